From an optimization exercise on the open Yosys and OpenROAD flow, aimed at small area; shortcuts taken in it are not production practice.
RTL that was checked went through simulation tests only; none was proved equivalent to the original.
Order is by start time. A run may have started before the one above it ended, and the first run may already hold edits.
The series may have gaps, and a smaller design here may also do less where the tests do not look.
Only the layout flow was run in runs 7 and 13; the RTL was not checked for function there.
The clock port is modelled as an ideal driver; clocking choices that lean on that would not hold on a real chip.
No activity file was given, so power comes from the tool's default toggle rates.

File: design/flow/run.sh
#!/bin/bash
# synth_recipe.tcl (not shown) runs the flow's synth.tcl, then flattens the netlist and writes it again
# the make line also repeats each setting of config.mk as NAME=value (left out here)
make -C /OpenROAD-flow-scripts/flow DESIGN_CONFIG=/design/flow/config.mk WORK_HOME=/design/flow/orfs CLKGATE_MAP_FILE= SYNTH_SCRIPT=/design/flow/synth_recipe.tcl finish
File: design/flow/config.mk
export PLATFORM = sky130hd
export DESIGN_NAME = uart_ctrl
export DESIGN_NICKNAME = uart_ctrl
export VERILOG_FILES = /design/flow/design.v
export SDC_FILE = /design/flow/constraint.sdc
export NUM_CORES = 4
export LEC_CHECK = 0
export CAP_MARGIN = 20
export CORE_MARGIN = 2
export CORE_UTILIZATION = 40
export SLEW_MARGIN = 20
File: design/flow/constraint.sdc
create_clock -name core_clock -period 10.0 [get_ports {CLK}]
set_input_delay 2.0000 -clock core_clock [delete_from_list [all_inputs] [get_ports {CLK}]]
set_output_delay 2.0000 -clock core_clock [all_outputs]
set_load 0.01 [all_outputs]
File: design/flow/design.v
`timescale 1ns / 1ps
module clk_div(
    input CLKIN,
    input RST,
    input [3:0] BAUD,
    output CLKOUT
    );
    parameter B300    = 19'b1010001011000010100;
    parameter B600    = 19'b0101000101100001010;
    parameter B1200   = 19'b0010100010110000100;
    parameter B2400   = 19'b0001010001011000010;
    parameter B4800   = 19'b0000101000101100000;
    parameter B9600   = 19'b0000010100010110000;
    parameter B19200  = 19'b0000001010001010111;
    parameter B38400  = 19'b0000000101000101011;
    parameter B57600  = 19'b0000000011011000111;
    parameter B115200 = 19'b0000000001101100011; 
    reg [19:0] clk_cntr;
    reg [19:0] baud_rate;
    always @ (*) begin
      if(RST == 1'b1) begin
        baud_rate = B9600;
      end
      else begin
        case(BAUD)
          4'h0    : baud_rate = B300;
          4'h1    : baud_rate = B600;
          4'h2    : baud_rate = B1200;
          4'h3    : baud_rate = B2400;
          4'h4    : baud_rate = B4800;
          4'h5    : baud_rate = B9600;
          4'h6    : baud_rate = B19200;
          4'h7    : baud_rate = B38400;
          4'h8    : baud_rate = B57600;
          4'h9    : baud_rate = B115200;
          default : baud_rate = B9600;
        endcase   
      end
    end
    always @ (posedge CLKIN) begin
      if(RST == 1'b1) begin
        clk_cntr <= 0;
      end
      else if(clk_cntr == baud_rate) begin
        clk_cntr <= 0;
      end
      else begin
        clk_cntr <= clk_cntr + 1'b1;
      end
    end
   assign CLKOUT = (RST == 1'b0) && (clk_cntr == baud_rate);
endmodule
`timescale 1ns / 1ps
module memory (
  input                       CLK,
  input                       WREN,
  input   [ADDRWIDTH - 1 : 0] WRADDR,
  input   [DATAWIDTH - 1 : 0] WRDATA,
  input   [ADDRWIDTH - 1 : 0] RDADDR,
  output  [DATAWIDTH - 1 : 0] RDDATA                
);
  parameter DATAWIDTH = 8;
  parameter ADDRWIDTH = 3;
  parameter MEMSIZE   = 8;
  reg [DATAWIDTH - 1 : 0] mem [MEMSIZE - 1 : 0];
  always @ (posedge CLK) begin
    if(WREN == 1'b1) begin
      mem[WRADDR] <= WRDATA;
    end
  end
  assign RDDATA = mem[RDADDR];
endmodule
`timescale 1ns / 1ps
module circular_buff(
  input                       CLK,
  input                       RST,
  input                       WRITE,
  input   [DATAWIDTH - 1 : 0] WRDATA,
  input                       READ,
  output  [DATAWIDTH - 1 : 0] RDDATA,
  output                      ISFULL,
  output                      ISEMPTY
);
  parameter DATAWIDTH = 8;
  parameter BUFFSIZE  = 8;
  parameter PTRSIZE   = 3;
  reg [PTRSIZE : 0] buff_count;
  reg [PTRSIZE - 1 : 0] wrptr;
  reg [PTRSIZE - 1 : 0] rdptr;
  wire wren;
  memory mem(
              .CLK(CLK),
              .WREN(wren),
              .WRADDR(wrptr),
              .WRDATA(WRDATA),
              .RDADDR(rdptr),
              .RDDATA(RDDATA)
            );
  assign wren = (RST == 1'b0) && (WRITE == 1'b1) &&
                ((buff_count < BUFFSIZE) || (READ == 1'b1));
  always @ (posedge CLK) begin
    if(RST == 1'b1) begin
      wrptr <= 0;
      rdptr <= 0;
      buff_count <= 0;
    end
    else begin
      case({READ, WRITE})
        'b01: begin
          if(buff_count < BUFFSIZE) begin
            wrptr <= wrptr + 1'b1;
            buff_count <= buff_count + 1'b1;
          end
        end
        'b10: begin
          if(buff_count > 0) begin
            rdptr <= rdptr + 1'b1;
            buff_count <= buff_count - 1'b1;
          end
        end
        'b11: begin
          if(buff_count == 0) begin
            wrptr <= wrptr + 1'b1;
            buff_count <= buff_count + 1'b1;
          end
          else begin
            wrptr <= wrptr + 1'b1;
            rdptr <= rdptr + 1'b1;
          end
        end
        default: begin
        end
      endcase
    end
  end
  assign ISEMPTY = (buff_count == 'b0) ? 1'b1 : 1'b0;
  assign ISFULL = (buff_count == BUFFSIZE) ? 1'b1 : 1'b0;
endmodule
`timescale 1ns / 1ps
module uart_tx(
  input                       CLK,
  input                       TICK,
  input                       RST,
  input                       EN,
  input   [DATAWIDTH - 1 : 0] DATA,
  input                       DATARDY,
  output                      READ,
  output                      TX
);
  parameter DATAWIDTH = 8;
  parameter IDLE      = 2'h0;
  parameter BIT_TX    = 2'h2;
  parameter STOP      = 2'h3;
  reg                     tx_reg;
  reg [DATAWIDTH - 1 : 0] data_reg;
  reg [1:0]               curr_state;
  reg [2:0]               bit_cnt;
  assign READ = (RST == 1'b0) && (TICK == 1'b1) && (curr_state == IDLE) &&
                (EN == 1'b1) && (DATARDY == 1'b1);
  always @ (posedge CLK) begin
    if(RST == 1) begin
      tx_reg <= 1;
      curr_state <= IDLE;
      bit_cnt <= 3'h0;
      data_reg <= 0;
    end
    else if(TICK == 1'b1) begin
      case(curr_state)
        IDLE: begin
          tx_reg <= 1'b1;
          bit_cnt <= 3'h0;
          if((EN == 1'b1) && (DATARDY == 1'b1)) begin
            data_reg <= DATA;
            tx_reg <= 1'b0;
            curr_state <= BIT_TX;
          end
        end
        BIT_TX: begin
          tx_reg <= data_reg[bit_cnt];
          if(bit_cnt == 3'h7) begin
            bit_cnt <= 3'h0;
            curr_state <= STOP;
          end
          else begin
            bit_cnt <= bit_cnt + 1'b1;
          end
        end
        STOP: begin
          tx_reg <= 1'b1;
          curr_state <= IDLE;
        end
        default: begin
          tx_reg <= 1'b1;
          curr_state <= IDLE;
        end
      endcase
    end
  end
  assign TX = tx_reg;
endmodule
`timescale 1ns / 1ps
module uart_rx(
  input                       CLK,
  input                       TICK,
  input                       RST,
  input                       EN,
  input                       RX,
  input                       ISFULL,
  output                      WRITE,
  output  [DATAWIDTH - 1 : 0] DATA
);
  parameter DATAWIDTH = 8;
  parameter IDLE      = 2'h0;
  parameter BIT_RX    = 2'h2;
  parameter STOP      = 2'h3;
  reg [DATAWIDTH - 1 : 0] data_reg;
  reg [1:0]               curr_state;
  reg [2:0]               bit_cnt;
  assign WRITE = (RST == 1'b0) && (TICK == 1'b1) && (curr_state == STOP);
  always @ (posedge CLK) begin
    if(RST == 1) begin
      curr_state  <=  IDLE;
      data_reg    <=  8'h0;
      bit_cnt     <=  3'h0;
    end
    else if(TICK == 1'b1) begin
      case(curr_state)
        IDLE: begin
          bit_cnt <= 3'h0;
          if((EN == 1'b1) && (RX == 1'b0) && (ISFULL == 1'b0)) begin
            curr_state <= BIT_RX;
          end
        end
        BIT_RX: begin
          data_reg[bit_cnt] <= RX;
          if(bit_cnt == 3'h7) begin
            bit_cnt <= 3'h0;
            curr_state <= STOP;
          end
          else begin
            bit_cnt <= bit_cnt + 1'b1;
          end
        end
        STOP: begin
          bit_cnt <= 3'h0;
          curr_state <= IDLE;
        end
        default: begin
          bit_cnt <= 3'h0;
          curr_state <= IDLE;
        end
      endcase
    end
  end
  assign DATA = data_reg;
endmodule
`timescale 1ns / 1ps
module uart_ctrl(
    input CLK,
    input RST,
    input EN,
    input [3:0] BAUD,
    input TXEN,
    input RXEN,
    output TX,
    input RX,
    input WRITE,
    input [7:0] WRDATA,
    output ISFULL,
    input READ,
    output [7:0] RDDATA,
    output DATARDY
    );
    wire uart_tick;
    wire uart_tx_read;
    wire [7:0] uart_tx_data;
    wire uart_tx_datardy;
    wire uart_tx_empty;
    wire uart_rx_write;
    wire [7:0] uart_rx_data;
    wire uart_rx_full;
    wire uart_rx_empty;
    wire tx_en;
    wire rx_en;
    clk_div clk_div_inst(
      .CLKIN(CLK),
      .RST(RST),
      .BAUD(BAUD),
      .CLKOUT(uart_tick)
    );
    circular_buff buff_tx(
      .CLK(CLK),
      .RST(RST),
      .WRITE(WRITE),
      .WRDATA(WRDATA),
      .READ(uart_tx_read),
      .RDDATA(uart_tx_data),
      .ISFULL(ISFULL),
      .ISEMPTY(uart_tx_empty)
    );
    assign uart_tx_datardy = ~uart_tx_empty;
    circular_buff buff_rx(
      .CLK(CLK),
      .RST(RST),
      .WRITE(uart_rx_write),
      .WRDATA(uart_rx_data),
      .READ(READ),
      .RDDATA(RDDATA),
      .ISFULL(uart_rx_full),
      .ISEMPTY(uart_rx_empty)
    );
    assign DATARDY = ~uart_rx_empty;
    uart_tx tx(
      .CLK(CLK),
      .TICK(uart_tick),
      .RST(RST),
      .EN(tx_en),
      .DATA(uart_tx_data),
      .DATARDY(uart_tx_datardy),
      .READ(uart_tx_read),
      .TX(TX)
    );
    uart_rx rx(
      .CLK(CLK),
      .TICK(uart_tick),
      .RST(RST),
      .EN(rx_en),
      .RX(RX),
      .ISFULL(uart_rx_full),
      .WRITE(uart_rx_write),
      .DATA(uart_rx_data)
    );
    assign tx_en = EN ? TXEN ? 1'b1 : 1'b0 : 1'b0;
    assign rx_en = EN ? RXEN ? 1'b1 : 1'b0 : 1'b0;
endmodule
==> impl_metrics.yaml, run 1 <==
sta:
  tightest_slew_ns: 1.07
  rsz0062_at_grt: "false"
  fmax_ghz: 0.154
  period_minus_slack_ns: 6.51
  tns_ns: 0
  slew_violations: 0
  finalSetupViolCount: 0
  hold_violations: 0
  skew_ns: 0.0145
  relSlewSlack_pct: 28.6
  period_share_pct: 65.1
clock_network:
  postCtsSetupBuffers: 0
  postCtsHoldBufs: 0
  root_buffer: "clkbuf_16"
  clock_latency_ns: 0.43
  cts.path.max_buffers: 2
  cts_tree: "built"
  cts.sinks: 198
  numCtsBuffers: 17
  cts_resized: 0
  path_clk_slew_ns: 0.07
  htree_levels: 4
placed_design:
  io_buffers: 30
  dp_hpwl_um: 12400
  placed_area_um2: 9770
  place_inst: 1007
  place_congestion: 0.845
detailed_routing:
  wl_per_cell_um: 17.6
  drt-total-wl_um: 18300
  num_vias: 5664
  postRouteAntennaNets: 0
  first_iter_violations: 374
  drc: 0
  via_per_inst: 5.45
  first_pass_iters: 6
synth:
  synth_cell_type_count: 64
  syn-cell-area_um2: 9220
  synth_top_area_share_pct: 41.7
  synth_largest_area_cell: "edfxtp_1"
  synth_most_common_cell: "edfxtp_1"
  syn_nets: 773
  async_flop_share_pct: 0
  ys.flop_type: "edfxtp_1"
  synth_edf_count: 128
  synth_common_cells: "128 x edfxtp_1, 70 x dfxtp_1, 65 x nor2_1"
  syn_inst: 728
  yosys_register_bits: 198
  avgSynthCellArea_um2: 12.7
  yosys_warnings: 5
  synthTopCellsByArea: "edfxtp_1 42%, dfxtp_1 15%, mux4_2 8.3%, mux2_2 3.2%, ha_1 3.1%"
  ys_seq_area_share_pct: 56.9
critical_path:
  reg2reg_from: "clk_div_inst.clk_cntr[17]"
  cp_max_fo: 13
  endpoint_kind: "register"
  cp.required_ns: 10.06
  path_class: "input pin to register"
  ff2ff_path_depth: 8
  r2r_setup_slack_ns: 5.93
  regToRegEndpoint: "buff_tx.mem.mem[2][3]"
  crit_arrival_ns: 6.57
  critPathLaunchType: "input pin"
floorplan:
  dieArea_um2: 24300
  die_w_um: 156
  initial_core_util_pct: 40.7
  core-area_um2: 22600
  die_h_um: 156
  num_rows: 55
  top_level_ports: 31
grt:
  grt_max_degree: 62
  antenna_found_initial: 0
  grt_pass1_vias: 5606
  grt_overflow: 0
  grt_pass1_wl_um: 29800
  grt.total_usage_pct: 15.8
finish:
  diodes: 0
  reg_top3: "buff_rx.mem.mem: 64 flops, buff_tx.mem.mem: 64 flops, clk_div_inst.clk_cntr: 20 flops"
  postLayoutCellArea_um2: 10400
  fin_nets: 786
  drive_gt1_share_pct: 16.0
  syn2layout_area_growth_pct: 12.6
  stdcell_count: 1039
worst_hold_path:
  min_to: "tx.data_reg[1]"
  hold_depth: 2
  min_from: "tx.data_reg[1]"
  holdCritPathClass: "register to register"
flow_run:
  max_cap_violations: 0
pwr:
  ir_worst_vdd_uv: 95.5
  powerDensity_nw_per_um2: 168
  p_leak_uw: 0.00351
outcome:
  status: "finished clean"
critical path, cell delays in order:
cell,delay [ns]
clkdlybuf4s50_1,0.75
inv_1,0.20
ha_1,0.36
nand2b_1,0.19
a22o_1,0.23
and3_1,0.18
a211o_1,0.27
nor4_2,0.59
and3_1,0.68
o21ai_0,0.33
nor2_1,0.78
worst max-delay path by stage:
stage	from	to	slack (ns)	depth (start not counted)
6_report	BAUD[0]	buff_tx.mem.mem[2][3]	3.49	11
3_3_place_gp	BAUD[1]	buff_tx.mem.mem[4][0]	2.97	11
3_5_place_dp	BAUD[0]	buff_tx.mem.mem[4][0]	2.88	11
5_1_grt	BAUD[1]	buff_tx.mem.mem[2][3]	3.02	11
2_1_floorplan	BAUD[1]	buff_tx.mem.mem[5][0]	3.74	12
4_1_cts	BAUD[1]	buff_tx.mem.mem[4][2]	3.32	11
area by class of cell:
type,instances,area [um2]
fill,1985,12300
sequential,198,5250
multi-input combinational,462,3720
clock buffer,18,429
timing repair buffer,39,363
tap,285,357
clock inverter,14,170
inverter,23,86.3
cells by family after synthesis:
logic type      after synthesis  share of synthesized area [%]
xor+xnor                     34                           3.23
buf+inv                      68                           3.09
flops                       198                           56.9
simple gates                233                           12.9
fa+ha+maj                    25                           3.56
mux                          83                           14.0
compound gates               87                           6.34
power by group:
part	internal (uW)	leakage, uW	switching (uW)
registers	880	0.00177	27.7
logic	77.8	0.00145	77.4
clock network	342	0.000286	343
per-stage QoR:
| stage | worst slack [ns] | hold slack, ns | total power, uW | util [%] |
|---|---|---|---|---|
| 4_1_cts | 3.32 | 0.504 | 1770 | 45.8 |
| 5_1_grt | 3.02 | 0.528 | 1820 | 45.8 |
| 2_1_floorplan | 3.74 | 0.442 | 1040 | - |
| 3_5_place_dp | 2.88 | 0.485 | 1080 | 43.2 |
| 6_report | 3.49 | 0.500 | 1750 | 45.8 |
| 3_3_place_gp | 2.97 | 0.471 | 1080 | 43.2 |
metal layers:
layer  part of all wire, %  track usage [%]  vias to the layer above
met4                  0.84             3.63                        0
met5                     0                0                        -
met2                    49             26.3                       91
met3                   3.0             3.25                       13
met1                    47             21.2                     2830
li1                      -                -                     2730
placed cells by master, fill, tap and decap left out, types with 5 or more instances in the layout:
cell,Yosys,layout
xor2_1,10,10
o21a_1,5,5
nor2_1,65,65
ha_1,23,23
inv_1,22,22
nand2_1,47,47
mux2_2,26,26
xnor2_1,24,24
buf_4,0,9
nand2b_1,9,9
inv_8,0,5
o211ai_1,11,11
mux4_2,34,34
nor3_1,16,14
o21ai_0,19,19
clkdlybuf4s50_1,0,29
nand3_1,20,20
and3_1,12,12
edfxtp_1,128,128
mux2i_1,23,23
nor2b_1,8,8
nand4_1,10,10
clkbuf_16,0,17
and2_1,8,8
or3_1,8,8
a21oi_1,21,21
dfxtp_1,70,69
==> inputs of run 2 (changes only) <==
==> design/flow/design.v (replaced) <==
`timescale 1ns / 1ps
module clk_div(
    input  CLK,
    input  RST,
    input  [3:0] BAUD,
    output TICK
    );
    reg [18:0] cnt;
    wire baud_dflt = (BAUD == 4'd5) | (BAUD >= 4'd10);
    assign TICK =
      ((BAUD == 4'd0) & cnt[2] & cnt[4] & cnt[9] & cnt[10] & cnt[12] & cnt[16] & cnt[18]) |
      ((BAUD == 4'd1) & cnt[1] & cnt[3] & cnt[8] & cnt[9] & cnt[11] & cnt[15] & cnt[17]) |
      ((BAUD == 4'd2) & cnt[2] & cnt[7] & cnt[8] & cnt[10] & cnt[14] & cnt[16]) |
      ((BAUD == 4'd3) & cnt[1] & cnt[6] & cnt[7] & cnt[9] & cnt[13] & cnt[15]) |
      ((BAUD == 4'd4) & cnt[5] & cnt[6] & cnt[8] & cnt[12] & cnt[14]) |
      (baud_dflt & cnt[4] & cnt[5] & cnt[7] & cnt[11] & cnt[13]) |
      ((BAUD == 4'd6) & cnt[0] & cnt[1] & cnt[2] & cnt[4] & cnt[6] & cnt[10] & cnt[12]) |
      ((BAUD == 4'd7) & cnt[0] & cnt[1] & cnt[3] & cnt[5] & cnt[9] & cnt[11]) |
      ((BAUD == 4'd8) & cnt[0] & cnt[1] & cnt[2] & cnt[6] & cnt[7] & cnt[9] & cnt[10]) |
      ((BAUD == 4'd9) & cnt[0] & cnt[1] & cnt[5] & cnt[6] & cnt[8] & cnt[9]);
    always @(posedge CLK) begin
      if (RST | TICK)
        cnt <= 19'd0;
      else
        cnt <= cnt + 19'd1;
    end
endmodule
`timescale 1ns / 1ps
module memory;
endmodule
`timescale 1ns / 1ps
module circular_buff;
endmodule
`timescale 1ns / 1ps
module uart_tx(
  input        CLK,
  input        RST,
  input        TICK,
  input        EN,
  input        WRITE,
  input  [7:0] WRDATA,
  output       ISFULL,
  output       TX
);
  reg [63:0] slots;
  reg [3:0]  cnt;
  reg [8:0]  sr;
  reg        tx_reg;
  wire       idle  = (sr == 9'd0);
  wire       pop   = TICK & idle & EN & (cnt != 4'd0);
  wire       push  = WRITE & (~cnt[3] | pop);
  reg  [7:0] hdata;
  integer    j;
  always @(*) begin
    hdata = 8'd0;
    for (j = 0; j < 8; j = j + 1)
      hdata = hdata | ({8{cnt[2:0] == ((j + 1) & 7)}} & slots[j*8 +: 8]);
  end
  always @(posedge CLK) begin
    if (push)
      slots <= {slots[55:0], WRDATA};
  end
  always @(posedge CLK) begin
    if (RST)
      cnt <= 4'd0;
    else if (push & ~pop)
      cnt <= cnt + 4'd1;
    else if (pop & ~push)
      cnt <= cnt - 4'd1;
  end
  always @(posedge CLK) begin
    if (RST) begin
      sr     <= 9'd0;
      tx_reg <= 1'b1;
    end
    else if (TICK) begin
      tx_reg <= pop ? 1'b0 : (idle | sr[0]);
      sr     <= pop ? {1'b1, hdata} : {1'b0, sr[8:1]};
    end
  end
  assign ISFULL = cnt[3];
  assign TX     = tx_reg;
endmodule
`timescale 1ns / 1ps
module uart_rx(
  input        CLK,
  input        RST,
  input        TICK,
  input        EN,
  input        RX,
  input        READ,
  output [7:0] RDDATA,
  output       DATARDY
);
  reg [63:0] slots;
  reg [3:0]  k;
  reg [3:0]  st;      
  wire       recv   = (st != 4'd0);
  wire       start  = TICK & ~recv & EN & ~RX & ~k[3];
  wire       sample = TICK & recv & (st != 4'd9);
  wire       rdy    = (k != 4'd0) & ~((k == 4'd1) & recv);
  wire       pop    = READ & rdy;
  reg  [7:0] head;
  integer    j;
  always @(*) begin
    head = 8'd0;
    for (j = 0; j < 8; j = j + 1)
      head = head | ({8{k[2:0] == ((j + 1) & 7)}} & slots[j*8 +: 8]);
  end
  always @(posedge CLK) begin
    if (start)
      slots[63:8] <= slots[55:0];
    if (start | sample)
      slots[7:0] <= {RX, slots[7:1]};
  end
  always @(posedge CLK) begin
    if (RST)
      k <= 4'd0;
    else if (start & ~pop)
      k <= k + 4'd1;
    else if (pop & ~start)
      k <= k - 4'd1;
  end
  always @(posedge CLK) begin
    if (RST)
      st <= 4'd0;
    else if (TICK) begin
      if (st == 4'd9)
        st <= 4'd0;
      else if (recv | start)
        st <= st + 4'd1;
    end
  end
  assign RDDATA  = head;
  assign DATARDY = rdy;
endmodule
`timescale 1ns / 1ps
module uart_ctrl(
    input CLK,
    input RST,
    input EN,
    input [3:0] BAUD,
    input TXEN,
    input RXEN,
    output TX,
    input RX,
    input WRITE,
    input [7:0] WRDATA,
    output ISFULL,
    input READ,
    output [7:0] RDDATA,
    output DATARDY
    );
    wire tick;
    clk_div clk_div_inst(
      .CLK(CLK),
      .RST(RST),
      .BAUD(BAUD),
      .TICK(tick)
    );
    uart_tx tx(
      .CLK(CLK),
      .RST(RST),
      .TICK(tick),
      .EN(EN & TXEN),
      .WRITE(WRITE),
      .WRDATA(WRDATA),
      .ISFULL(ISFULL),
      .TX(TX)
    );
    uart_rx rx(
      .CLK(CLK),
      .RST(RST),
      .TICK(tick),
      .EN(EN & RXEN),
      .RX(RX),
      .READ(READ),
      .RDDATA(RDDATA),
      .DATARDY(DATARDY)
    );
endmodule
==> run 2 against run 1 <==
Sequential cell count is 29 lower; non-clock buffer count is 5 lower; via count is 28% lower; maximum frequency is 19% higher; clock-buffer cell count is 1 higher; area after synthesis is 24% lower; power is 12% higher; clock skew is 0.0036 ns lower; highest routed layer unchanged; critical path depth is 4 higher; cell count is 29% lower; clock power is 6.7% lower.
==> impl_metrics.yaml, run 2 <==
critical_path:
  ff2ff_path_depth: 14
  cp_max_fo: 24
  endpoint_kind: "register"
  crit_arrival_ns: 5.78
  cp.required_ns: 10.33
  path_class: "input pin to register"
  r2r_setup_slack_ns: 6.35
  critPathLaunchType: "input pin"
pwr:
  p_leak_uw: 0.00272
  totalPowerFinal_uw: 1950
  powerDensity_nw_per_um2: 241
  ir_worst_vdd_uv: 141
  switchingPower_uw: 533
  p_sw_share_pct: 27.3
  p_comb_share_pct: 22.3
  p_seq_share_pct: 45.0
  p_clk_share_pct: 32.7
  internal_power_uw: 1420
grt:
  grt_pass1_vias: 4013
  grt.total_usage_pct: 14.6
  grt_max_degree: 65
  grt_pass1_wl_um: 21100
  antenna_found_initial: 0
  grt_overflow: 0
detailed_routing:
  via_per_inst: 5.49
  num_vias: 4058
  drt-total-wl_um: 12600
  wl_per_cell_um: 17.1
  drc: 0
  first_pass_iters: 6
  first_iter_violations: 346
  postRouteAntennaNets: 0
floorplan:
  core-area_um2: 17200
  dieArea_um2: 18600
  num_rows: 48
  top_level_ports: 31
  initial_core_util_pct: 40.7
  die_w_um: 137
  die_h_um: 137
flow_run:
  max_cap_violations: 0
worst_hold_path:
  hold_depth: 0
  holdCritPathClass: "register to register"
sta:
  rsz0062_at_grt: "false"
  finalSetupViolCount: 0
  slew_violations: 0
  tightest_slew_ns: 0.910
  tns_ns: 0
  holdWs_ns: 0.449
  relSlewSlack_pct: 39.1
  period_minus_slack_ns: 5.46
  period_share_pct: 54.6
  hold_violations: 0
  fmax_ghz: 0.183
  skew_ns: 0.0109
synth:
  synth_edf_count: 128
  synth_common_cells: "128 x edfxtp_1, 41 x dfxtp_1, 36 x nor2_1"
  synth_largest_area_cell: "edfxtp_1"
  ys.flop_type: "edfxtp_1"
  async_flop_share_pct: 0
  yosys_warnings: 3
  ys_seq_area_share_pct: 66.4
  avgSynthCellArea_um2: 14.9
  syn_nets: 505
  synth_most_common_cell: "edfxtp_1"
  syn-cell-area_um2: 7020
  synthTopCellsByArea: "edfxtp_1 55%, dfxtp_1 12%, mux4_2 4.5%, mux2i_1 3.3%, ha_1 2.1%"
  yosys_register_bits: 169
  syn_inst: 472
  synth_cell_type_count: 56
  synth_top_area_share_pct: 54.7
clock_network:
  postCtsHoldBufs: 0
  cts_tree: "built"
  cts.path.max_buffers: 2
  clock_latency_ns: 0.42
  postCtsSetupBuffers: 0
  htree_levels: 4
  cts.sinks: 169
  path_clk_slew_ns: 0.06
  numCtsBuffers: 17
  root_buffer: "clkbuf_16"
  cts_resized: 0
finish:
  layout_commonest_cell: "edfxtp_1"
  syn2layout_area_growth_pct: 15.3
  reg_top3: "rx.slots: 64 flops, tx.slots: 64 flops, clk_div_inst.cnt: 19 flops"
  final_core_util_pct: 47.0
  layout_common_cells: "128 x edfxtp_1, 41 x dfxtp_1, 36 x nor2_1"
  stdcell_count: 739
  fin_nets: 534
  diodes: 0
  drive_gt1_share_pct: 13.2
placed_design:
  dp_hpwl_um: 7820
  io_buffers: 30
  place_congestion: 0.868
  place_inst: 707
outcome:
  status: "finished clean"
## run 2: changes by cell type after synthesis, sizes merged, moves of 11 or more
cell / before / now
nand2: 47 / 11
dfxtp: 70 / 41
mux2: 26 / 0
mux4: 34 / 14
nor2: 65 / 46
clkbuf: 28 / 12
a222oi: 0 / 14
nor3: 17 / 4
xnor2: 24 / 11
ha: 23 / 12
## run 2: cell type report
type	count	area, um2
fillers	1485	9140
multi-input cells	266	2190
clock inverters	13	144
clock buffers	19	433
flip-flops and latches	169	4660
repair buffers	34	330
well taps	225	282
inverters	13	48.8
## run 2: worst paths after layout
path	from	end
max reg2reg	clk_div_inst.cnt[6]	tx.cnt[3]
min reg2reg	tx.slots[38]	tx.slots[46]
max	BAUD[1]	tx.cnt[3]
min	tx.slots[38]	tx.slots[46]
## run 2: cells by family (layout without fill, tap and decap cells)
family | Yosys count | in the layout | share of synthesized area (%)
xor+xnor | 23 | 23 | 2.87
fa+ha+maj | 13 | 13 | 2.42
simple gates | 121 | 121 | 10.0
buf+inv | 37 | 79 | 2.53
mux | 37 | 37 | 7.77
compound gates | 72 | 72 | 7.96
flops | 169 | 169 | 66.4
## run 2: metrics by stage
step	instance area [um2]	worst slack, ns
2_1_floorplan	7020	1.89
6_report	8100	4.54
4_1_cts	8100	4.58
3_5_place_dp	7520	4.14
3_3_place_gp	7520	4.28
5_1_grt	8100	4.25
## run 2: critical path, stage by stage
cell and delay [ns]:
clkdlybuf4s50_1 0.67, nor4bb_4 0.09, and4_1 0.22, o2111ai_1 0.23, nand4_2 0.60, nand2_1 0.37, a21boi_4 0.09, ha_1 0.24
inv_1 0.12, ha_1 0.24, a21o_1 0.17, a21oi_1 0.18, xnor2_1 0.10, or3_1 0.31, a21oi_1 0.14
## run 2: layer usage
metal  track usage [%]  part of all wire [%]
met5                 0                     0
met3              4.07                   3.7
met1              20.0                    48
met4              5.67                   1.4
met2              22.2                    47
## run 2: power groups by stage
stage          logic (uW)  clock network (uW)  registers, uW
6_report              435                 639            879
2_1_floorplan         305                   0            878
5_1_grt               480                 687            887
4_1_cts               441                 657            879
3_5_place_dp          440                   0            892
3_3_place_gp          434                   0            888
==> inputs of run 3 (changes only) <==
--- a/design/flow/config.mk
+++ b/design/flow/config.mk
@@ -7,5 +7,7 @@
 export LEC_CHECK = 0
 export CAP_MARGIN = 20
 export CORE_MARGIN = 2
-export CORE_UTILIZATION = 40
+export CORE_UTILIZATION = 65
+export CTS_BUF_LIST = sky130_fd_sc_hd__clkbuf_2 sky130_fd_sc_hd__clkbuf_4 sky130_fd_sc_hd__clkbuf_8
+export PLACE_DENSITY = 0.8
 export SLEW_MARGIN = 20
==> run 3 against run 2 <==
Critical path depth unchanged; largest cell class unchanged; cell area decreased by 2.6%; clock-buffer cell count is 2 lower; highest routed layer unchanged; register-to-register slack about the same; via count up 1.2%.
==> impl_metrics.yaml, run 3 <==
flow_run:
  max_cap_violations: 0
finish:
  num-fill-cells: 659
  postLayoutCellArea_um2: 7890
  fin_nets: 534
  drive_gt1_share_pct: 13.6
  reg_top3: "rx.slots: 64 flops, tx.slots: 64 flops, clk_div_inst.cnt: 19 flops"
  layout_common_cells: "128 x edfxtp_1, 41 x dfxtp_1, 36 x nor2_1"
  layout_commonest_cell: "edfxtp_1"
  syn2layout_area_growth_pct: 12.3
  diodes: 0
  final_core_util_pct: 75.7
critical_path:
  cp_slowest_cell: "clkdlybuf4s50_1"
  crit_arrival_ns: 5.77
  path_cells: "clkdlybuf4s50_1 > and3b_1 > and3_1 > a32oi_1 > nand4_2 > nand2_1 > a21boi_4 > ha_1 > inv_1 > ha_1 > a21o_1 > a21oi_1 > xnor2_1 > or3_1 > a21oi_1"
  max_stage_delay_ns: 0.62
  cp_top_family: "simple AND/OR/NAND/NOR gates"
  cp.required_ns: 10.37
  cp_max_fo: 24
  critPathLaunchType: "input pin"
  endpoint_kind: "register"
  critPathBufInv: 2
  path_class: "input pin to register"
outcome:
  status: "finished clean"
detailed_routing:
  via_per_inst: 6.32
  drc: 0
  wl_per_cell_um: 19.2
  first_pass_iters: 6
  drt-total-wl_um: 12500
  first_iter_violations: 338
  num_vias: 4105
  postRouteAntennaNets: 0
clock_network:
  clock_latency_ns: 0.46
  numCtsBuffers: 17
  cts.path.max_buffers: 2
  htree_levels: 4
  postCtsHoldBufs: 0
  postCtsSetupBuffers: 0
  cts.sinks: 169
  root_buffer: "clkbuf_8"
  cts_tree: "built"
  path_clk_slew_ns: 0.09
  cts_resized: 0
floorplan:
  die_w_um: 108
  top_level_ports: 31
  dieArea_um2: 11700
  core-area_um2: 10400
  num_rows: 37
  initial_core_util_pct: 67.4
  die_h_um: 108
synth:
  synth_top_area_share_pct: 54.7
  avgSynthCellArea_um2: 14.9
  synthTopCellsByArea: "edfxtp_1 55%, dfxtp_1 12%, mux4_2 4.5%, mux2i_1 3.3%, ha_1 2.1%"
  yosys_warnings: 3
  synth_cell_type_count: 56
  ys.flop_type: "edfxtp_1"
  synth_most_common_cell: "edfxtp_1"
  async_flop_share_pct: 0
  synth_common_cells: "128 x edfxtp_1, 41 x dfxtp_1, 36 x nor2_1"
  syn-cell-area_um2: 7020
  ys_seq_area_share_pct: 66.4
  yosys_register_bits: 169
  synth_edf_count: 128
  syn_inst: 472
  syn_nets: 505
  synth_largest_area_cell: "edfxtp_1"
placed_design:
  placed_area_um2: 7410
  io_buffers: 30
  place_congestion: 0.869
  dp_hpwl_um: 7950
pwr:
  ir_worst_vdd_uv: 215
  p_leak_uw: 0.00267
  totalPowerFinal_uw: 1880
  powerDensity_nw_per_um2: 239
sta:
  hold_violations: 0
  holdWs_ns: 0.448
  tns_ns: 0
  slew_violations: 0
  finalSetupViolCount: 0
  skew_ns: 0.00906
  rsz0062_at_grt: "false"
  relSlewSlack_pct: 40.1
  period_share_pct: 53.9
  period_minus_slack_ns: 5.39
  fmax_ghz: 0.186
  tightest_slew_ns: 0.895
grt:
  grt.total_usage_pct: 23.2
  grt_pass1_vias: 4143
  grt_max_degree: 65
  antenna_found_initial: 0
  grt_overflow: 0
  grt_pass1_wl_um: 20100
worst_hold_path:
  holdCritPathClass: "register to register"
## run 3: cell counts after synthesis
Identical to the previous run, type by type.
## run 3: final cells by class
type,instances,area (um2),share of cell area [%]
clock buffers,17,234,2.97
inverters,13,48.8,0.619
multi-input cells,266,2190,27.8
flip-flops and latches,169,4660,59.1
clock inverters,15,248,3.14
repair buffers,34,330,4.19
well taps,136,170,2.16
## run 3: final timing paths
| check | cells after the start | slack (ns) | to | start |
|---|---|---|---|---|
| min | 0 | 0.45 | tx.slots[57] | tx.slots[49] |
| max reg2reg | 14 | 6.35 | tx.cnt[3] | clk_div_inst.cnt[6] |
| min reg2reg | 0 | 0.45 | tx.slots[57] | tx.slots[49] |
| max | 15 | 4.61 | tx.cnt[3] | BAUD[0] |
## run 3: stage by stage
step	instances	setup WS, ns
floorplan	472	1.89
global placement	618	4.33
detailed placement	618	4.16
CTS	650	4.68
global route	650	4.35
finish	650	4.61
## run 3: power by group
group | switching (uW) | internal, uW | total, uW
logic | 220 | 216 | 436
registers | 45.1 | 832 | 877
clock network | 247 | 323 | 570
total | 512 | 1370 | 1880
## run 3: routing by layer
metal | vias up | track usage [%] | wire length [um]
met5 | - | 0 | 0
met4 | 0 | 9.25 | 187
met3 | 16 | 6.81 | 593
met2 | 114 | 36.7 | 6170
met1 | 2067 | 30.6 | 5560
li1 | 1908 | - | -
## run 3: cell families (layout without fill, tap and decap cells)
| kind of cell | after synthesis | in the layout | share of synthesized area, % |
|---|---|---|---|
| flops | 169 | 169 | 66.4 |
| mux | 37 | 37 | 7.77 |
| xor+xnor | 23 | 23 | 2.87 |
| compound gates | 72 | 72 | 7.96 |
| simple gates | 121 | 121 | 10.0 |
| fa+ha+maj | 13 | 13 | 2.42 |
| buf+inv | 37 | 79 | 2.53 |
==> inputs of run 4 (changes only) <==
--- a/design/flow/config.mk
+++ b/design/flow/config.mk
@@ -8,6 +8,8 @@
 export CAP_MARGIN = 20
 export CORE_MARGIN = 2
 export CORE_UTILIZATION = 65
-export CTS_BUF_LIST = sky130_fd_sc_hd__clkbuf_2 sky130_fd_sc_hd__clkbuf_4 sky130_fd_sc_hd__clkbuf_8
+export CTS_BUF_LIST = sky130_fd_sc_hd__clkbuf_8
+export CTS_CLUSTER_DIAMETER = 100
+export CTS_CLUSTER_SIZE = 30
 export PLACE_DENSITY = 0.8
 export SLEW_MARGIN = 20
==> run 4 against run 3 <==
First-iteration DRC count stayed put; sequential share of layout area did not move; wire length is the same; register-to-register slack about the same; critical path depth did not move; cell count did not move; cell area did not move; via count unchanged; sequential cell count unchanged; largest cell class unchanged.
==> impl_metrics.yaml, run 4 <==
clock_network:
  root_buffer: "clkbuf_8"
  cts.sinks: 169
  htree_levels: 4
  cts.path.max_buffers: 2
  postCtsSetupBuffers: 0
  clock_latency_ns: 0.46
  postCtsHoldBufs: 0
  cts_tree: "built"
  path_clk_slew_ns: 0.09
  numCtsBuffers: 17
  cts_resized: 0
sta:
  period_share_pct: 53.9
  tns_ns: 0
  fmax_ghz: 0.186
  slew_violations: 0
  hold_violations: 0
  relSlewSlack_pct: 40.1
  rsz0062_at_grt: "false"
  period_minus_slack_ns: 5.39
  skew_ns: 0.00906
  tightest_slew_ns: 0.895
  finalSetupViolCount: 0
synth:
  synth_edf_count: 128
  syn-cell-area_um2: 7020
  yosys_warnings: 3
  ys.flop_type: "edfxtp_1"
  synth_top_area_share_pct: 54.7
  syn_inst: 472
  synth_most_common_cell: "edfxtp_1"
  syn_nets: 505
  avgSynthCellArea_um2: 14.9
  async_flop_share_pct: 0
  synthTopCellsByArea: "edfxtp_1 55%, dfxtp_1 12%, mux4_2 4.5%, mux2i_1 3.3%, ha_1 2.1%"
  ys_seq_area_share_pct: 66.4
  synth_cell_type_count: 56
  yosys_register_bits: 169
  synth_largest_area_cell: "edfxtp_1"
  synth_common_cells: "128 x edfxtp_1, 41 x dfxtp_1, 36 x nor2_1"
outcome:
  status: "finished clean"
worst_hold_path:
  holdCritPathClass: "register to register"
  hold_depth: 0
  min_to: "tx.slots[57]"
  min_from: "tx.slots[49]"
detailed_routing:
  num_vias: 4105
  drt-total-wl_um: 12500
  wl_per_cell_um: 19.2
  first_iter_violations: 338
  postRouteAntennaNets: 0
  first_pass_iters: 6
  via_per_inst: 6.32
  drc: 0
critical_path:
  cp.required_ns: 10.37
  reg2reg_from: "clk_div_inst.cnt[6]"
  cp_max_fo: 24
  max_stage_delay_ns: 0.62
  cp_top_family: "simple AND/OR/NAND/NOR gates"
  endpoint_kind: "register"
  ff2ff_path_depth: 14
  path_class: "input pin to register"
  r2r_setup_slack_ns: 6.35
  cp_slowest_cell: "clkdlybuf4s50_1"
  regToRegEndpoint: "tx.cnt[3]"
  path_cells: "clkdlybuf4s50_1 > and3b_1 > and3_1 > a32oi_1 > nand4_2 > nand2_1 > a21boi_4 > ha_1 > inv_1 > ha_1 > a21o_1 > a21oi_1 > xnor2_1 > or3_1 > a21oi_1"
  critPathBufInv: 2
  critPathLaunchType: "input pin"
  crit_arrival_ns: 5.77
floorplan:
  die_h_um: 108
  core-area_um2: 10400
  num_rows: 37
  initial_core_util_pct: 67.4
  dieArea_um2: 11700
  top_level_ports: 31
  die_w_um: 108
grt:
  grt_pass1_vias: 4143
  grt_overflow: 0
  grt_pass1_wl_um: 20100
  grt.total_usage_pct: 23.2
  antenna_found_initial: 0
  grt_max_degree: 65
flow_run:
  max_cap_violations: 0
finish:
  drive_gt1_share_pct: 13.6
  diodes: 0
  layout_common_cells: "128 x edfxtp_1, 41 x dfxtp_1, 36 x nor2_1"
  layout_commonest_cell: "edfxtp_1"
  fin_nets: 534
  num-fill-cells: 659
  syn2layout_area_growth_pct: 12.3
  reg_top3: "rx.slots: 64 flops, tx.slots: 64 flops, clk_div_inst.cnt: 19 flops"
  multi_input_area_um2: 2190
  regArea_um2: 4660
placed_design:
  dp_hpwl_um: 7950
  place_congestion: 0.869
  io_buffers: 30
pwr:
  ir_worst_vdd_uv: 215
  p_leak_uw: 0.00267
  totalPowerFinal_uw: 1880
  powerDensity_nw_per_um2: 239
## run 4: cell counts after synthesis
No cell type changed its count.
## run 4: metrics by stage
stage	hold WS (ns)	instances	util, %	cell area, um2	setup slack (ns)
2_1_floorplan	0.418	472	-	7020	1.89
3_3_place_gp	0.426	618	71.1	7410	4.33
3_5_place_dp	0.430	618	71.1	7410	4.16
4_1_cts	0.446	650	75.7	7890	4.68
5_1_grt	0.456	650	75.7	7890	4.35
6_report	0.448	650	75.7	7890	4.61
## run 4: cell type report
cell class,instances,area share (%)
Clock buffer,17,2.97
Clock inverter,15,3.14
Inverter,13,0.619
Multi-Input combinational cell,266,27.8
Sequential cell,169,59.1
Tap cell,136,2.16
Timing Repair Buffer,34,4.19
## run 4: power breakdown
part / switching (uW) / internal (uW)
clock network: 247 / 323
logic: 220 / 216
registers: 45.1 / 832
total: 512 / 1370
## run 4: cell families after synthesis
kind of cell / Yosys count / synth area share, %
DFF: 169 / 66.4
adders and majority gates: 13 / 2.42
AOI/OAI and AO/OA: 72 / 7.96
and+or+nand+nor: 121 / 10.0
buffers and inverters: 37 / 2.53
xor gates and xnor gates: 23 / 2.87
muxes: 37 / 7.77
## run 4: how the worst max path moves through the flow
stage / to / startpoint / depth (start not counted) / slack [ns]
2_1_floorplan: tx.cnt[3] / BAUD[1] / 16 / 1.89
3_3_place_gp: tx.cnt[3] / BAUD[1] / 15 / 4.33
3_5_place_dp: tx.cnt[3] / BAUD[1] / 15 / 4.16
4_1_cts: tx.cnt[3] / BAUD[0] / 15 / 4.68
5_1_grt: rx.k[3] / BAUD[1] / 13 / 4.35
6_report: tx.cnt[3] / BAUD[0] / 15 / 4.61
## run 4: routing by layer
metal / track usage [%] / wire (um)
met2: 36.7 / 6170
met4: 9.25 / 187
met3: 6.81 / 593
met1: 30.6 / 5560
met5: 0 / 0
==> inputs of run 5 (changes only) <==
==> design/flow/flow/run.sh (new file) <==
#!/bin/bash
# Layout flow: the standard ORFS flow, with three changes that only save cell
# area: an area-oriented ABC mapping script in synthesis (registers are left as
# the standard synthesis makes them), the smallest buffer on the ports, and a
# clock tree of clkbuf_8 without dummy balancing loads.
set -euo pipefail
W=$(pwd)
F=$W/flow

rm -rf "$W/scripts_area"
cp -r "$FLOW_HOME/scripts" "$W/scripts_area"
cp "$F/abc_area.script" "$W/scripts_area/abc_speed.script"

bash standard.sh synth SCRIPTS_DIR="$W/scripts_area" > "$W/synth.log" 2>&1
bash standard.sh place \
  BUFFER_PORTS_ARGS="-buffer_cell sky130_fd_sc_hd__buf_1" > "$W/place.log" 2>&1
bash standard.sh cts \
  CTS_ARGS="-sink_clustering_enable -repair_clock_nets -dont_use_dummy_load -buf_list sky130_fd_sc_hd__clkbuf_8" \
  > "$W/cts.log" 2>&1
bash standard.sh finish > "$W/finish.log" 2>&1
==> design/flow/flow/abc_area.script (new file) <==
&get -n
&st
&dch
&nf -a
&st
&dch
&nf -a
&put
==> design/flow/standard.sh (new file) <==
#!/bin/bash
# synth_recipe.tcl (not shown) runs the flow's synth.tcl, then flattens the netlist and writes it again
# the make line also repeats each setting of config.mk as NAME=value (left out here)
make -C /OpenROAD-flow-scripts/flow DESIGN_CONFIG=/design/flow/config.mk WORK_HOME=/design/flow/orfs CLKGATE_MAP_FILE= SYNTH_SCRIPT=/design/flow/synth_recipe.tcl "${@:-finish}"
==> design/flow/config.mk (replaced) <==
export PLATFORM = sky130hd
export DESIGN_NAME = uart_ctrl
export DESIGN_NICKNAME = uart_ctrl
export VERILOG_FILES = /design/flow/design.v
export SDC_FILE = /design/flow/constraint.sdc
export NUM_CORES = 4
export LEC_CHECK = 0
export CAP_MARGIN = 20
export CORE_MARGIN = 2
export CORE_UTILIZATION = 40
export SLEW_MARGIN = 20
removed: design/flow/run.sh
==> run 5 against run 4 <==
First-iteration DRC count up 36%; power shrank 20%; cell count grew 12%; combinational power shrank about 30%; wire length increased by 9.7%; via count is 4.0% higher; critical endpoint unchanged.
==> impl_metrics.yaml, run 5 <==
grt:
  grt_overflow: 0
  grt.total_usage_pct: 16.1
  grt_pass1_vias: 3986
  grt_pass1_wl_um: 21900
  grt_max_degree: 66
  antenna_found_initial: 0
synth:
  yosys_warnings: 3
  synth_common_cells: "128 x edfxtp_1, 41 x dfxtp_1, 26 x a222oi_1, 26 x nand3_1"
  synth_top_area_share_pct: 58.4
  synth_largest_area_cell: "edfxtp_1"
  yosys_register_bits: 169
  avgSynthCellArea_um2: 14.4
  syn_inst: 456
  synth_edf_count: 128
  synth_most_common_cell: "edfxtp_1"
  syn_nets: 489
  async_flop_share_pct: 0
  syn-cell-area_um2: 6580
  synthTopCellsByArea: "edfxtp_1 58%, dfxtp_1 12%, a222oi_1 4.0%, ha_1 2.3%, nand3_1 2.0%"
  ys.flop_type: "edfxtp_1"
  ys_seq_area_share_pct: 70.8
  synth_cell_type_count: 45
finish:
  final_core_util_pct: 45.4
  layout_commonest_cell: "edfxtp_1"
  syn2layout_area_growth_pct: 10.4
  reg_top3: "rx.slots: 64 flops, tx.slots: 64 flops, clk_div_inst.cnt: 19 flops"
  fin_nets: 545
  num-fill-cells: 1471
  diodes: 0
  postLayoutCellArea_um2: 7270
  drive_gt1_share_pct: 5.10
  layout_common_cells: "128 x edfxtp_1, 41 x dfxtp_1, 30 x buf_1"
critical_path:
  path_cells: "buf_1 > nand4bb_1 > nor4_1 > nor4_1 > nand4_1 > nand2_1 > a21boi_4 > buf_4 > ha_1 > clkinv_1 > ha_1 > a21o_1 > a21oi_1 > o21ai_0 > a21oi_1 > o21bai_1 > a21oi_1"
  path_class: "input pin to register"
  cp_slowest_cell: "buf_4"
  cp.required_ns: 10.37
  max_stage_delay_ns: 0.63
  crit_top_cell: "a21oi_1"
  ff2ff_path_depth: 16
  crit_arrival_ns: 5.85
  critPathLaunchType: "input pin"
  endpoint_kind: "register"
  cp_max_fo: 65
detailed_routing:
  drt-met1-wl_um: 6570
  via_per_inst: 5.88
  met2_length_um: 6090
  drc: 0
  postRouteAntennaNets: 0
  num_vias: 4270
  top_layer: "met4"
  wl_per_cell_um: 18.9
  drt-total-wl_um: 13700
  first_pass_iters: 5
  wl_met3_um: 883
  first_iter_violations: 460
floorplan:
  num_rows: 46
  dieArea_um2: 17500
  die_h_um: 132
  die_w_um: 132
  core-area_um2: 16000
  top_level_ports: 31
  initial_core_util_pct: 41.1
clock_network:
  htree_levels: 4
  cts.path.max_buffers: 2
  cts_resized: 0
  clock_latency_ns: 0.46
  cts.sinks: 169
  root_buffer: "clkbuf_8"
  path_clk_slew_ns: 0.09
  cts_tree: "built"
  postCtsSetupBuffers: 0
  numCtsBuffers: 17
  postCtsHoldBufs: 0
sta:
  relSlewSlack_pct: 35.6
  period_minus_slack_ns: 5.48
  tns_ns: 0
  rsz0062_at_grt: "false"
  skew_ns: 0.0357
  tightest_slew_ns: 0.964
  hold_violations: 0
  slew_violations: 0
  period_share_pct: 54.8
  finalSetupViolCount: 0
  fmax_ghz: 0.182
placed_design:
  placed_area_um2: 7020
  dp_hpwl_um: 8550
  io_buffers: 30
  place_congestion: 0.892
outcome:
  status: "finished clean"
worst_hold_path:
  hold_depth: 0
  holdCritPathClass: "register to register"
pwr:
  powerDensity_nw_per_um2: 207
  ir_worst_vdd_uv: 96.5
  p_leak_uw: 0.00230
flow_run:
  max_cap_violations: 0
run 5: cell types whose count changed in the layout (fill, tap and decap cells not counted), moves of 13 or more:
cell,change
buf_1,+30
clkdlybuf4s50_1,-30
mux2i_1,-23
nor2_1,-15
mux4_2,-14
nor3_1,+13
run 5: report_power, final:
part | internal [uW] | switching, uW | leakage, uW
Sequential | 804 | 37.2 | 0.00152
Combinational | 114 | 191 | 0.000654
Clock | 150 | 212 | 0.000122
run 5: worst max-delay path, delay by kind of cell:
kind | cells | cell delay [ns]
compound gates | 7 | 0.98
simple gates | 5 | 1.35
fa+ha+maj | 2 | 0.60
buf+inv | 3 | 0.90
run 5: final cells by class:
type / instances / area, um2 / area share (%)
Tap cell: 216 / 270 / 3.72
Sequential cell: 169 / 4660 / 64.2
Multi-Input combinational cell: 276 / 1890 / 26.0
Inverter: 11 / 41.3 / 0.568
Timing Repair Buffer: 37 / 169 / 2.32
Clock buffer: 17 / 234 / 3.22
run 5: final timing paths:
kind | from | to | slack, ns
setup / recovery | BAUD[1] | tx.cnt[3] | 4.52
hold / removal | tx.slots[10] | tx.slots[18] | 0.43
setup reg to reg | clk_div_inst.cnt[9] | tx.cnt[3] | 5.80
hold reg to reg | tx.slots[10] | tx.slots[18] | 0.43
run 5: kinds of logic after synthesis:
logic type / count (synthesis) / synth area share, %
adders and majority gates: 13 / 2.58
and+or+nand+nor: 146 / 12.0
xor gates and xnor gates: 6 / 0.798
AOI/OAI and AO/OA: 111 / 13.2
buffers and inverters: 11 / 0.627
DFF: 169 / 70.8
run 5: layer usage:
| metal | vias to the layer above | GRT usage, % |
|---|---|---|
| li1 | 1970 | - |
| met1 | 2131 | 23.6 |
| met2 | 148 | 23.0 |
| met3 | 21 | 5.07 |
| met4 | 0 | 4.90 |
| met5 | - | 0 |
run 5: metrics by stage:
step / setup WS, ns / std cells / total power, uW / hold slack (ns)
3_5_place_dp: 4.12 / 708 / 1160 / 0.432
5_1_grt: 4.00 / 726 / 1590 / 0.433
3_3_place_gp: 4.36 / 708 / 1150 / 0.428
2_1_floorplan: 0.378 / 456 / 1050 / 0.425
4_1_cts: 4.58 / 725 / 1520 / 0.431
6_report: 4.52 / 726 / 1510 / 0.426
==> inputs of run 6 (changes only) <==
--- a/design/flow/design.v
+++ b/design/flow/design.v
@@ -5,25 +5,28 @@
     input  [3:0] BAUD,
     output TICK
     );
-    reg [18:0] cnt;
+    reg [18:0] s;
+    reg        tick_r;
     wire baud_dflt = (BAUD == 4'd5) | (BAUD >= 4'd10);
-    assign TICK =
-      ((BAUD == 4'd0) & cnt[2] & cnt[4] & cnt[9] & cnt[10] & cnt[12] & cnt[16] & cnt[18]) |
-      ((BAUD == 4'd1) & cnt[1] & cnt[3] & cnt[8] & cnt[9] & cnt[11] & cnt[15] & cnt[17]) |
-      ((BAUD == 4'd2) & cnt[2] & cnt[7] & cnt[8] & cnt[10] & cnt[14] & cnt[16]) |
-      ((BAUD == 4'd3) & cnt[1] & cnt[6] & cnt[7] & cnt[9] & cnt[13] & cnt[15]) |
-      ((BAUD == 4'd4) & cnt[5] & cnt[6] & cnt[8] & cnt[12] & cnt[14]) |
-      (baud_dflt & cnt[4] & cnt[5] & cnt[7] & cnt[11] & cnt[13]) |
-      ((BAUD == 4'd6) & cnt[0] & cnt[1] & cnt[2] & cnt[4] & cnt[6] & cnt[10] & cnt[12]) |
-      ((BAUD == 4'd7) & cnt[0] & cnt[1] & cnt[3] & cnt[5] & cnt[9] & cnt[11]) |
-      ((BAUD == 4'd8) & cnt[0] & cnt[1] & cnt[2] & cnt[6] & cnt[7] & cnt[9] & cnt[10]) |
-      ((BAUD == 4'd9) & cnt[0] & cnt[1] & cnt[5] & cnt[6] & cnt[8] & cnt[9]);
+    wire pre =
+      ((BAUD == 4'd0) & ~s[0] & ~s[1] & ~s[3] & ~s[4] & s[5] & ~s[6] & s[7] & ~s[8] & s[9] & s[10] & s[11] & s[12] & s[14] & s[15] & ~s[17] & ~s[18]) |
+      ((BAUD == 4'd1) & s[1] & s[2] & s[3] & ~s[4] & s[5] & s[6] & ~s[8] & s[9] & s[10] & ~s[12] & ~s[14] & ~s[15] & ~s[16] & s[17] & ~s[18]) |
+      ((BAUD == 4'd2) & s[0] & s[1] & ~s[2] & s[4] & ~s[5] & s[6] & ~s[7] & ~s[8] & ~s[9] & s[10] & ~s[11] & ~s[13] & ~s[15] & s[16]) |
+      ((BAUD == 4'd3) & s[1] & ~s[2] & s[3] & ~s[4] & ~s[5] & s[7] & s[8] & ~s[9] & ~s[10] & s[12] & s[13] & s[16] & s[18]) |
+      ((BAUD == 4'd4) & ~s[2] & ~s[3] & s[4] & s[5] & s[6] & s[7] & ~s[8] & ~s[9] & s[11] & s[12] & s[16] & s[17]) |
+      (baud_dflt & ~s[1] & s[2] & s[5] & ~s[8] & ~s[9] & s[11] & ~s[12] & ~s[15] & s[16] & s[17] & s[18]) |
+      ((BAUD == 4'd6) & s[0] & s[1] & ~s[2] & ~s[7] & s[8] & s[12] & ~s[14] & s[16] & s[17] & s[18]) |
+      ((BAUD == 4'd7) & s[0] & s[2] & ~s[4] & ~s[7] & ~s[9] & s[10] & s[13] & s[14] & s[18]) |
+      ((BAUD == 4'd8) & ~s[3] & s[9] & s[10] & ~s[11] & ~s[14] & ~s[15] & ~s[16] & s[17]) |
+      ((BAUD == 4'd9) & ~s[2] & ~s[5] & ~s[9] & ~s[11] & ~s[12] & s[17] & ~s[18]);
     always @(posedge CLK) begin
-      if (RST | TICK)
-        cnt <= 19'd0;
+      tick_r <= ~RST & ~tick_r & pre;
+      if (RST | tick_r)
+        s <= 19'd0;
       else
-        cnt <= cnt + 19'd1;
+        s <= {s[17:0], ~(s[18] ^ s[17] ^ s[16] ^ s[13])};
     end
+    assign TICK = tick_r;
 endmodule
 `timescale 1ns / 1ps
 module memory;
@@ -49,6 +52,12 @@
   wire       idle  = (sr == 9'd0);
   wire       pop   = TICK & idle & EN & (cnt != 4'd0);
   wire       push  = WRITE & (~cnt[3] | pop);
+  wire       inc = push & ~pop;
+  wire       dec = pop & ~push;
+  wire [3:0] tgl = {(inc & (&cnt[2:0])) | (dec & ~(|cnt[2:0])),
+                    (inc & (&cnt[1:0])) | (dec & ~(|cnt[1:0])),
+                    (inc & cnt[0]) | (dec & ~cnt[0]),
+                    inc | dec};
   reg  [7:0] hdata;
   integer    j;
   always @(*) begin
@@ -63,10 +72,8 @@
   always @(posedge CLK) begin
     if (RST)
       cnt <= 4'd0;
-    else if (push & ~pop)
-      cnt <= cnt + 4'd1;
-    else if (pop & ~push)
-      cnt <= cnt - 4'd1;
+    else
+      cnt <= cnt ^ tgl;
   end
   always @(posedge CLK) begin
     if (RST) begin
@@ -100,6 +107,12 @@
   wire       sample = TICK & recv & (st != 4'd9);
   wire       rdy    = (k != 4'd0) & ~((k == 4'd1) & recv);
   wire       pop    = READ & rdy;
+  wire       inc = start & ~pop;
+  wire       dec = pop & ~start;
+  wire [3:0] tgl = {(inc & (&k[2:0])) | (dec & ~(|k[2:0])),
+                    (inc & (&k[1:0])) | (dec & ~(|k[1:0])),
+                    (inc & k[0]) | (dec & ~k[0]),
+                    inc | dec};
   reg  [7:0] head;
   integer    j;
   always @(*) begin
@@ -116,10 +129,8 @@
   always @(posedge CLK) begin
     if (RST)
       k <= 4'd0;
-    else if (start & ~pop)
-      k <= k + 4'd1;
-    else if (pop & ~start)
-      k <= k - 4'd1;
+    else
+      k <= k ^ tgl;
   end
   always @(posedge CLK) begin
     if (RST)
==> run 6 against run 5 <==
Still clean on timing, DRC and antenna; cell count fell by 2.8%; clock skew fell by 0.0057 ns; power fell by 9.5%; wire length fell by 5.5%; global-route usage fell by 0.18 points; synthesized cell count fell by 5.0%; cell area fell by 2.4%; die area fell by 2.7%; combinational power fell by 33%; register-to-register slack improved by 1.2 ns; clock-buffer cell count did not move; critical path depth fell by 11; largest power group unchanged.
==> impl_metrics.yaml, run 6 <==
sta:
  slew_violations: 0
  tns_ns: 0
  tightest_slew_ns: 1.06
  finalSetupViolCount: 0
  relSlewSlack_pct: 29.2
  period_minus_slack_ns: 4.32
  skew_ns: 0.0301
  period_share_pct: 43.2
  hold_violations: 0
  rsz0062_at_grt: "false"
  fmax_ghz: 0.231
  holdWs_ns: 0.448
pwr:
  p_leak_uw: 0.00229
  powerDensity_nw_per_um2: 192
  ir_worst_vdd_uv: 113
synth:
  synth_largest_area_cell: "edfxtp_1"
  synth_common_cells: "128 x edfxtp_1, 42 x dfxtp_1, 33 x nand2_1"
  async_flop_share_pct: 0
  syn_nets: 457
  synth_edf_count: 128
  synth_most_common_cell: "edfxtp_1"
  yosys_register_bits: 170
  syn-cell-area_um2: 6400
  ys_seq_area_share_pct: 73.2
  synthTopCellsByArea: "edfxtp_1 60%, dfxtp_1 13%, a222oi_1 3.6%, and2_0 2.0%, nand2_1 1.9%"
  synth_cell_type_count: 42
  yosys_warnings: 3
  ys.flop_type: "edfxtp_1"
  synth_top_area_share_pct: 60.1
  avgSynthCellArea_um2: 14.8
  syn_inst: 433
finish:
  layout_common_cells: "128 x edfxtp_1, 42 x dfxtp_1, 33 x nand2_1"
  layout_commonest_cell: "edfxtp_1"
  syn2layout_area_growth_pct: 10.9
  drive_gt1_share_pct: 6.33
  diodes: 0
  postLayoutCellArea_um2: 7100
  final_core_util_pct: 45.0
  reg_top3: "rx.slots: 64 flops, tx.slots: 64 flops, clk_div_inst.s: 19 flops"
  fin_nets: 516
  num-fill-cells: 1436
detailed_routing:
  first_iter_violations: 509
  num_vias: 4043
  wl_per_cell_um: 18.4
  drc: 0
  via_per_inst: 5.73
  first_pass_iters: 5
  postRouteAntennaNets: 0
  drt-total-wl_um: 13000
floorplan:
  initial_core_util_pct: 40.6
  die_h_um: 130
  top_level_ports: 31
  die_w_um: 130
  num_rows: 46
  dieArea_um2: 17000
  core-area_um2: 15800
clock_network:
  htree_levels: 4
  cts_resized: 0
  cts.path.max_buffers: 2
  cts_tree: "built"
  clock_latency_ns: 0.44
  postCtsSetupBuffers: 0
  cts.sinks: 170
  path_clk_slew_ns: 0.08
  root_buffer: "clkbuf_8"
  postCtsHoldBufs: 0
  numCtsBuffers: 17
outcome:
  status: "finished clean"
placed_design:
  place_congestion: 0.925
  dp_hpwl_um: 8170
  placed_area_um2: 6860
  io_buffers: 30
grt:
  grt_max_degree: 65
  grt_overflow: 0
  grt.total_usage_pct: 16.0
  grt_pass1_wl_um: 20600
  antenna_found_initial: 0
  grt_pass1_vias: 3881
critical_path:
  path_class: "register to primary output"
  endpoint_kind: "primary output"
  crit_arrival_ns: 2.32
  cp.required_ns: 8.00
  critPathLaunchType: "register"
  cp_max_fo: 9
worst_hold_path:
  holdCritPathClass: "register to register"
flow_run:
  max_cap_violations: 0
==> run 6: changes by cell type after synthesis, sizes merged, moves of 6 or more <==
cell | previous run | this run
and2 | 9 | 20
a21oi | 23 | 13
nand2 | 23 | 33
nand3 | 26 | 17
o2bb2ai | 9 | 0
ha | 12 | 4
a22o | 6 | 12
nand4 | 4 | 10
nor3 | 17 | 11
o21ai | 1 | 7
==> run 6: final cells by class <==
type                       instances  area [um2]  area share (%)
clock buffer                      17         234            3.30
inverter                           9        35.0           0.494
multi-input combinational        254        1690            23.8
sequential                       170        4680            66.0
tap                              216         270            3.81
timing repair buffer              40         183            2.57
==> run 6: cells by family after synthesis <==
kind of cell	Yosys count	synth area share [%]
AND/OR/NAND/NOR	150	13.0
XOR/XNOR	3	0.411
buffers and inverters	9	0.528
AO/OA/AOI/OAI	96	11.9
adder cells (fa/ha/maj)	4	0.782
multiplexers	1	0.176
flip-flops	170	73.2
==> run 6: where the power goes <==
group          switching (uW)  total (uW)  internal (uW)
combinational             120         204           83.5
clock                     202         352            150
sequential               27.5         808            781
total                     350        1360           1010
==> run 6: worst paths after layout <==
path | startpoint | endpoint | slack, ns | cells past startpoint
max | rx.k[0] | RDDATA[3] | 5.68 | 6
min | rx.slots[39] | rx.slots[47] | 0.45 | 0
max reg2reg | tx.sr[0] | tx.slots[41] | 6.96 | 7
min reg2reg | rx.slots[39] | rx.slots[47] | 0.45 | 0
==> run 6: metrics by stage <==
step,setup slack [ns],cells,total power (uW)
after floorplan,4.91,433,942
after global placement,5.79,687,1020
after detailed placement,5.64,689,1030
after CTS,5.26,706,1380
after global routing,5.49,706,1430
final,5.68,706,1360
==> run 6: critical path, cell delays in order, from the launching register on <==
cell and delay, ns:
dfxtp_1 0.48, clkinv_1 0.23, and3_1 0.33, a22o_1 0.28
a221oi_1 0.31, nand3_1 0.12, buf_1 0.14
==> run 6: routing by layer <==
layer / part of all wire [%] / GRT usage [%] / up-vias
li1: - / - / 1877
met1: 45 / 21.1 / 1987
met2: 48 / 26.1 / 153
met3: 5.3 / 4.07 / 26
met4: 1.5 / 5.07 / 0
met5: 0 / 0 / -
==> inputs of run 7 (changes only) <==
==> design/flow/design.v (replaced) <==
`timescale 1ns / 1ps
module clk_div(
    input  CLK,
    input  RST,
    input  [3:0] BAUD,
    output TICK
    );
    reg [18:0] s;
    reg        tick_r;
    wire baud_dflt = (BAUD == 4'd5) | (BAUD >= 4'd10);
    wire pre =
      ((BAUD == 4'd0) & ~s[0] & ~s[1] & s[2] & s[3] & s[4] & ~s[5] & ~s[6] & s[7] & s[8] & ~s[9] & s[10] & ~s[11] & s[12] & ~s[13] & s[14] & ~s[16] & ~s[17]) |
      ((BAUD == 4'd1) & s[2] & ~s[3] & ~s[4] & s[5] & ~s[6] & s[7] & s[8] & ~s[9] & s[10] & ~s[11] & ~s[12] & ~s[13] & ~s[14] & s[17] & s[18]) |
      ((BAUD == 4'd2) & ~s[0] & s[1] & s[2] & ~s[5] & s[7] & s[8] & ~s[10] & ~s[11] & ~s[12] & ~s[13] & s[14] & s[15] & s[17] & ~s[18]) |
      ((BAUD == 4'd3) & ~s[0] & s[1] & s[2] & ~s[4] & ~s[5] & ~s[7] & s[8] & s[9] & ~s[11] & s[15] & ~s[16] & ~s[17] & s[18]) |
      ((BAUD == 4'd4) & s[0] & s[1] & s[2] & s[3] & ~s[4] & ~s[6] & s[7] & ~s[10] & s[13] & ~s[15] & ~s[17] & s[18]) |
      (baud_dflt & ~s[1] & s[2] & s[3] & s[5] & s[6] & ~s[7] & ~s[10] & s[13] & ~s[14] & s[16] & s[18]) |
      ((BAUD == 4'd6) & ~s[0] & s[1] & s[2] & s[4] & ~s[5] & ~s[6] & ~s[7] & s[8] & s[13] & ~s[17]) |
      ((BAUD == 4'd7) & ~s[3] & ~s[4] & s[7] & ~s[8] & s[10] & ~s[11] & s[15] & s[16] & s[17]) |
      ((BAUD == 4'd8) & ~s[4] & ~s[6] & s[8] & ~s[9] & s[13] & s[14] & s[15] & ~s[18]) |
      ((BAUD == 4'd9) & ~s[2] & ~s[4] & ~s[5] & s[8] & s[9] & s[10] & ~s[15]);
    always @(posedge CLK) begin
      tick_r <= ~RST & ~tick_r & pre;
      if (RST | tick_r)
        s <= 19'd0;
      else
        s <= ~{s[17:0], s[18] ^ s[17] ^ s[16] ^ s[13]};
    end
    assign TICK = tick_r;
endmodule
`timescale 1ns / 1ps
module memory;
endmodule
`timescale 1ns / 1ps
module circular_buff;
endmodule
`timescale 1ns / 1ps
module uart_tx(
  input        CLK,
  input        RST,
  input        TICK,
  input        EN,
  input        WRITE,
  input  [7:0] WRDATA,
  output       ISFULL,
  output       TX
);
  reg [63:0] slots;
  reg [3:0]  cnt;
  reg [8:0]  sr;
  reg        tx_reg;
  wire       idle  = (sr == 9'd0);
  wire       pop   = TICK & idle & EN & (cnt != 4'd0);
  wire       push  = WRITE & (~cnt[3] | pop);
  wire       inc   = push & ~pop;
  wire       dec   = pop & ~push;
  wire [3:0] tgl   = {(inc & (&cnt[2:0])) | (dec & ~(|cnt[2:0])),
                      (inc & (&cnt[1:0])) | (dec & ~(|cnt[1:0])),
                      (inc & cnt[0]) | (dec & ~cnt[0]),
                      inc | dec};
  reg  [7:0] hdata;
  integer    j;
  always @(*) begin
    hdata = 8'd0;
    for (j = 0; j < 8; j = j + 1)
      hdata = hdata | ({8{pop & (cnt[2:0] == ((j + 1) & 7))}} & slots[j*8 +: 8]);
  end
  always @(posedge CLK) begin
    if (push)
      slots <= {slots[55:0], WRDATA};
  end
  always @(posedge CLK) begin
    if (RST)
      cnt <= 4'd0;
    else
      cnt <= cnt ^ tgl;
  end
  always @(posedge CLK) begin
    if (RST) begin
      sr     <= 9'd0;
      tx_reg <= 1'b1;
    end
    else if (TICK) begin
      tx_reg <= pop ? 1'b0 : (idle | sr[0]);
      sr     <= {pop, hdata | ({8{~pop}} & sr[8:1])};    
    end
  end
  assign ISFULL = cnt[3];
  assign TX     = tx_reg;
endmodule
`timescale 1ns / 1ps
module uart_rx(
  input        CLK,
  input        RST,
  input        TICK,
  input        EN,
  input        RX,
  input        READ,
  output [7:0] RDDATA,
  output       DATARDY
);
  reg [63:0] slots;
  reg [3:0]  k;
  reg [3:0]  st;
  wire       recv   = (st != 4'd0);
  wire       start  = TICK & ~recv & EN & ~RX & ~k[3];
  wire       sample = TICK & recv & (st != 4'd13);
  reg  [3:0] st_nx;
  always @(*) begin
    case (st)
      4'd8: st_nx = 4'd12;
      4'd12: st_nx = 4'd14;
      4'd14: st_nx = 4'd15;
      4'd15: st_nx = 4'd7;
      4'd7: st_nx = 4'd3;
      4'd3: st_nx = 4'd1;
      4'd1: st_nx = 4'd9;
      4'd9: st_nx = 4'd13;
      4'd13: st_nx = 4'd0;
      default: st_nx = 4'd8;
    endcase
  end
  wire       rdy    = (k != 4'd0) & ~((k == 4'd1) & recv);
  wire       pop    = READ & rdy;
  wire       inc    = start & ~pop;
  wire       dec    = pop & ~start;
  wire [3:0] tgl    = {(inc & (&k[2:0])) | (dec & ~(|k[2:0])),
                       (inc & (&k[1:0])) | (dec & ~(|k[1:0])),
                       (inc & k[0]) | (dec & ~k[0]),
                       inc | dec};
  reg  [7:0] head;
  integer    j;
  always @(*) begin
    head = 8'd0;
    for (j = 0; j < 8; j = j + 1)
      head = head | ({8{k[2:0] == ((j + 1) & 7)}} & slots[j*8 +: 8]);
  end
  always @(posedge CLK) begin
    if (start)
      slots[63:8] <= slots[55:0];
    if (start | sample)
      slots[7:0] <= {RX, slots[7:1]};
  end
  always @(posedge CLK) begin
    if (RST)
      k <= 4'd0;
    else
      k <= k ^ tgl;
  end
  always @(posedge CLK) begin
    if (RST)
      st <= 4'd0;
    else if (TICK & (recv | start))
      st <= st_nx;
  end
  assign RDDATA  = head;
  assign DATARDY = rdy;
endmodule
`timescale 1ns / 1ps
module uart_ctrl(
    input CLK,
    input RST,
    input EN,
    input [3:0] BAUD,
    input TXEN,
    input RXEN,
    output TX,
    input RX,
    input WRITE,
    input [7:0] WRDATA,
    output ISFULL,
    input READ,
    output [7:0] RDDATA,
    output DATARDY
    );
    wire tick;
    clk_div clk_div_inst(
      .CLK(CLK),
      .RST(RST),
      .BAUD(BAUD),
      .TICK(tick)
    );
    uart_tx tx(
      .CLK(CLK),
      .RST(RST),
      .TICK(tick),
      .EN(EN & TXEN),
      .WRITE(WRITE),
      .WRDATA(WRDATA),
      .ISFULL(ISFULL),
      .TX(TX)
    );
    uart_rx rx(
      .CLK(CLK),
      .RST(RST),
      .TICK(tick),
      .EN(EN & RXEN),
      .RX(RX),
      .READ(READ),
      .RDDATA(RDDATA),
      .DATARDY(DATARDY)
    );
endmodule
==> run 7 against run 6 <==
Still clean; setup slack lost 0.10 ns; power increased by 0.45%; register-to-register slack got worse by 0.40 ns; largest power group unchanged.
==> impl_metrics.yaml, run 7 <==
outcome:
  status: "finished clean"
sta:
  slew_violations: 0
  holdWs_ns: 0.436
  tns_ns: 0
  fmax_ghz: 0.226
  period_share_pct: 44.2
  period_minus_slack_ns: 4.42
  relSlewSlack_pct: 32.7
  tightest_slew_ns: 1.00
  finalSetupViolCount: 0
  hold_violations: 0
  skew_ns: 0.0290
  rsz0062_at_grt: "false"
grt:
  grt_pass1_wl_um: 21000
  grt_pass1_vias: 3986
  grt.total_usage_pct: 16.4
  antenna_found_initial: 0
  grt_overflow: 0
  grt_max_degree: 65
synth:
  syn_nets: 467
  synth_largest_area_cell: "edfxtp_1"
  yosys_register_bits: 170
  synthTopCellsByArea: "edfxtp_1 60%, dfxtp_1 13%, nor2_1 2.7%, a22oi_1 2.2%, a222oi_1 1.9%"
  synth_most_common_cell: "edfxtp_1"
  synth_common_cells: "128 x edfxtp_1, 46 x nor2_1, 42 x dfxtp_1"
  ys_seq_area_share_pct: 73.0
  ys.flop_type: "edfxtp_1"
  avgSynthCellArea_um2: 14.5
  yosys_warnings: 3
  synth_top_area_share_pct: 59.9
  async_flop_share_pct: 0
  synth_cell_type_count: 43
  synth_edf_count: 128
  syn-cell-area_um2: 6410
  syn_inst: 443
critical_path:
  endpoint_kind: "primary output"
  cp_slowest_cell: "nor3b_1"
  reg2reg_from: "clk_div_inst.tick_r"
  critPathLaunchType: "register"
  cp_max_fo: 8
  critPathLaunch: "rx.k[0]"
  crit_arrival_ns: 2.42
  critPathBufInv: 3
  cp.required_ns: 8.00
  path_class: "register to primary output"
  r2r_setup_slack_ns: 6.56
  path_cells: "clkinv_1 > nor3b_1 > buf_4 > a22oi_1 > nand4_1 > buf_1"
  cp_top_family: "simple AND/OR/NAND/NOR gates"
  max_stage_delay_ns: 0.61
placed_design:
  dp_hpwl_um: 8460
  io_buffers: 30
  place_congestion: 0.882
  placed_area_um2: 6910
pwr:
  powerDensity_nw_per_um2: 191
  ir_worst_vdd_uv: 93.0
  p_leak_uw: 0.00227
flow_run:
  max_cap_violations: 0
clock_network:
  root_buffer: "clkbuf_8"
  clock_latency_ns: 0.44
  cts_tree: "built"
  postCtsSetupBuffers: 0
  cts.sinks: 170
  cts.path.max_buffers: 2
  postCtsHoldBufs: 0
  numCtsBuffers: 17
  htree_levels: 4
  path_clk_slew_ns: 0.09
  cts_resized: 0
detailed_routing:
  wl_per_cell_um: 18.7
  num_vias: 4207
  drc: 0
  drt-total-wl_um: 13400
  via_per_inst: 5.86
  first_pass_iters: 6
  first_iter_violations: 435
  postRouteAntennaNets: 0
worst_hold_path:
  holdCritPathClass: "register to register"
  min_from: "clk_div_inst.s[1]"
finish:
  num-fill-cells: 1450
  layout_commonest_cell: "edfxtp_1"
  syn2layout_area_growth_pct: 11.8
  drive_gt1_share_pct: 7.37
  regArea_um2: 4680
  reg_top3: "rx.slots: 64 flops, tx.slots: 64 flops, clk_div_inst.s: 19 flops"
  layout_common_cells: "128 x edfxtp_1, 46 x nor2_1, 42 x dfxtp_1"
  multi_input_area_um2: 1730
  fin_nets: 528
  postLayoutCellArea_um2: 7170
  diodes: 0
floorplan:
  core-area_um2: 15800
  dieArea_um2: 17100
  initial_core_util_pct: 40.7
  top_level_ports: 31
  die_h_um: 131
  num_rows: 46
  die_w_um: 131
## run 7: cell types whose count changed after synthesis, moves of 5 or more
cell      before  now
nor4_1         5   10
nand2_1       33   17
nand3_1       17    9
nor2_1        17   46
a22oi_1        7   19
a222oi_1      23   12
a311oi_1       0    9
nor3_1        11   17
o211ai_1       6    1
and2_0        20    0
## run 7: cells by family after synthesis
group / share of synthesized area, %
XOR/XNOR: 0.410
buffers and inverters: 0.702
AO/OA/AOI/OAI: 12.8
AND/OR/NAND/NOR: 12.3
adder cells (fa/ha/maj): 0.780
flip-flops: 73.0
## run 7: report_power, final
| group | internal (uW) | total (uW) | switching [uW] | leakage [uW] |
|---|---|---|---|---|
| Clock | 150 | 356 | 206 | 0.000122 |
| Combinational | 75.8 | 192 | 116 | 0.000604 |
| Sequential | 786 | 822 | 35.6 | 0.00155 |
## run 7: layout make-up
cell class                      count  share of cell area, %
Timing Repair Buffer               42                   2.83
Clock buffer                       17                   3.26
Multi-Input combinational cell    261                   24.2
Sequential cell                   170                   65.4
Tap cell                          216                   3.77
Inverter                           12                  0.628
## run 7: worst paths after layout
| kind | to | cells after the start |
|---|---|---|
| worst min-delay path | clk_div_inst.s[2] | 1 |
| worst min register to register | clk_div_inst.s[2] | 1 |
| worst max-delay path | RDDATA[1] | 6 |
| worst max register to register | tx.sr[6] | 6 |
## run 7: through the flow
stage	worst slack (ns)	instances	power, uW	utilization (%)
3_3_place_gp	5.60	701	1020	43.8
3_5_place_dp	5.43	701	1030	43.8
5_1_grt	5.44	718	1430	45.5
6_report	5.58	718	1370	45.5
2_1_floorplan	2.04	443	945	-
4_1_cts	5.29	718	1380	45.3
## run 7: per-layer routing
layer,part of all wire [%],up-vias,global-route usage [%]
li1,-,1914,-
met2,45,178,24.8
met4,1.6,0,5.76
met1,46,2088,22.8
met3,6.7,27,4.44
met5,0,-,0
==> inputs of run 8 (changes only) <==
==> design/flow/design.v: back to that of run 6 <==
--- a/design/flow/config.mk
+++ b/design/flow/config.mk
@@ -7,5 +7,6 @@
 export LEC_CHECK = 0
 export CAP_MARGIN = 20
 export CORE_MARGIN = 2
-export CORE_UTILIZATION = 40
+export CORE_UTILIZATION = 70
+export PLACE_DENSITY = 0.85
 export SLEW_MARGIN = 20
==> run 8 against run 7 <==
Setup slack got worse by 0.22 ns; first-iteration DRC count is 32% higher; area after synthesis shrank 0.25%; synthesized cell count fell by 2.3%; sequential cell count unchanged; clock power shrank 4%; cell count fell by 17%; global-route usage grew 11 points.
==> impl_metrics.yaml, run 8 <==
critical_path:
  crit_arrival_ns: 2.65
  max_stage_delay_ns: 0.86
  critPathLaunchType: "register"
  reg2reg_from: "tx.sr[0]"
  cp_max_fo: 9
  path_class: "register to primary output"
  r2r_setup_slack_ns: 6.65
  ff2ff_path_depth: 12
  endpoint_kind: "primary output"
  path_cells: "clkinv_1 > nor3_1 > a222oi_1 > nand3_1 > buf_1"
  regToRegEndpoint: "tx.cnt[3]"
  cp_slowest_cell: "nor3_1"
  cp.required_ns: 8.00
detailed_routing:
  top_layer: "met4"
  wl_per_cell_um: 21.5
  wl_met3_um: 1000
  drt-met1-wl_um: 5170
  num_vias: 4130
  via_per_inst: 6.95
  drc: 0
  met2_length_um: 6320
  first_iter_violations: 573
  drt-total-wl_um: 12700
  first_pass_iters: 6
  postRouteAntennaNets: 0
clock_network:
  postCtsHoldBufs: 0
  cts.path.max_buffers: 2
  htree_levels: 4
  cts.sinks: 170
  cts_resized: 0
  cts_tree: "built"
  clock_latency_ns: 0.43
  postCtsSetupBuffers: 0
  numCtsBuffers: 17
  root_buffer: "clkbuf_8"
  path_clk_slew_ns: 0.08
sta:
  hold_violations: 0
  rsz0062_at_grt: "false"
  skew_ns: 0.0268
  tns_ns: 0
  period_share_pct: 46.5
  slew_violations: 0
  finalSetupViolCount: 0
  fmax_ghz: 0.215
  relSlewSlack_pct: 24.1
  tightest_slew_ns: 1.13
  period_minus_slack_ns: 4.65
grt:
  grt_pass1_wl_um: 20200
  grt_overflow: 0
  grt.total_usage_pct: 27.1
  grt_pass1_vias: 3904
  antenna_found_initial: 0
  grt_max_degree: 66
flow_run:
  max_cap_violations: 0
synth:
  avgSynthCellArea_um2: 14.8
  yosys_warnings: 3
  synth_edf_count: 128
  syn_inst: 433
  yosys_register_bits: 170
  syn-cell-area_um2: 6400
  synth_cell_type_count: 42
  syn_nets: 457
  async_flop_share_pct: 0
  synthTopCellsByArea: "edfxtp_1 60%, dfxtp_1 13%, a222oi_1 3.6%, and2_0 2.0%, nand2_1 1.9%"
  ys.flop_type: "edfxtp_1"
  ys_seq_area_share_pct: 73.2
  synth_top_area_share_pct: 60.1
  synth_most_common_cell: "edfxtp_1"
  synth_common_cells: "128 x edfxtp_1, 42 x dfxtp_1, 33 x nand2_1"
  synth_largest_area_cell: "edfxtp_1"
placed_design:
  place_congestion: 0.855
  io_buffers: 30
  dp_hpwl_um: 8250
  place_inst: 577
finish:
  syn2layout_area_growth_pct: 8.41
  reg_top3: "rx.slots: 64 flops, tx.slots: 64 flops, clk_div_inst.s: 19 flops"
  diodes: 0
  final_core_util_pct: 78.8
  layout_commonest_cell: "edfxtp_1"
  fin_nets: 512
  layout_common_cells: "128 x edfxtp_1, 42 x dfxtp_1, 33 x nand2_1"
  drive_gt1_share_pct: 5.56
  stdcell_count: 594
floorplan:
  top_level_ports: 31
  die_h_um: 99.6
  num_rows: 34
  core-area_um2: 8810
  initial_core_util_pct: 72.6
  die_w_um: 99.6
  dieArea_um2: 9920
worst_hold_path:
  holdCritPathClass: "register to register"
  min_from: "rx.slots[27]"
  min_to: "rx.slots[35]"
  hold_depth: 0
pwr:
  ir_worst_vdd_uv: 113
  p_leak_uw: 0.00227
  totalPowerFinal_uw: 1350
  powerDensity_nw_per_um2: 194
outcome:
  status: "finished clean"
==> run 8: cell count changes after synthesis, moves of 5 or more <==
cell	delta
a311oi_1	-9
and2_0	+20
a22oi_1	-12
a222oi_1	+11
nor3_1	-6
nor4_1	-5
nand2_1	+16
nand3_1	+8
o211ai_1	+5
nor2_1	-29
==> run 8: cell families (layout without fill, tap and decap cells) <==
logic type	Yosys count	count (layout)	share of synthesized area, %
flops	170	170	73.2
buf+inv	9	62	0.528
fa+ha+maj	4	4	0.782
mux	1	1	0.176
xor+xnor	3	3	0.411
compound gates	96	96	11.9
simple gates	150	150	13.0
==> run 8: worst max path at each step <==
stage,end,startpoint,cells past startpoint,slack (ns)
final,RDDATA[3],rx.k[0],5,5.35
after CTS,RDDATA[0],rx.k[0],6,5.37
after global routing,RDDATA[4],rx.k[0],6,5.11
after global placement,tx.cnt[2],EN,12,5.85
after detailed placement,rx.k[2],RX,9,5.70
after floorplan,tx.cnt[1],EN,9,4.91
==> run 8: through the flow <==
stage          hold slack [ns]  worst slack (ns)  instance area, um2
6_report                 0.436              5.35                6940
2_1_floorplan            0.423              4.91                6400
3_5_place_dp             0.433              5.70                6690
5_1_grt                  0.446              5.11                6940
3_3_place_gp             0.428              5.85                6690
4_1_cts                  0.436              5.37                6920
==> run 8: final cells by class <==
cell class	count	area, um2
Inverter	9	35.0
Multi-Input combinational cell	254	1690
Tap cell	108	135
Sequential cell	170	4680
Timing Repair Buffer	36	158
Fill cell	503	1870
Clock buffer	17	234
==> run 8: report_power, final <==
part / total [uW] / switching [uW] / internal [uW]
Sequential: 810 / 29.0 / 781
Clock: 343 / 193 / 150
Combinational: 193 / 116 / 76.8
==> run 8: metal layers <==
metal,up-vias,track usage (%)
li1,1871,-
met1,2011,37.1
met2,221,42.6
met3,27,6.54
met4,0,11.0
met5,-,0
==> run 8: critical path: cells and delay by family, from the launching register on <==
family | cells | cell delay [ns]
AOI/OAI and AO/OA | 1 | 0.29
buffers and inverters | 2 | 0.39
DFF | 1 | 0.48
and+or+nand+nor | 2 | 1.05
==> inputs of run 9 (changes only) <==
==> design/flow/flow/run.sh (replaced) <==
#!/bin/bash
# Layout flow: the standard ORFS flow, with changes that only save cell
# area: an area-oriented ABC mapping script in synthesis (registers are left as
# the standard synthesis makes them), the smallest buffer on the ports, and a
# clock tree of clkbuf_4 without dummy balancing loads, in which post_cts.tcl
# upsizes any buffer whose loads would see a clock slew over 115 ps.
set -euo pipefail
W=$(pwd)
F=$W/flow

rm -rf "$W/scripts_area"
cp -r "$FLOW_HOME/scripts" "$W/scripts_area"
cp "$F/abc_area.script" "$W/scripts_area/abc_speed.script"

bash standard.sh synth SCRIPTS_DIR="$W/scripts_area" > "$W/synth.log" 2>&1
bash standard.sh place \
  BUFFER_PORTS_ARGS="-buffer_cell sky130_fd_sc_hd__buf_1" > "$W/place.log" 2>&1
bash standard.sh cts \
  CTS_ARGS="-sink_clustering_enable -repair_clock_nets -dont_use_dummy_load -buf_list sky130_fd_sc_hd__clkbuf_4" \
  POST_CTS_TCL="$F/post_cts.tcl" > "$W/cts.log" 2>&1
bash standard.sh finish > "$W/finish.log" 2>&1
==> design/flow/flow/post_cts.tcl (new file) <==
# Upsize the clock tree's buffers whose loads see a slow clock edge. Only
# drive strength changes; the tree's topology stays as CTS built it.
proc clk_buf_worst_load_slew { inst } {
  set worst 0.0
  set net [[$inst findITerm X] getNet]
  foreach it [$net getITerms] {
    if {[$it isOutputSignal]} continue
    set pin [get_pins [$it getName]]
    foreach a {max min} {
      foreach e {rise fall} {
        set s [get_property $pin slew_${a}_$e]
        if {[string is double -strict $s] && $s > $worst} { set worst $s }
      }
    }
  }
  return $worst
}

proc upsize_slow_clock_buffers { limit_ns } {
  set db [ord::get_db]
  set block [ord::get_db_block]
  set next [dict create \
    sky130_fd_sc_hd__clkbuf_2 sky130_fd_sc_hd__clkbuf_4 \
    sky130_fd_sc_hd__clkbuf_4 sky130_fd_sc_hd__clkbuf_8 \
    sky130_fd_sc_hd__clkbuf_8 sky130_fd_sc_hd__clkbuf_16]
  for {set pass 0} {$pass < 4} {incr pass} {
    estimate_parasitics -placement
    set changed 0
    foreach inst [$block getInsts] {
      set m [[$inst getMaster] getName]
      if {![dict exists $next $m]} continue
      set xt [$inst findITerm X]
      if {$xt eq "NULL" || [$xt getNet] eq "NULL"} continue
      if {[[$xt getNet] getSigType] ne "CLOCK"} continue
      set w [clk_buf_worst_load_slew $inst]
      if {$w > $limit_ns} {
        puts "upsize [$inst getName] $m (load slew [format %.1f [expr {$w * 1000}]] ps)"
        $inst swapMaster [$db findMaster [dict get $next $m]]
        incr changed
      }
    }
    if {$changed == 0} break
    detailed_placement
  }
  estimate_parasitics -placement
}

upsize_slow_clock_buffers 0.115
==> run 9 against run 8 <==
Still clean on timing, DRC and antenna; power is 3.5% lower; synthesized cell count stayed put; register-to-register slack worse by 0.07 ns; wire length is 2.4% lower; clock-buffer cell count stayed put; critical path type unchanged; highest routed layer unchanged.
==> impl_metrics.yaml, run 9 <==
critical_path:
  endpoint_kind: "primary output"
  path_class: "register to primary output"
  cp.required_ns: 8.00
  max_stage_delay_ns: 0.87
  cp_max_fo: 9
  path_cells: "clkinv_1 > nor3_1 > a222oi_1 > nand3_1 > buf_1"
  cp_slowest_cell: "nor3_1"
  crit_arrival_ns: 2.54
  critPathLaunchType: "register"
floorplan:
  die_w_um: 99.6
  die_h_um: 99.6
  core-area_um2: 8810
  num_rows: 34
  dieArea_um2: 9920
  top_level_ports: 31
  initial_core_util_pct: 72.6
finish:
  final_core_util_pct: 78.0
  diodes: 0
  syn2layout_area_growth_pct: 7.43
  layout_commonest_cell: "edfxtp_1"
  reg_top3: "rx.slots: 64 flops, tx.slots: 64 flops, clk_div_inst.s: 19 flops"
  drive_gt1_share_pct: 5.35
  layout_common_cells: "128 x edfxtp_1, 42 x dfxtp_1, 33 x nand2_1"
  fin_nets: 512
placed_design:
  place_congestion: 0.855
  pre_cts_ws_ns: 5.70
  dp_hpwl_um: 8250
  io_buffers: 30
detailed_routing:
  via_per_inst: 6.99
  first_iter_violations: 604
  first_pass_iters: 6
  wl_per_cell_um: 21.0
  postRouteAntennaNets: 0
  drc: 0
  drt-total-wl_um: 12400
  num_vias: 4153
synth:
  ys_seq_area_share_pct: 73.2
  synth_most_common_cell: "edfxtp_1"
  ys.flop_type: "edfxtp_1"
  synth_compound_area_share_pct: 11.9
  async_flop_share_pct: 0
  synth_adder_area_share_pct: 0.782
  synth_edf_count: 128
  yosys_register_bits: 170
  syn-cell-area_um2: 6400
  synth_largest_area_cell: "edfxtp_1"
  synth_common_cells: "128 x edfxtp_1, 42 x dfxtp_1, 33 x nand2_1"
  synth_mux_area_share_pct: 0.176
  syn_inst: 433
  synth_top_area_share_pct: 60.1
  syn_nets: 457
  avgSynthCellArea_um2: 14.8
  synth_cell_type_count: 42
  synthTopCellsByArea: "edfxtp_1 60%, dfxtp_1 13%, a222oi_1 3.6%, and2_0 2.0%, nand2_1 1.9%"
  synth-simple-area-share_pct: 13.0
  yosys_warnings: 3
  synth-xor-area-share_pct: 0.411
  synth_top_family_by_area: "simple AND/OR/NAND/NOR gates"
grt:
  grt_overflow: 0
  grt.total_usage_pct: 26.5
  grt_pass1_wl_um: 19900
  grt_pass1_vias: 3846
  grt_max_degree: 66
  antenna_found_initial: 0
pwr:
  ir_worst_vdd_uv: 122
  p_leak_uw: 0.00225
  powerDensity_nw_per_um2: 189
clock_network:
  clock_latency_ns: 0.37
  path_clk_slew_ns: 0.11
  cts.sinks: 170
  cts_tree: "built"
sta:
  holdWs_ns: 0.423
  relSlewSlack_pct: 23.9
  tightest_slew_ns: 1.13
  period_minus_slack_ns: 4.54
  slew_violations: 0
  hold_violations: 0
  period_share_pct: 45.4
  finalSetupViolCount: 0
  setup_ws_ns: 5.46
  skew_ns: 0.0323
  fmax_ghz: 0.220
  rsz0062_at_grt: "false"
  tns_ns: 0
worst_hold_path:
  holdCritPathClass: "register to register"
outcome:
  status: "finished clean"
flow_run:
  max_cap_violations: 0
-- run 9: cell counts after synthesis --
Identical to the previous run, type by type.
-- run 9: worst max-delay path: cells and delay by family, from the launching register on --
kind,cells,cell delay (ns)
AND/OR/NAND/NOR,2,1.05
AO/OA/AOI/OAI,1,0.29
buffers and inverters,2,0.38
flip-flops,1,0.48
-- run 9: cells by family after synthesis --
logic type	after synthesis
DFF	170
AOI/OAI and AO/OA	96
and+or+nand+nor	150
xor gates and xnor gates	3
adders and majority gates	4
muxes	1
buffers and inverters	9
-- run 9: area by class of cell --
cell class,count,area (um2)
Tap cell,108,135
Fill cell,507,1930
Timing Repair Buffer,36,158
Clock buffer,17,176
Inverter,9,35.0
Multi-Input combinational cell,254,1680
Sequential cell,170,4680
-- run 9: path summary, 6_finish.rpt --
path | slack, ns | cells after the start | start | end
worst max-delay path | 5.46 | 5 | rx.k[0] | RDDATA[3]
worst min-delay path | 0.42 | 0 | rx.slots[12] | rx.slots[20]
worst max register to register | 6.58 | 12 | tx.sr[0] | tx.cnt[3]
worst min register to register | 0.42 | 0 | rx.slots[12] | rx.slots[20]
-- run 9: per-stage QoR --
| stage | power, uW | instances | instance area (um2) |
|---|---|---|---|
| 2_1_floorplan | 942 | 433 | 6400 |
| 3_3_place_gp | 1000 | 577 | 6690 |
| 3_5_place_dp | 1010 | 577 | 6690 |
| 5_1_grt | 1360 | 594 | 6870 |
| 6_report | 1300 | 594 | 6870 |
-- run 9: report_power, final --
group / internal [uW] / switching (uW)
combinational: 76.7 / 114
sequential: 780 / 28.2
clock: 115 / 186
total: 972 / 328
-- run 9: metal layers --
layer | global-route usage, % | share of wire (%)
met1 | 36.7 | 40
met3 | 6.18 | 9.1
met4 | 10.3 | 1.2
met2 | 41.6 | 50
met5 | 0 | 0
==> inputs of run 10 (changes only) <==
--- a/design/flow/config.mk
+++ b/design/flow/config.mk
@@ -8,5 +8,6 @@
 export CAP_MARGIN = 20
 export CORE_MARGIN = 2
 export CORE_UTILIZATION = 70
+export GPL_TIMING_DRIVEN = 0
 export PLACE_DENSITY = 0.85
 export SLEW_MARGIN = 20
==> run 10 against run 9 <==
Via count down 2.3%; wire length up 0.87%; synthesized cell count unchanged; non-clock buffer count decreased by 4; die area unchanged; first-iteration DRC count shrank 44%; global-route usage is 0.24 points lower; setup slack worse by 0.11 ns; clock power is essentially flat.
==> impl_metrics.yaml, run 10 <==
synth:
  ys_seq_area_share_pct: 73.2
  synth_largest_area_cell: "edfxtp_1"
  synth_adder_area_share_pct: 0.782
  synth_compound_area_share_pct: 11.9
  synth-simple-area-share_pct: 13.0
  synth_edf_count: 128
  ys.flop_type: "edfxtp_1"
  yosys_register_bits: 170
  synth_common_cells: "128 x edfxtp_1, 42 x dfxtp_1, 33 x nand2_1"
  synth-xor-area-share_pct: 0.411
  synth_top_area_share_pct: 60.1
  syn_nets: 457
  synth_cell_type_count: 42
  synthTopCellsByArea: "edfxtp_1 60%, dfxtp_1 13%, a222oi_1 3.6%, and2_0 2.0%, nand2_1 1.9%"
  synth_most_common_cell: "edfxtp_1"
  async_flop_share_pct: 0
  synth_top_family_by_area: "simple AND/OR/NAND/NOR gates"
  syn-cell-area_um2: 6400
  avgSynthCellArea_um2: 14.8
  synth_mux_area_share_pct: 0.176
  yosys_warnings: 3
  syn_inst: 433
sta:
  hold_violations: 0
  period_share_pct: 46.5
  period_minus_slack_ns: 4.65
  tightest_slew_ns: 1.08
  fmax_ghz: 0.215
  slew_violations: 0
  holdWs_ns: 0.430
  tns_ns: 0
  skew_ns: 0.0365
  relSlewSlack_pct: 27.6
  finalSetupViolCount: 0
  rsz0062_at_grt: "false"
floorplan:
  num_rows: 34
  die_h_um: 99.6
  initial_core_util_pct: 72.6
  dieArea_um2: 9920
  die_w_um: 99.6
  core-area_um2: 8810
  top_level_ports: 31
detailed_routing:
  drc: 0
  wl_per_cell_um: 21.3
  drt-total-wl_um: 12600
  first_iter_violations: 339
  postRouteAntennaNets: 0
  via_per_inst: 6.88
  num_vias: 4058
  first_pass_iters: 5
critical_path:
  regToRegEndpoint: "tx.cnt[1]"
  endpoint_kind: "primary output"
  r2r_setup_slack_ns: 6.90
  critPathLaunchType: "register"
  crit_arrival_ns: 2.65
  cp.required_ns: 8.00
  reg2reg_from: "tx.cnt[2]"
  path_class: "register to primary output"
  cp_max_fo: 9
  ff2ff_path_depth: 9
flow_run:
  max_cap_violations: 0
grt:
  grt_pass1_vias: 3963
  grt_overflow: 0
  grt_max_degree: 50
  grt.total_usage_pct: 26.3
  antenna_found_initial: 0
  grt_pass1_wl_um: 20000
finish:
  fin_nets: 508
  reg_top3: "rx.slots: 64 flops, tx.slots: 64 flops, clk_div_inst.s: 19 flops"
  regArea_um2: 4680
  drive_gt1_share_pct: 6.02
  multi_input_area_um2: 1720
  num-fill-cells: 535
  diodes: 0
  final_core_util_pct: 78.4
  layout_common_cells: "128 x edfxtp_1, 42 x dfxtp_1, 33 x nand2_1"
  syn2layout_area_growth_pct: 7.88
  layout_commonest_cell: "edfxtp_1"
clock_network:
  cts_tree: "built"
  path_clk_slew_ns: 0.10
  cts.sinks: 170
  clock_latency_ns: 0.37
outcome:
  status: "finished clean"
worst_hold_path:
  holdCritPathClass: "register to register"
  min_to: "rx.slots[62]"
  min_from: "rx.slots[54]"
  hold_depth: 0
placed_design:
  place_congestion: 0.886
  io_buffers: 30
  dp_hpwl_um: 8280
pwr:
  powerDensity_nw_per_um2: 189
  ir_worst_vdd_uv: 121
  totalPowerFinal_uw: 1300
  p_leak_uw: 0.00225
run 10: cell counts after synthesis:
No cell type changed its count.
run 10: kinds of logic (layout without fill, tap and decap cells):
| logic type | after synthesis | count (layout) |
|---|---|---|
| compound gates | 96 | 96 |
| xor+xnor | 3 | 3 |
| fa+ha+maj | 4 | 4 |
| buf+inv | 9 | 58 |
| flops | 170 | 170 |
| mux | 1 | 1 |
| simple gates | 150 | 150 |
run 10: power breakdown:
part,switching [uW],internal [uW]
Clock,187,115
Sequential,29.7,780
Combinational,115,75.4
Total,331,970
run 10: metrics by stage:
stage	instances	cell area, um2	worst slack [ns]
2_1_floorplan	433	6400	4.91
3_3_place_gp	571	6650	4.16
3_5_place_dp	573	6720	5.67
5_1_grt	590	6900	5.16
6_report	590	6900	5.35
run 10: worst max path at each step:
stage | startpoint | to | slack [ns] | depth (start not counted)
after detailed placement | EN | tx.cnt[1] | 5.67 | 10
after global placement | EN | tx.cnt[1] | 4.16 | 10
after floorplan | EN | tx.cnt[1] | 4.91 | 9
after global routing | rx.k[0] | RDDATA[2] | 5.16 | 5
final | rx.k[0] | RDDATA[2] | 5.35 | 5
run 10: layer usage:
layer  up-vias  wire length (um)  GRT usage [%]
met4         0               251           10.6
met5         -                 0              0
met3        23               829           6.11
met2       198              6130           41.8
li1       1869                 -              -
met1      1968              5340           35.6
run 10: layout make-up:
| cell class | count | share of cell area [%] |
|---|---|---|
| sequential | 170 | 67.9 |
| inverter | 9 | 0.526 |
| clock buffer | 17 | 2.56 |
| tap | 108 | 1.96 |
| timing repair buffer | 32 | 2.21 |
| multi-input combinational | 254 | 24.9 |
run 10: critical path, stage by stage (launching register included):
cell      delay, ns
dfxtp_1        0.52
clkinv_1       0.25
nor3_1         0.92
a222oi_1       0.31
nand3_1        0.16
buf_1          0.16
==> inputs of run 11 (changes only) <==
==> design/flow/config.mk (replaced) <==
export PLATFORM = sky130hd
export DESIGN_NAME = uart_ctrl
export DESIGN_NICKNAME = uart_ctrl
export VERILOG_FILES = /design/flow/design.v
export SDC_FILE = /design/flow/constraint.sdc
export NUM_CORES = 4
export LEC_CHECK = 0
export CAP_MARGIN = 0
export CORE_MARGIN = 2
export CORE_UTILIZATION = 70
export PLACE_DENSITY = 0.85
export SLEW_MARGIN = 0
==> run 11 against run 10 <==
Still clean; critical path depth did not move; non-clock buffer count rose by 4; global-route usage rose by 0.24 points; cell area fell by 0.51%; core utilization fell by 0.40 points; largest cell class unchanged; largest power group unchanged; highest routed layer unchanged.
==> impl_metrics.yaml, run 11 <==
critical_path:
  critPathLaunch: "rx.k[0]"
  ff2ff_path_depth: 12
  regToRegEndpoint: "tx.cnt[3]"
  endpoint_kind: "primary output"
  crit_arrival_ns: 2.50
  r2r_setup_slack_ns: 6.64
  path_class: "register to primary output"
  crit_end: "RDDATA[4]"
  reg2reg_from: "tx.sr[0]"
  max_stage_delay_ns: 0.85
  cp_slowest_cell: "nor3_1"
  cp.required_ns: 8.00
  path_cells: "clkinv_1 > nor3_1 > a222oi_1 > nand3_1 > buf_1"
  cp_max_fo: 9
  critPathLaunchType: "register"
detailed_routing:
  via_per_inst: 6.89
  first_iter_violations: 671
  num_vias: 4095
  first_pass_iters: 7
  wl_per_cell_um: 21.0
  postRouteAntennaNets: 0
  drt-total-wl_um: 12500
  drc: 0
pwr:
  p_leak_uw: 0.00225
  totalPowerFinal_uw: 1300
  powerDensity_nw_per_um2: 189
  ir_worst_vdd_uv: 122
synth:
  synth_edf_count: 128
  avgSynthCellArea_um2: 14.8
  yosys_register_bits: 170
  ys.flop_type: "edfxtp_1"
  syn_inst: 433
  synth_top_area_share_pct: 60.1
  synth_common_cells: "128 x edfxtp_1, 42 x dfxtp_1, 33 x nand2_1"
  synthTopCellsByArea: "edfxtp_1 60%, dfxtp_1 13%, a222oi_1 3.6%, and2_0 2.0%, nand2_1 1.9%"
  ys_seq_area_share_pct: 73.2
  syn-cell-area_um2: 6400
  synth_largest_area_cell: "edfxtp_1"
  synth_most_common_cell: "edfxtp_1"
  syn_nets: 457
  yosys_warnings: 3
  synth_cell_type_count: 42
  async_flop_share_pct: 0
clock_network:
  path_clk_slew_ns: 0.11
  clock_latency_ns: 0.36
  cts.sinks: 170
  cts_tree: "built"
finish:
  drive_gt1_share_pct: 5.14
  reg_top3: "rx.slots: 64 flops, tx.slots: 64 flops, clk_div_inst.s: 19 flops"
  stdcell_count: 594
  syn2layout_area_growth_pct: 7.33
  layout_commonest_cell: "edfxtp_1"
  diodes: 0
  layout_common_cells: "128 x edfxtp_1, 42 x dfxtp_1, 33 x nand2_1"
  fin_nets: 512
placed_design:
  io_buffers: 30
  place_congestion: 0.855
  dp_hpwl_um: 8250
  pre_cts_ws_ns: 5.70
  place_inst: 577
sta:
  hold_violations: 0
  tightest_slew_ns: 1.18
  period_share_pct: 45.0
  period_minus_slack_ns: 4.50
  finalSetupViolCount: 0
  setup_ws_ns: 5.50
  slew_violations: 0
  skew_ns: 0.0304
  rsz0062_at_grt: "false"
  tns_ns: 0
  fmax_ghz: 0.222
  relSlewSlack_pct: 20.6
flow_run:
  max_cap_violations: 0
floorplan:
  die_w_um: 99.6
  die_h_um: 99.6
  num_rows: 34
  core-area_um2: 8810
  dieArea_um2: 9920
  initial_core_util_pct: 72.6
  top_level_ports: 31
grt:
  grt_pass1_vias: 3846
  grt_overflow: 0
  grt_max_degree: 66
  antenna_found_initial: 0
  grt.total_usage_pct: 26.5
  grt_pass1_wl_um: 19900
worst_hold_path:
  holdCritPathClass: "register to register"
outcome:
  status: "finished clean"
[run 11: cells by family after synthesis]
kind of cell / share of synthesized area, %
DFF: 73.2
adders and majority gates: 0.782
xor gates and xnor gates: 0.411
and+or+nand+nor: 13.0
buffers and inverters: 0.528
muxes: 0.176
AOI/OAI and AO/OA: 11.9
[run 11: layout make-up]
class                   count  area, um2
fillers                   507       1940
multi-input cells         254       1680
inverters                   9       33.8
repair buffers             36        158
well taps                 108        135
clock buffers              17        176
flip-flops and latches    170       4680
[run 11: how the worst min path moves through the flow]
stage / endpoint / cells past startpoint / startpoint / slack [ns]
floorplan: tx.sr[0] / 2 / tx.sr[0] / 0.42
global placement: rx.slots[54] / 0 / rx.slots[46] / 0.43
detailed placement: tx.slots[20] / 0 / tx.slots[12] / 0.43
global route: rx.slots[20] / 0 / rx.slots[12] / 0.43
finish: rx.slots[20] / 0 / rx.slots[12] / 0.42
[run 11: worst max-delay path: cells and delay by family, from the launching register on]
family / cells / cell delay, ns
AOI/OAI and AO/OA: 1 / 0.32
buffers and inverters: 2 / 0.35
and+or+nand+nor: 2 / 1.02
DFF: 1 / 0.47
[run 11: through the flow]
stage	util (%)	hold WS [ns]	area, um2
6_report	78.0	0.425	6870
5_1_grt	78.0	0.430	6870
3_5_place_dp	76.0	0.433	6690
3_3_place_gp	76.0	0.428	6690
2_1_floorplan	-	0.423	6400
[run 11: report_power, final]
group	switching [uW]	total [uW]	internal [uW]
registers	27.2	808	780
logic	115	191	76.0
clock network	186	300	115
[run 11: metal layers]
layer  track usage, %  vias to the layer above  share of wire (%)
met4             10.3                        0                1.3
met2             41.6                      226                 50
met1             36.7                     1981                 41
li1                 -                     1871                  -
met5                0                        -                  0
met3             6.18                       17                8.1
==> inputs of run 12 (changes only) <==
==> design/flow/config.mk (replaced) <==
export PLATFORM = sky130hd
export DESIGN_NAME = uart_ctrl
export DESIGN_NICKNAME = uart_ctrl
export VERILOG_FILES = /design/flow/design.v
export SDC_FILE = /design/flow/constraint.sdc
export NUM_CORES = 4
export LEC_CHECK = 0
export CAP_MARGIN = 20
export CORE_MARGIN = 2
export CORE_UTILIZATION = 80
export PLACE_DENSITY = 0.92
export SLEW_MARGIN = 20
==> run 12 against run 11 <==
Via count grew 6.1%; sequential share of layout area grew 0.062 points; synthesized cell count is the same; core utilization grew 11 points; first-iteration DRC count grew 13%; register-to-register slack gained 0.35 ns; clock power grew 2%; area after synthesis is the same; largest cell class unchanged; highest routed layer unchanged.
==> impl_metrics.yaml, run 12 <==
pwr:
  p_sw_share_pct: 26.0
  powerDensity_nw_per_um2: 191
  internal_power_uw: 971
  p_clk_share_pct: 23.3
  p_comb_share_pct: 14.9
  ir_worst_vdd_uv: 120
  p_leak_uw: 0.00224
  totalPowerFinal_uw: 1310
  p_seq_share_pct: 61.9
  switchingPower_uw: 341
floorplan:
  top_level_ports: 31
  initial_core_util_pct: 82.8
  num_rows: 32
  dieArea_um2: 8730
  die_h_um: 93.4
  core-area_um2: 7730
  die_w_um: 93.4
synth:
  avgSynthCellArea_um2: 14.8
  syn-cell-area_um2: 6400
  synth_adder_area_share_pct: 0.782
  ys.flop_type: "edfxtp_1"
  synth_top_area_share_pct: 60.1
  synth_cell_type_count: 42
  synth_top_family_by_area: "simple AND/OR/NAND/NOR gates"
  synth-simple-area-share_pct: 13.0
  synth_most_common_cell: "edfxtp_1"
  synth_mux_area_share_pct: 0.176
  ys_seq_area_share_pct: 73.2
  synth-xor-area-share_pct: 0.411
  yosys_register_bits: 170
  synth_largest_area_cell: "edfxtp_1"
  async_flop_share_pct: 0
  syn_nets: 457
  synth_edf_count: 128
  synthTopCellsByArea: "edfxtp_1 60%, dfxtp_1 13%, a222oi_1 3.6%, and2_0 2.0%, nand2_1 1.9%"
  synth_compound_area_share_pct: 11.9
  yosys_warnings: 3
  synth_common_cells: "128 x edfxtp_1, 42 x dfxtp_1, 33 x nand2_1"
  syn_inst: 433
grt:
  antenna_found_initial: 0
  grt_overflow: 0
  use_met3_pct: 8.30
  grt_max_degree: 65
  grt-busiest-layer: "met2"
  grt_pass1_wl_um: 21700
  grt.total_usage_pct: 33.7
  grt_pass1_vias: 4236
  met2_usage_pct: 53.6
  grt_use_met1_pct: 43.6
sta:
  slew_violations: 0
  period_minus_slack_ns: 4.80
  tightest_slew_ns: 1.18
  fmax_ghz: 0.208
  relSlewSlack_pct: 20.8
  tns_ns: 0
  hold_violations: 0
  holdWs_ns: 0.453
  skew_ns: 0.0347
  finalSetupViolCount: 0
  period_share_pct: 48.0
  rsz0062_at_grt: "false"
clock_network:
  cts_tree: "built"
  cts.sinks: 170
  path_clk_slew_ns: 0.10
  clock_latency_ns: 0.38
critical_path:
  path_class: "register to primary output"
  endpoint_kind: "primary output"
  critPathBufInv: 2
  cp_top_family: "simple AND/OR/NAND/NOR gates"
  crit_arrival_ns: 2.80
  critPathLaunchType: "register"
  max_stage_delay_ns: 0.99
  cp_slowest_cell: "nor3_1"
  cp_max_fo: 9
  cp.required_ns: 8.00
  path_cells: "clkinv_1 > nor3_1 > a222oi_1 > nand3_1 > buf_1"
finish:
  regArea_um2: 4680
  syn2layout_area_growth_pct: 7.24
  drive_gt1_share_pct: 5.37
  final_core_util_pct: 88.8
  fin_nets: 510
  layout_common_cells: "128 x edfxtp_1, 42 x dfxtp_1, 33 x nand2_1"
  num-fill-cells: 289
  layout_commonest_cell: "edfxtp_1"
  diodes: 0
  multi_input_area_um2: 1690
  reg_top3: "rx.slots: 64 flops, tx.slots: 64 flops, clk_div_inst.s: 19 flops"
flow_run:
  max_cap_violations: 0
detailed_routing:
  first_pass_iters: 6
  first_iter_violations: 757
  drt-total-wl_um: 13700
  drc: 0
  num_vias: 4343
  postRouteAntennaNets: 0
  wl_per_cell_um: 23.4
  via_per_inst: 7.41
worst_hold_path:
  holdCritPathClass: "register to register"
placed_design:
  io_buffers: 30
  place_congestion: 0.969
  dp_hpwl_um: 8990
outcome:
  status: "finished clean"
## run 12: cell counts after synthesis
Identical to the previous run, type by type.
## run 12: path summary, 6_finish.rpt
kind         depth (start not counted)          from  slack (ns)            to
max                                  5       rx.k[0]        5.20     RDDATA[7]
min                                  0  rx.slots[27]        0.45  rx.slots[35]
max reg2reg                          7      tx.sr[0]        6.99  tx.slots[19]
min reg2reg                          0  rx.slots[27]        0.45  rx.slots[35]
## run 12: final cells by class
cell class / instances / share of cell area [%]
Sequential cell: 170 / 68.3
Timing Repair Buffer: 34 / 2.08
Tap cell: 102 / 1.86
Multi-Input combinational cell: 254 / 24.7
Inverter: 9 / 0.511
Clock buffer: 17 / 2.57
## run 12: metrics by stage
step	area [um2]	setup slack [ns]	cells
finish	6860	5.20	586
global route	6860	5.13	586
detailed placement	6670	5.60	569
global placement	6670	5.85	569
floorplan	6400	4.91	433
## run 12: routing by layer
metal / share of wire (%) / routed length [um]
met3: 11 / 1450
met2: 50 / 6920
met5: 0 / 0
met4: 2.9 / 403
met1: 36 / 4940
## run 12: power by group through the flow
stage | Clock, uW | Combinational, uW | Sequential [uW]
2_1_floorplan | 0 | 128 | 814
5_1_grt | 331 | 211 | 816
6_report | 305 | 195 | 812
3_5_place_dp | 0 | 191 | 824
3_3_place_gp | 0 | 180 | 820
## run 12: cell families after synthesis
group,after synthesis
flops,170
simple gates,150
compound gates,96
buf+inv,9
fa+ha+maj,4
xor+xnor,3
mux,1
==> inputs of run 13 (changes only) <==
--- a/design/flow/design.v
+++ b/design/flow/design.v
@@ -52,18 +52,18 @@
   wire       idle  = (sr == 9'd0);
   wire       pop   = TICK & idle & EN & (cnt != 4'd0);
   wire       push  = WRITE & (~cnt[3] | pop);
-  wire       inc = push & ~pop;
-  wire       dec = pop & ~push;
-  wire [3:0] tgl = {(inc & (&cnt[2:0])) | (dec & ~(|cnt[2:0])),
-                    (inc & (&cnt[1:0])) | (dec & ~(|cnt[1:0])),
-                    (inc & cnt[0]) | (dec & ~cnt[0]),
-                    inc | dec};
+  wire       inc   = push & ~pop;
+  wire       dec   = pop & ~push;
+  wire [3:0] tgl   = {(inc & (&cnt[2:0])) | (dec & ~(|cnt[2:0])),
+                      (inc & (&cnt[1:0])) | (dec & ~(|cnt[1:0])),
+                      (inc & cnt[0]) | (dec & ~cnt[0]),
+                      inc | dec};
   reg  [7:0] hdata;
   integer    j;
   always @(*) begin
     hdata = 8'd0;
     for (j = 0; j < 8; j = j + 1)
-      hdata = hdata | ({8{cnt[2:0] == ((j + 1) & 7)}} & slots[j*8 +: 8]);
+      hdata = hdata | ({8{pop & (cnt[2:0] == ((j + 1) & 7))}} & slots[j*8 +: 8]);
   end
   always @(posedge CLK) begin
     if (push)
@@ -82,7 +82,7 @@
     end
     else if (TICK) begin
       tx_reg <= pop ? 1'b0 : (idle | sr[0]);
-      sr     <= pop ? {1'b1, hdata} : {1'b0, sr[8:1]};
+      sr     <= {pop, hdata | ({8{~pop}} & sr[8:1])};    
     end
   end
   assign ISFULL = cnt[3];
--- a/design/flow/config.mk
+++ b/design/flow/config.mk
@@ -7,6 +7,6 @@
 export LEC_CHECK = 0
 export CAP_MARGIN = 20
 export CORE_MARGIN = 2
-export CORE_UTILIZATION = 80
-export PLACE_DENSITY = 0.92
+export CORE_UTILIZATION = 70
+export PLACE_DENSITY = 0.85
 export SLEW_MARGIN = 20
==> run 13 against run 12 <==
Critical path type unchanged; setup slack better by 0.28 ns; highest routed layer unchanged; area after synthesis is 1.1% higher; worst hold slack lost 0.032 ns; register-to-register slack got worse by 0.07 ns; synthesized cell count up 0.69%; still clean.
==> impl_metrics.yaml, run 13 <==
critical_path:
  crit_end: "RDDATA[6]"
  cp.required_ns: 8.00
  critPathLaunch: "rx.k[0]"
  reg2reg_from: "clk_div_inst.tick_r"
  crit_arrival_ns: 2.52
  endpoint_kind: "primary output"
  ff2ff_path_depth: 6
  path_class: "register to primary output"
  regToRegEndpoint: "tx.sr[5]"
  cp_slowest_cell: "nor3_1"
  critPathLaunchType: "register"
  r2r_setup_slack_ns: 6.92
  path_cells: "clkinv_1 > nor3_1 > a222oi_1 > nand3_1 > buf_1"
  cp_max_fo: 9
  max_stage_delay_ns: 0.83
detailed_routing:
  drc: 0
  num_vias: 4198
  via_per_inst: 7.01
  drt-total-wl_um: 12700
  wl_per_cell_um: 21.3
  postRouteAntennaNets: 0
  first_pass_iters: 5
  first_iter_violations: 392
grt:
  antenna_found_initial: 0
  grt.total_usage_pct: 27.1
  grt_max_degree: 65
  grt_pass1_vias: 4098
  grt_overflow: 0
  grt_pass1_wl_um: 20500
pwr:
  p_clk_share_pct: 23.3
  p_sw_share_pct: 25.6
  switchingPower_uw: 332
  p_leak_uw: 0.00226
  powerDensity_nw_per_um2: 186
  internal_power_uw: 964
  ir_worst_vdd_uv: 117
  p_comb_share_pct: 14.3
  p_seq_share_pct: 62.4
clock_network:
  path_clk_slew_ns: 0.11
  cts_tree: "built"
  clock_latency_ns: 0.37
  cts.sinks: 170
floorplan:
  core-area_um2: 9110
  dieArea_um2: 10000
  die_h_um: 100
  num_rows: 35
  top_level_ports: 31
  initial_core_util_pct: 71.0
  die_w_um: 100
synth:
  syn_nets: 460
  syn_inst: 436
  ys.flop_type: "edfxtp_1"
  synth_largest_area_cell: "edfxtp_1"
  synth_top_area_share_pct: 59.4
  synth_edf_count: 128
  synth_common_cells: "128 x edfxtp_1, 42 x dfxtp_1, 22 x and2_0"
  synth_cell_type_count: 47
  yosys_register_bits: 170
  yosys_warnings: 3
  async_flop_share_pct: 0
  ys_seq_area_share_pct: 72.4
  synthTopCellsByArea: "edfxtp_1 59%, dfxtp_1 13%, a222oi_1 2.2%, and2_0 2.1%, a22oi_1 1.6%"
  synth_most_common_cell: "edfxtp_1"
  syn-cell-area_um2: 6470
  avgSynthCellArea_um2: 14.8
placed_design:
  pre_cts_ws_ns: 5.55
  placed_area_um2: 6790
  io_buffers: 30
  place_congestion: 0.881
  dp_hpwl_um: 8420
sta:
  finalSetupViolCount: 0
  holdWs_ns: 0.421
  period_minus_slack_ns: 4.52
  slew_violations: 0
  tns_ns: 0
  fmax_ghz: 0.221
  hold_violations: 0
  period_share_pct: 45.2
  tightest_slew_ns: 1.05
  setup_ws_ns: 5.48
  rsz0062_at_grt: "false"
  relSlewSlack_pct: 29.4
  skew_ns: 0.0436
finish:
  syn2layout_area_growth_pct: 7.76
  num-fill-cells: 576
  reg_top3: "rx.slots: 64 flops, tx.slots: 64 flops, clk_div_inst.s: 19 flops"
  layout_commonest_cell: "edfxtp_1"
  postLayoutCellArea_um2: 6970
  diodes: 0
  final_core_util_pct: 76.5
  fin_nets: 514
  layout_common_cells: "128 x edfxtp_1, 42 x dfxtp_1, 30 x buf_1"
  drive_gt1_share_pct: 6.35
worst_hold_path:
  holdCritPathClass: "register to register"
outcome:
  status: "finished clean"
flow_run:
  max_cap_violations: 0
run 13: cell types whose count changed in the layout (fill, tap and decap cells not counted), sizes merged, moves of 6 or more:
cell / change
a31oi: +8
a2111oi: +6
a22oi: +7
a222oi: -9
o21bai: +9
nand2: -15
o211ai: -6
run 13: how the worst min path moves through the flow:
stage,slack (ns),end,depth (start not counted),startpoint
after floorplan,0.42,tx.slots[11],0,tx.slots[3]
after global placement,0.42,tx.slots[56],0,tx.slots[48]
after detailed placement,0.43,rx.slots[19],0,rx.slots[11]
after global routing,0.44,tx.slots[35],0,tx.slots[27]
final,0.42,tx.slots[35],0,tx.slots[27]
run 13: critical path, delay by kind of cell (launching register included):
family | cells | cell delay, ns
AO/OA/AOI/OAI | 1 | 0.26
buffers and inverters | 2 | 0.40
flip-flops | 1 | 0.52
AND/OR/NAND/NOR | 2 | 0.98
run 13: layout make-up:
type / instances / area, um2 / area share, %
sequential: 170 / 4680 / 67.2
multi-input combinational: 253 / 1780 / 25.5
clock buffer: 17 / 170 / 2.44
timing repair buffer: 35 / 150 / 2.15
tap: 111 / 139 / 1.99
inverter: 13 / 50.0 / 0.718
run 13: metrics by stage:
step                      cells  total power [uW]
after global placement      582              1000
after floorplan             436               932
after detailed placement    582              1010
after global routing        599              1350
final                       599              1300
run 13: power by group through the flow:
stage | combinational, uW | clock (uW) | sequential (uW)
after global routing | 203 | 332 | 813
after detailed placement | 184 | 0 | 823
final | 185 | 302 | 809
after global placement | 180 | 0 | 820
after floorplan | 117 | 0 | 814
run 13: cell families (layout without fill, tap and decap cells):
kind of cell,count (synthesis),after routing,share of synthesized area (%)
multiplexers,1,1,0.174
AO/OA/AOI/OAI,119,119,14.0
flip-flops,170,170,72.4
buffers and inverters,13,65,0.755
XOR/XNOR,3,3,0.406
AND/OR/NAND/NOR,126,126,11.5
adder cells (fa/ha/maj),4,4,0.774
run 13: layer usage:
| layer | track usage, % | share of wire, % |
|---|---|---|
| met2 | 43.9 | 50 |
| met5 | 0 | 0 |
| met3 | 6.20 | 7.5 |
| met1 | 35.8 | 40 |
| met4 | 11.7 | 2.7 |
==> inputs of run 14 (changes only) <==
--- a/design/flow/design.v
+++ b/design/flow/design.v
@@ -52,18 +52,18 @@
   wire       idle  = (sr == 9'd0);
   wire       pop   = TICK & idle & EN & (cnt != 4'd0);
   wire       push  = WRITE & (~cnt[3] | pop);
-  wire       inc   = push & ~pop;
-  wire       dec   = pop & ~push;
-  wire [3:0] tgl   = {(inc & (&cnt[2:0])) | (dec & ~(|cnt[2:0])),
-                      (inc & (&cnt[1:0])) | (dec & ~(|cnt[1:0])),
-                      (inc & cnt[0]) | (dec & ~cnt[0]),
-                      inc | dec};
+  wire       inc = push & ~pop;
+  wire       dec = pop & ~push;
+  wire [3:0] tgl = {(inc & (&cnt[2:0])) | (dec & ~(|cnt[2:0])),
+                    (inc & (&cnt[1:0])) | (dec & ~(|cnt[1:0])),
+                    (inc & cnt[0]) | (dec & ~cnt[0]),
+                    inc | dec};
   reg  [7:0] hdata;
   integer    j;
   always @(*) begin
     hdata = 8'd0;
     for (j = 0; j < 8; j = j + 1)
-      hdata = hdata | ({8{pop & (cnt[2:0] == ((j + 1) & 7))}} & slots[j*8 +: 8]);
+      hdata = hdata | ({8{cnt[2:0] == ((j + 1) & 7)}} & slots[j*8 +: 8]);
   end
   always @(posedge CLK) begin
     if (push)
@@ -82,7 +82,7 @@
     end
     else if (TICK) begin
       tx_reg <= pop ? 1'b0 : (idle | sr[0]);
-      sr     <= {pop, hdata | ({8{~pop}} & sr[8:1])};    
+      sr     <= pop ? {1'b1, hdata} : {1'b0, sr[8:1]};
     end
   end
   assign ISFULL = cnt[3];
==> design/flow/config.mk (replaced) <==
export PLATFORM = sky130hd
export DESIGN_NAME = uart_ctrl
export DESIGN_NICKNAME = uart_ctrl
export VERILOG_FILES = /design/flow/design.v
export SDC_FILE = /design/flow/constraint.sdc
export NUM_CORES = 4
export LEC_CHECK = 0
export CAP_MARGIN = 0
export CORE_MARGIN = 2
export CORE_UTILIZATION = 80
export PLACE_DENSITY = 0.92
export SLEW_MARGIN = 0
==> run 14 against run 13 <==
Non-clock buffer count is 1 lower; largest power group unchanged; largest cell class unchanged; cell area shrank 1.8%; critical path type unchanged; clock power grew 1%; first-iteration DRC count is 82% higher; via count grew 4.9%; die area is 13% lower.
==> impl_metrics.yaml, run 14 <==
worst_hold_path:
  holdCritPathClass: "register to register"
  min_to: "tx.slots[34]"
  min_from: "tx.slots[26]"
  hold_depth: 0
synth:
  synth_edf_count: 128
  ys_seq_area_share_pct: 73.2
  synth_top_family_by_area: "simple AND/OR/NAND/NOR gates"
  synth_mux_area_share_pct: 0.176
  synth-simple-area-share_pct: 13.0
  synth_most_common_cell: "edfxtp_1"
  synth-xor-area-share_pct: 0.411
  async_flop_share_pct: 0
  synth_adder_area_share_pct: 0.782
  synth_common_cells: "128 x edfxtp_1, 42 x dfxtp_1, 33 x nand2_1"
  yosys_warnings: 3
  syn_inst: 433
  synth_top_area_share_pct: 60.1
  synthTopCellsByArea: "edfxtp_1 60%, dfxtp_1 13%, a222oi_1 3.6%, and2_0 2.0%, nand2_1 1.9%"
  ys.flop_type: "edfxtp_1"
  synth_compound_area_share_pct: 11.9
  avgSynthCellArea_um2: 14.8
  synth_largest_area_cell: "edfxtp_1"
  syn-cell-area_um2: 6400
  synth_cell_type_count: 42
  yosys_register_bits: 170
  syn_nets: 457
floorplan:
  dieArea_um2: 8730
  num_rows: 32
  die_h_um: 93.4
  initial_core_util_pct: 82.8
  core-area_um2: 7730
  die_w_um: 93.4
  top_level_ports: 31
outcome:
  status: "finished clean"
sta:
  hold_violations: 0
  slew_violations: 0
  tightest_slew_ns: 1.29
  tns_ns: 0
  period_share_pct: 47.3
  fmax_ghz: 0.211
  skew_ns: 0.0373
  rsz0062_at_grt: "false"
  period_minus_slack_ns: 4.73
  finalSetupViolCount: 0
  relSlewSlack_pct: 14.1
placed_design:
  place_inst: 569
  dp_hpwl_um: 8990
  io_buffers: 30
  place_congestion: 0.969
detailed_routing:
  first_iter_violations: 715
  first_pass_iters: 6
  wl_per_cell_um: 23.5
  drc: 0
  drt-total-wl_um: 13800
  postRouteAntennaNets: 0
  via_per_inst: 7.51
  num_vias: 4402
critical_path:
  cp.required_ns: 8.00
  regToRegEndpoint: "rx.k[2]"
  reg2reg_from: "rx.st[1]"
  r2r_setup_slack_ns: 6.90
  endpoint_kind: "primary output"
  ff2ff_path_depth: 8
  critPathLaunchType: "register"
  path_class: "register to primary output"
  crit_arrival_ns: 2.73
  cp_max_fo: 9
pwr:
  p_clk_share_pct: 23.3
  powerDensity_nw_per_um2: 192
  p_comb_share_pct: 14.9
  p_sw_share_pct: 26.1
  ir_worst_vdd_uv: 120
  internal_power_uw: 970
  p_seq_share_pct: 61.8
  switchingPower_uw: 342
  p_leak_uw: 0.00224
finish:
  reg_top3: "rx.slots: 64 flops, tx.slots: 64 flops, clk_div_inst.s: 19 flops"
  drive_gt1_share_pct: 4.75
  layout_commonest_cell: "edfxtp_1"
  layout_common_cells: "128 x edfxtp_1, 42 x dfxtp_1, 33 x nand2_1"
  syn2layout_area_growth_pct: 6.98
  diodes: 0
  fin_nets: 510
  stdcell_count: 586
clock_network:
  clock_latency_ns: 0.38
  path_clk_slew_ns: 0.10
  cts_tree: "built"
  cts.sinks: 170
grt:
  grt.total_usage_pct: 33.7
  grt_max_degree: 65
  grt_pass1_wl_um: 21700
  grt_pass1_vias: 4236
  antenna_found_initial: 0
  grt_overflow: 0
flow_run:
  max_cap_violations: 0
==> run 14: final cells by class <==
type | count | area [um2]
timing repair buffer | 34 | 143
multi-input combinational | 254 | 1680
sequential | 170 | 4680
inverter | 9 | 33.8
tap | 102 | 128
clock buffer | 17 | 176
fill | 294 | 883
==> run 14: how the worst max path moves through the flow <==
| stage | from | end | cells past startpoint |
|---|---|---|---|
| 5_1_grt | rx.k[0] | RDDATA[0] | 5 |
| 3_5_place_dp | RX | rx.k[2] | 9 |
| 6_report | rx.k[0] | RDDATA[2] | 5 |
| 2_1_floorplan | EN | tx.cnt[1] | 9 |
| 3_3_place_gp | RX | rx.k[2] | 9 |
==> run 14: routing by layer <==
metal | vias up | wire (um) | GRT usage [%]
met2 | 372 | 6810 | 53.6
met5 | - | 0 | 0
met1 | 2082 | 4900 | 43.6
li1 | 1879 | - | -
met4 | 0 | 582 | 17.5
met3 | 69 | 1480 | 8.30
==> run 14: critical path: stages (launching register included) <==
cell      delay, ns
dfxtp_1        0.51
clkinv_1       0.22
nor3_1         0.97
a222oi_1       0.33
nand3_1        0.17
buf_1          0.16
==> run 14: logic make-up after synthesis <==
family	count (synthesis)
flip-flops	170
AND/OR/NAND/NOR	150
AO/OA/AOI/OAI	96
buffers and inverters	9
adder cells (fa/ha/maj)	4
XOR/XNOR	3
multiplexers	1
==> run 14: through the flow <==
stage                     util, %  setup WS [ns]  hold slack [ns]  cell area (um2)  power [uW]
after detailed placement     86.3           5.60            0.433             6670        1020
after global placement       86.3           5.85            0.427             6670        1000
final                        88.6           5.27            0.447             6840        1310
after floorplan                 -           4.91            0.423             6400         942
after global routing         88.6           5.17            0.464             6840        1350
==> run 14: power by group through the flow <==
stage | sequential, uW | clock (uW) | combinational (uW)
finish | 811 | 306 | 195
global route | 814 | 331 | 209
detailed placement | 824 | 0 | 191
global placement | 820 | 0 | 180
floorplan | 814 | 0 | 128
==> inputs of run 15 (changes only) <==
--- a/design/flow/flow/post_cts.tcl
+++ b/design/flow/flow/post_cts.tcl
@@ -45,4 +45,4 @@
   estimate_parasitics -placement
 }
 
-upsize_slow_clock_buffers 0.115
+upsize_slow_clock_buffers 0.122
==> run 15 against run 14 <==
Still clean; sequential power about the same; clock-buffer cell count unchanged; non-clock buffer count unchanged; wire length about the same; first-iteration DRC count down 6.9%; cell area about the same; critical endpoint unchanged.
==> impl_metrics.yaml, run 15 <==
outcome:
  status: "finished clean"
detailed_routing:
  drt-total-wl_um: 13800
  postRouteAntennaNets: 0
  via_per_inst: 7.47
  first_iter_violations: 666
  num_vias: 4376
  first_pass_iters: 6
  drc: 0
  wl_per_cell_um: 23.5
synth:
  syn_nets: 457
  ys_seq_area_share_pct: 73.2
  ys.flop_type: "edfxtp_1"
  synth_most_common_cell: "edfxtp_1"
  syn_inst: 433
  synth_common_cells: "128 x edfxtp_1, 42 x dfxtp_1, 33 x nand2_1"
  synth_cell_type_count: 42
  yosys_register_bits: 170
  async_flop_share_pct: 0
  synthTopCellsByArea: "edfxtp_1 60%, dfxtp_1 13%, a222oi_1 3.6%, and2_0 2.0%, nand2_1 1.9%"
  synth_top_area_share_pct: 60.1
  syn-cell-area_um2: 6400
  yosys_warnings: 3
  avgSynthCellArea_um2: 14.8
  synth_edf_count: 128
  synth_largest_area_cell: "edfxtp_1"
floorplan:
  die_h_um: 93.4
  top_level_ports: 31
  initial_core_util_pct: 82.8
  num_rows: 32
  die_w_um: 93.4
  dieArea_um2: 8730
  core-area_um2: 7730
placed_design:
  dp_hpwl_um: 8990
  place_congestion: 0.969
  place_inst: 569
  io_buffers: 30
  pre_cts_ws_ns: 5.60
finish:
  drive_gt1_share_pct: 4.75
  layout_common_cells: "128 x edfxtp_1, 42 x dfxtp_1, 33 x nand2_1"
  stdcell_count: 586
  diodes: 0
  reg_top3: "rx.slots: 64 flops, tx.slots: 64 flops, clk_div_inst.s: 19 flops"
  fin_nets: 510
  syn2layout_area_growth_pct: 6.88
  layout_commonest_cell: "edfxtp_1"
sta:
  tns_ns: 0
  finalSetupViolCount: 0
  skew_ns: 0.0360
  fmax_ghz: 0.214
  hold_violations: 0
  holdWs_ns: 0.434
  period_share_pct: 46.7
  period_minus_slack_ns: 4.67
  rsz0062_at_grt: "false"
  setup_ws_ns: 5.33
  relSlewSlack_pct: 12.9
  tightest_slew_ns: 1.30
  slew_violations: 0
critical_path:
  cp.required_ns: 8.00
  cp_max_fo: 9
  critPathLaunchType: "register"
  endpoint_kind: "primary output"
  ff2ff_path_depth: 8
  crit_arrival_ns: 2.67
  path_class: "register to primary output"
pwr:
  p_leak_uw: 0.00223
  powerDensity_nw_per_um2: 191
  ir_worst_vdd_uv: 120
grt:
  antenna_found_initial: 0
  grt_pass1_wl_um: 21700
  grt_pass1_vias: 4236
  grt_overflow: 0
  grt_max_degree: 65
  grt.total_usage_pct: 33.7
flow_run:
  max_cap_violations: 0
clock_network:
  path_clk_slew_ns: 0.12
  cts.sinks: 170
  cts_tree: "built"
  clock_latency_ns: 0.38
worst_hold_path:
  hold_depth: 0
  holdCritPathClass: "register to register"
## run 15: cell counts after synthesis
Identical to the previous run, type by type.
## run 15: power breakdown
part | internal [uW] | switching [uW] | leakage, uW | total (uW)
sequential | 780 | 30.1 | 0.00154 | 810
clock | 110 | 190 | 0.0000963 | 300
combinational | 74.6 | 120 | 0.000596 | 194
## run 15: logic make-up after synthesis
kind of cell	Yosys count	synth area share, %
AOI/OAI and AO/OA	96	11.9
xor gates and xnor gates	3	0.411
adders and majority gates	4	0.782
buffers and inverters	9	0.528
DFF	170	73.2
muxes	1	0.176
and+or+nand+nor	150	13.0
## run 15: area by class of cell
class                   count  area [um2]
clock buffers              17         170
fillers                   296         890
inverters                   9        33.8
multi-input cells         254        1680
flip-flops and latches    170        4680
well taps                 102         128
repair buffers             34         143
## run 15: per-layer routing
layer  GRT usage (%)  vias up  routed length [um]
met2            53.6      355                6850
li1                -     1883                   -
met1            43.6     2070                4930
met4            17.5        0                 559
met3            8.30       68                1440
met5               0        -                   0
## run 15: metrics by stage
stage | total power, uW | area (um2) | util, %
after detailed placement | 1020 | 6670 | 86.3
after global routing | 1350 | 6840 | 88.5
final | 1300 | 6840 | 88.5
after global placement | 1000 | 6670 | 86.3
after floorplan | 942 | 6400 | -
## run 15: worst paths after layout
check | from | to | slack, ns
setup / recovery | rx.k[0] | RDDATA[2] | 5.33
hold / removal | rx.slots[50] | rx.slots[58] | 0.43
setup reg to reg | rx.st[1] | rx.k[2] | 6.91
hold reg to reg | rx.slots[50] | rx.slots[58] | 0.43
## run 15: critical path, cell delays in order (launching register included)
cell	delay (ns)
dfxtp_1	0.51
clkinv_1	0.22
nor3_1	0.92
a222oi_1	0.32
nand3_1	0.17
buf_1	0.16

what the ideal ports hide:
How much do the figures lean on ideal ports? The routed layouts below were timed once more, with nothing changed but the port constraints. Step 1: set_driving_cell puts a clkbuf_16 on CLK and a buf_2 on each other input, an assumption about the parent block. Step 2 times the ports against the registers' clock, not the clock port: input delays grow and output delays shrink by t, the midpoint of the rising clock arrivals with the driver on. Three values: ideal, step 1, step 2; two values: the first two.
run | t (ns) | setup WS [ns] | clock arrival spread, ns
run 1 | 0.472 | 3.487 / 3.503 / 3.032 | 0.014 / 0.015
run 2 | 0.455 | 4.545 / 4.561 / 4.106 | 0.012 / 0.012
run 3 | 0.488 | 4.609 / 4.619 / 4.131 | 0.009 / 0.010
run 4 | 0.488 | 4.609 / 4.619 / 4.131 | 0.009 / 0.010
run 5 | 0.475 | 4.516 / 4.529 / 4.054 | 0.036 / 0.036
run 6 | 0.463 | 5.676 / 5.638 / 5.696 | 0.031 / 0.030
run 7 | 0.460 | 5.576 / 5.542 / 5.418 | 0.033 / 0.034
run 8 | 0.454 | 5.352 / 5.315 / 5.706 | 0.032 / 0.031
run 9 | 0.385 | 5.462 / 5.426 / 5.733 | 0.037 / 0.038
run 10 | 0.387 | 5.352 / 5.315 / 5.682 | 0.037 / 0.036
run 11 | 0.387 | 5.499 / 5.460 / 5.721 | 0.036 / 0.036
run 12 | 0.395 | 5.198 / 5.163 / 5.558 | 0.035 / 0.034
run 13 | 0.389 | 5.480 / 5.441 / 5.628 | 0.044 / 0.043
run 14 | 0.397 | 5.269 / 5.234 / 5.529 | 0.038 / 0.038
run 15 | 0.396 | 5.331 / 5.296 / 5.533 | 0.041 / 0.041
After both steps every run listed still meets setup and hold.
